This is an optimization exercise on Yosys and OpenROAD, whose aim is a short achievable clock period and few clock cycles, not a production implementation. RTL that was checked went through simulation tests only; none was proved equivalent to the original. Order is by start time. A run may have started before the one above it ended, and the first run may already hold edits. Not every run is shown, and edits may drop behaviour that the tests do not exercise. Only the layout flow was run in runs 2 to 5, 9 and 10; the RTL was not checked for function there. Power is estimated from default activity; no workload was simulated.

## run.sh

```bash
#!/bin/bash
# synth_recipe.tcl (not shown) runs the flow's synth.tcl, then flattens the netlist and writes it again
# the make line also repeats each setting of config.mk as NAME=value (left out here)
make -C /OpenROAD-flow-scripts/flow DESIGN_CONFIG=/design/flow/config.mk WORK_HOME=/design/flow/orfs CLKGATE_MAP_FILE= SYNTH_SCRIPT=/design/flow/synth_recipe.tcl finish
```

## config.mk

```make
export PLATFORM = sky130hd
export DESIGN_NAME = top
export DESIGN_NICKNAME = top
export VERILOG_FILES = /design/flow/design.v
export SDC_FILE = /design/flow/constraint.sdc
export NUM_CORES = 4
export LEC_CHECK = 0
export CAP_MARGIN = 20
export CORE_MARGIN = 2
export CORE_UTILIZATION = 40
export SLEW_MARGIN = 20
```

## constraint.sdc

```tcl
create_clock -name core_clock -period 10.0 [get_ports {clk}]
set_input_delay 2.0000 -clock core_clock [delete_from_list [all_inputs] [get_ports {clk}]]
set_output_delay 2.0000 -clock core_clock [all_outputs]
set_load 0.01 [all_outputs]
```

## design.v

```verilog
`timescale 1ns / 1ps
module ALU_unit(
   input [3:0] alu_op,
   input [31:0] operand_1,operand_2,
   output [31:0] out,
   output zero
    );
   reg [31:0] out_d;
 always@(*)begin
 case(alu_op)
 4'b0000: out_d=operand_1& operand_2;
 4'b0001: out_d=operand_1|operand_2;
 4'b0010: out_d=operand_1+ operand_2;
 4'b0110: out_d=operand_1-operand_2;
 4'b0111: out_d={31'b0,($signed(operand_1)<$signed(operand_2))};
 4'b1100: out_d=~(operand_1|operand_2);
 default:out_d=32'b0;
 endcase
 end
 assign out=out_d;
 assign zero=(out==32'b0);
endmodule
`timescale 1ns / 1ps
module alu_control(input [1:0] AluOp,input [5:0] funct,output reg [3:0] Alu_control);
always@(*) begin
casez({AluOp,funct})
8'b00??????:Alu_control = 4'b0010;
8'b01??????:Alu_control = 4'b0110;
8'b10100000:Alu_control = 4'b0010;
8'b10100010:Alu_control = 4'b0110;
8'b10100100:Alu_control = 4'b0000;
8'b10100101:Alu_control = 4'b0001;
8'b10101010:Alu_control = 4'b0111;
default:Alu_control = 4'b1111;
endcase
end
endmodule
`timescale 1ns / 1ps
module control_unit(
input[5:0] op,
output reg Jump,
output reg RegDst, AluSrc, MemtoReg,RegWrite,Memread, MemWrite, Branch,
output reg[1:0] AluOp
);
always@* begin
Jump = (op==6'd2);
case(op)
6'd0: {RegDst, AluSrc, MemtoReg,RegWrite,Memread, MemWrite, Branch,AluOp}= 9'b100100010;
6'd35:{RegDst, AluSrc, MemtoReg,RegWrite,Memread, MemWrite, Branch,AluOp}= 9'b011110000;
6'd43:{RegDst, AluSrc, MemtoReg,RegWrite,Memread, MemWrite, Branch,AluOp}= 9'b010001000;
6'd4:{RegDst, AluSrc, MemtoReg,RegWrite,Memread, MemWrite, Branch,AluOp}= 9'b000000101;
6'd8:{RegDst, AluSrc, MemtoReg,RegWrite,Memread, MemWrite, Branch,AluOp}= 9'b010100000;
default:{RegDst, AluSrc, MemtoReg,RegWrite,Memread, MemWrite, Branch,AluOp} = 9'd0;
endcase
end
endmodule
`timescale 1ns / 1ps
module registers(input [4:0] read_reg1,read_reg2,write_reg,input clk,input RegWrite,input[31:0] write_data,output [31:0] read_data1,read_data2);
reg [31:0] mem [31:1];
assign read_data1 = (read_reg1==5'd0) ? 32'b0 : mem[read_reg1];
assign read_data2 = (read_reg2==5'd0) ? 32'b0 : mem[read_reg2];
always@(posedge clk)
begin
if(RegWrite && write_reg!=5'd0) mem[write_reg]<=write_data;
end
endmodule
`timescale 1ns / 1ps
module top(
input clk,rst,
output [31:0] imem_addr,
input  [31:0] imem_rdata,
output [31:0] dmem_addr,
output [31:0] dmem_wdata,
output        dmem_we,
input  [31:0] dmem_rdata
);
wire [3:0]alu_control;
wire [4:0] read_reg1,read_reg2,write_reg;
wire[1:0] Aluop;
wire [5:0] funct,op;
wire[31:0] operand_1, operand_2,out,addr,write_data,read_data,read_adress,instruction,write_data1,read_data1,read_data2;
wire zero,Jump,RegDst,AluSrc,MemtoReg,RegWrite,Memread,MemWrite,Branch;
wire and_out;
reg [31:0] PC;
wire [31:0] PC_next;
assign and_out  = zero & Branch;
wire [31:0] add_result;
wire [31:0] sign_extension;
wire [31:0] shifted_input;
wire [31:0] mux_1_result;
wire [31:0] PC_input;
wire [31:0] jump_ins;
assign instruction = imem_rdata;
assign op = instruction[31:26];
assign funct = instruction[5:0];
assign read_reg1 = instruction[25:21];
assign read_reg2 = instruction[20:16];
assign sign_extension = {{16{instruction[15]}},instruction[15:0]};
assign shifted_input = sign_extension << 2;
assign PC_next = PC+4;
assign add_result = PC_next+ shifted_input;
assign mux_1_result = and_out?add_result:PC_next;
assign jump_ins = {PC_next[31:28],instruction[25:0],2'b0};
assign PC_input = Jump?jump_ins:mux_1_result;
always@(posedge clk) begin
  if (rst) PC<=32'b0;
  else PC<=PC_input;
end
assign read_adress = PC;
assign imem_addr = read_adress;
ALU_unit a (.alu_op(alu_control),.operand_1(operand_1),.operand_2(operand_2),.out(out),.zero(zero));
alu_control b(.AluOp(Aluop),.funct(funct),.Alu_control(alu_control));
control_unit c(.op(op),.Jump(Jump),.RegDst(RegDst), .AluSrc(AluSrc), .MemtoReg(MemtoReg),.RegWrite(RegWrite),.Memread(Memread), .MemWrite(MemWrite), .Branch(Branch),.AluOp(Aluop));
registers f(.read_reg1(read_reg1),.read_reg2(read_reg2),.write_reg(write_reg),.clk(clk),.RegWrite(RegWrite & ~rst),.write_data(write_data1),.read_data1(read_data1),.read_data2(read_data2));
assign operand_1 = read_data1;
assign addr = out;
assign write_data = read_data2;
assign read_data = dmem_rdata;
assign dmem_addr = addr;
assign dmem_wdata = write_data;
assign dmem_we = MemWrite & ~rst;
assign write_reg=(RegDst? instruction[15:11]: instruction[20:16]);
assign operand_2=(AluSrc?sign_extension:read_data2);
assign write_data1=(MemtoReg?read_data:out);
endmodule
```

==> results of run 1 <==
==> worst reg2reg max path: stages, from the launching register on <==
cell and delay (ns):
edfxtp_1 0.39, mux4_2 0.48, mux4_2 0.50, mux2i_1 0.32, buf_4 0.21, nor3_1 0.05, a21oi_1 0.26, ha_1 0.35
nor2b_1 0.10, or4_4 0.45, o211ai_1 0.39, buf_4 0.22, nor3_1 0.06, o21ai_0 0.18, a22oi_1 0.28, buf_4 0.30
or4b_1 0.51, nor4_1 0.50, buf_4 0.23, nand4b_1 0.10, buf_4 0.19, nor4_4 0.18, buf_12 0.26, mux2i_1 0.13
a211oi_1 0.32
==> worst paths after layout <==
check	end	depth (start not counted)
worst max-delay path	dmem_addr[26]	19
worst max register to register	PC[19]	24
worst min register to register	PC[31]	3
worst min-delay path	PC[31]	3
==> cells by family after synthesis <==
logic type      after synthesis
fa+ha+maj                   129
mux                         732
other cells                   1
simple gates                677
compound gates              602
buf+inv                     374
flops                      1022
xor+xnor                     56
==> cells in the mapped netlist (all sizes together) (15+ instances only) <==
master | count | area [sq um]
a211oi | 55 | 412.9
dfxtp | 30 | 600.6
inv | 122 | 457.9
clkbuf | 186 | 698.2
nor2 | 247 | 927.1
nor4 | 20 | 131.4
nand4 | 17 | 106.4
mux4 | 556 | 12520
nand2 | 137 | 514.2
mux2 | 33 | 371.6
o211ai | 18 | 135.1
nand2b | 49 | 306.5
ha | 126 | 1577
nor3 | 51 | 255.2
a21o | 68 | 510.5
mux2i | 143 | 1431
and3 | 19 | 118.9
xor2 | 20 | 175.2
a21oi | 192 | 960.9
nor3b | 15 | 112.6
a221oi | 17 | 148.9
edfxtp | 992 | 29790
nand3 | 35 | 175.2
nor2b | 22 | 137.6
o21ai | 83 | 415.4
buf | 64 | 291.5
xnor2 | 36 | 315.3
o22ai | 22 | 137.6
a31oi | 16 | 100.1
==> sequential cells by signal, indices dropped and copies added (netlist names) <==
register	count
PC	30
f.mem	992
==> cell usage in the layout (no fill, tap or decap), types with 25 or more instances in the layout <==
master	Yosys	layout
edfxtp_1	992	992
mux4_2	556	556
buf_4	3	250
nor2_1	247	225
a21oi_1	192	190
clkdlybuf4s50_1	0	150
mux2i_1	143	143
nand2_1	137	137
ha_1	126	125
inv_1	121	121
clkbuf_16	0	110
o21ai_0	78	77
a21o_1	68	68
a211oi_1	55	54
nand2b_1	49	49
nor3_1	51	48
xnor2_1	36	36
nand3_1	35	35
mux2_2	33	33
dfxtp_1	30	30
clkinv_1	2	25
==> timing repair <==
action                     4_1_cts  5_1_grt
resized for setup                0        7
setup endpoints to repair        0        7
setup buffers                    0        0
==> report_power, final <==
| part | switching [mW] | total [mW] | internal [mW] |
|---|---|---|---|
| Clock | 1.73 | 4.16 | 2.43 |
| Sequential | 0.00450 | 5.23 | 5.22 |
| Combinational | 1.73 | 2.66 | 0.932 |
| Total | 3.46 | 12.0 | 8.58 |
==> per-layer routing <==
layer	part of all wire [%]	vias up	routed length, um	GRT usage (%)
met1	40	19430	77620	38.87
met4	3.9	10	7576	9.909
li1	-	15300	-	-
met3	11	384	21520	5.233
met2	45	2258	86850	41.15
met5	0.039	-	75	0
==> area by class of cell <==
type / count / area (sq um)
inverters: 124 / 465.4
flip-flops and latches: 1022 / 30390
diodes: 2 / 5.005
clock buffers: 138 / 2898
multi-input cells: 2198 / 24070
fillers: 11680 / 72810
clock inverters: 59 / 728.2
well taps: 1794 / 2245
repair buffers: 435 / 4046
==> per-stage QoR <==
step	std cells	setup TNS (ns)	area (sq um)
floorplan	3594	0	55570
global route	5770	-0.03103	64840
detailed placement	5573	0	61180
global placement	5571	0	61120
finish	5772	0	64850
CTS	5770	0	64800
==> flow_metrics.env, run 1 <==
export IMPL_cts_tree="done"
export IMPL_grt_start_max_net_pins=66
export IMPL_start_kind="primary input"
export IMPL_route_detailed_wl_per_inst_um=33.55
export IMPL_crit_chain="buf_8 -> buf_16 -> buf_12 -> mux2_2 -> a21oi_1 -> o21ai_0 -> a21oi_1 -> nor3b_1 -> o21ai_0 -> buf_4 -> o21ai_0 -> ha_2 -> nand4_1 -> or3_1 -> a2111o_1 -> and3_1 -> o221a_2 -> nor2_1 -> clkdlybuf4s50_1"
export IMPL_wirelength_um=193600
export IMPL_ys_types=88
export IMPL_synthArstFlopShare_pct=0
export IMPL_die_x_um=376.7
export IMPL_coreArea_sq_um=137700
export IMPL_cts_buffers=108
export IMPL_critPathBufInv=5
export IMPL_fin_util_pct=47.11
export IMPL_h_tree_depth=3
export IMPL_grt_use_total_pct=27.10
export IMPL_ys_seq_elements=1022
export IMPL_area_growth_pct=16.70
export IMPL_syn_area_sq_um=55570
export IMPL_muxShareOfSynthArea_pct=25.78
export IMPL_synth_compound_area_share_pct=7.201
export IMPL_synth_edff_count=992
export IMPL_vias=37380
export IMPL_outcome="finished clean"
export IMPL_synth_adder_area_share_pct=2.945
export IMPL_finalHoldViolCount=0
export IMPL_remaining_drc_errors=0
export IMPL_dp_hpwl_um=124700
export IMPL_pre_cts_slack_ns=0.06643
export IMPL_num_nets_final=4084
export IMPL_worst_ep_required_time_ns=8.00
export IMPL_grt_pass1_wl_um=273300
export IMPL_rr_startpoint="f.mem[24][6]"
export IMPL_antenna_found_initial=10
export IMPL_vias_per_cell=6.476
export IMPL_overflow=0
export IMPL_drive_gt1_share_pct=27.72
export IMPL_syn_inst=3593
export IMPL_synth_top_family_by_area="multiplexers"
export IMPL_cts_max_path_buffers=3
export IMPL_hold_ws_ns=0.7083
export IMPL_postCtsHoldBufs=0
export IMPL_max_cap_violations=0
export IMPL_gp_congestion=1.067
export IMPL_fin_crit_sh_pct=98.42
export IMPL_cpPeakStageDelay_ns=0.65
export IMPL_ys_warn_count=5
export IMPL_cp_arrival_ns=7.84
export IMPL_setup_viol=0
export IMPL_cpLargestDelayFamily="compound AO/OA/AOI/OAI gates"
export IMPL_slew_limit_headroom_pct=22.21
export IMPL_leakagePower_nw=21.96
export IMPL_synth_xor_area_share_pct=0.8826
export IMPL_io_pins=163
export IMPL_cp_common_cell="o21ai_0"
export IMPL_path_class="primary input to output port"
export IMPL_antenna_left=0
export IMPL_worst_pin_slew_ns=1.164
export IMPL_crit_fanout=31
export IMPL_min_delay_start="PC[31]"
export IMPL_fmax_mhz=101.6
export IMPL_cts_sinks=1022
export IMPL_portBuffers=160
export IMPL_r2r_setup_slack_ns=2.95
export IMPL_cts_root_buf="clkbuf_16"
export IMPL_synth_flop_cell="edfxtp_1"
export IMPL_slew_violations=0
export IMPL_fin_skew_ns=0.04615
export IMPL_clk_pin_slew_worst_paths_ns=0.06
export IMPL_die_y_um=376.7
export IMPL_drtPass1Iterations=7
export IMPL_die_area_sq_um=141900
export IMPL_start_util_pct=40.37
export IMPL_timing_final_crit_period_ns=9.842
export IMPL_synth_simple_gate_area_share_pct=5.881
export IMPL_clkLatencyLatePin_ns=0.73
export IMPL_yosysSeqAreaShare_pct=54.69
export IMPL_end_kind="output port"
export IMPL_startpoint="imem_rdata[16]"
export IMPL_power_density_nw_per_um2=185.7
export IMPL_timing_final_ws_setup_ns=0.1577
export IMPL_grt_pass1_vias=36590
export IMPL_syn_area_per_cell_sq_um=15.47
export IMPL_rows=136
export IMPL_crit_path_top_delay_cell="clkdlybuf4s50_1"
export IMPL_hold_class="register to register"
export IMPL_fin_total_pwr_mw=12.04
export IMPL_worst_ir_drop_vdd_mv=0.1433
export IMPL_first_iter_violations=5305
Testbench counts, summed over its fixed seeds: cycles 43,870.
==> run 2, diff against run 1 <==
==> design.v (replaced) <==
`timescale 1ns / 1ps
module ALU_unit(
   input        op_add, op_sub, op_and, op_or, op_slt,
   input [31:0] operand_1, operand_2,
   output [31:0] out,
   output        eq
    );
   wire [31:0] sum  = operand_1 + operand_2;
   wire [31:0] diff = operand_1 - operand_2;
   wire        lt   = (operand_1[31] ^ operand_2[31]) ? operand_1[31] : diff[31];
   assign out = ({32{op_add}} & sum)
              | ({32{op_sub}} & diff)
              | ({32{op_and}} & (operand_1 & operand_2))
              | ({32{op_or}}  & (operand_1 | operand_2))
              | {31'b0, op_slt & lt};
   assign eq = (operand_1 == operand_2);
endmodule
`timescale 1ns / 1ps
module alu_control(input is_r, input [5:0] funct,
                   output op_add, op_sub, op_and, op_or, op_slt);
assign op_slt = is_r &  funct[3];
assign op_sub = is_r & ~funct[3] & ~funct[2] &  funct[1];
assign op_and = is_r & ~funct[3] &  funct[2] & ~funct[0];
assign op_or  = is_r & ~funct[3] &  funct[2] &  funct[0];
assign op_add = ~(op_slt | op_sub | op_and | op_or);
endmodule
`timescale 1ns / 1ps
module control_unit(
input [31:0] ins,
output is_r, is_addi, is_lw, is_sw, is_beq, is_j,
output beq_always,       
output [4:0] dst,        
output uses_rs,          
output uses_rt,          
output use_imm
);
wire [5:0] op = ins[31:26];
assign is_r    = (op == 6'd0);
assign is_addi = (op == 6'd8);
assign is_lw   = (op == 6'd35);
assign is_sw   = (op == 6'd43);
assign is_beq  = (op == 6'd4);
assign is_j    = (op == 6'd2);
assign beq_always = is_beq & (ins[25:21] == ins[20:16]);
assign dst = is_r ? ins[15:11] : (is_addi | is_lw) ? ins[20:16] : 5'd0;
assign uses_rs = is_r | is_addi | is_lw | is_sw | (is_beq & ~beq_always);
assign uses_rt = is_r | (is_beq & ~beq_always);
assign use_imm = is_addi | is_lw | is_sw;
endmodule
`timescale 1ns / 1ps
module registers(input [4:0] read_reg1,read_reg2,write_reg,input clk,input RegWrite,input[31:0] write_data,output [31:0] read_data1,read_data2);
reg [31:0] mem [31:1];
assign read_data1 = (read_reg1==5'd0) ? 32'b0 : mem[read_reg1];
assign read_data2 = (read_reg2==5'd0) ? 32'b0 : mem[read_reg2];
always@(posedge clk)
begin
if(RegWrite && write_reg!=5'd0) mem[write_reg]<=write_data;
end
endmodule
`timescale 1ns / 1ps
module top(
input clk,rst,
output [31:0] imem_addr,
input  [31:0] imem_rdata,
output [31:0] dmem_addr,
output [31:0] dmem_wdata,
output        dmem_we,
input  [31:0] dmem_rdata
);
reg  [9:0] pc;
assign imem_addr = {20'b0, pc, 2'b00};
wire [31:0] fi = imem_rdata;
wire        f_is_j  = (fi[31:26] == 6'd2);
wire        f_is_bu = (fi[31:26] == 6'd4) & (fi[25:21] == fi[20:16]);
wire [9:0]  pc_inc  = pc + 10'd1;
wire [9:0]  f_bu_tgt = pc_inc + fi[9:0];
wire [9:0]  f_tgt = f_is_j ? fi[9:0] : f_bu_tgt;
localparam NF = 8;
reg  [NF-1:0] fv;
reg  [9:0]    fkey [0:NF-1];
reg  [9:0]    ftgt [0:NF-1];
reg  [2:0]    fptr;
reg  [9:0]    fold_tgt;
reg           fold_hit;
integer k;
always @* begin
  fold_hit = 1'b0;
  fold_tgt = 10'd0;
  for (k = 0; k < NF; k = k + 1)
    if (fv[k] && fkey[k] == pc) begin
      fold_hit = 1'b1;
      fold_tgt = fold_tgt | ftgt[k];
    end
end
reg        ir_valid;
reg [31:0] ir;
reg [9:0]  ir_pc;
reg        ex_valid;
reg [4:0]  ex_rd;
reg        ex_is_lw, ex_is_sw, ex_cbeq;
reg        ex_add, ex_sub, ex_and, ex_or, ex_slt;
reg [31:0] ex_a, ex_b, ex_sd;
reg        fa_mem, fa_wb, fb_mem, fb_wb, sd_ld, sd_mem, sd_wb;
reg [9:0]  ex_tgt;
reg [31:0] mem_res, mem_sd;
reg [4:0]  mem_rd;
reg        mem_is_lw, mem_is_sw;
reg [31:0] wb_data;
reg [4:0]  wb_rd;
wire d_is_r, d_is_addi, d_is_lw, d_is_sw, d_is_beq, d_is_j, d_beq_always;
wire [4:0] d_dst;
wire d_uses_rs, d_uses_rt, d_use_imm;
control_unit c(.ins(ir), .is_r(d_is_r), .is_addi(d_is_addi), .is_lw(d_is_lw),
  .is_sw(d_is_sw), .is_beq(d_is_beq), .is_j(d_is_j), .beq_always(d_beq_always),
  .dst(d_dst), .uses_rs(d_uses_rs), .uses_rt(d_uses_rt), .use_imm(d_use_imm));
wire d_add, d_sub, d_and, d_or, d_slt;
alu_control b(.is_r(d_is_r), .funct(ir[5:0]), .op_add(d_add), .op_sub(d_sub),
  .op_and(d_and), .op_or(d_or), .op_slt(d_slt));
wire [4:0] rs = ir[25:21];
wire [4:0] rt = ir[20:16];
wire [31:0] rf1, rf2;
registers f(.read_reg1(rs), .read_reg2(rt), .write_reg(wb_rd), .clk(clk),
  .RegWrite(1'b1), .write_data(wb_data), .read_data1(rf1), .read_data2(rf2));
wire [31:0] d_a = (wb_rd == rs && rs != 5'd0) ? wb_data : rf1;
wire [31:0] d_rt = (wb_rd == rt && rt != 5'd0) ? wb_data : rf2;
wire [31:0] d_imm = {{16{ir[15]}}, ir[15:0]};
wire stall = ir_valid & ex_valid & ex_is_lw & (ex_rd != 5'd0) &
             ((d_uses_rs & ex_rd == rs) | (d_uses_rt & ex_rd == rt));
wire m_a  = (ex_rd == rs) & (rs != 5'd0);
wire w_a  = (mem_rd == rs) & (rs != 5'd0);
wire m_b  = (ex_rd == rt) & (rt != 5'd0);
wire w_b  = (mem_rd == rt) & (rt != 5'd0);
wire [31:0] opa = fa_mem ? mem_res : fa_wb ? wb_data : ex_a;
wire [31:0] opb = fb_mem ? mem_res : fb_wb ? wb_data : ex_b;
wire [31:0] alu_out;
wire        alu_eq;
ALU_unit a(.op_add(ex_add), .op_sub(ex_sub), .op_and(ex_and), .op_or(ex_or),
  .op_slt(ex_slt), .operand_1(opa), .operand_2(opb), .out(alu_out), .eq(alu_eq));
wire [31:0] sd = sd_ld ? dmem_rdata : sd_mem ? mem_res : sd_wb ? wb_data : ex_sd;
wire redirect = ex_valid & ex_cbeq & alu_eq;
assign dmem_addr  = mem_res;
assign dmem_wdata = mem_sd;
assign dmem_we    = mem_is_sw;
always @(posedge clk) begin
  if (rst)           pc <= 10'd0;
  else if (redirect) pc <= ex_tgt;
  else if (stall)    pc <= pc;
  else if (f_is_j | f_is_bu) pc <= f_tgt;
  else if (fold_hit) pc <= fold_tgt;
  else               pc <= pc_inc;
  if (rst) begin
    fv <= {NF{1'b0}};
    fptr <= 3'd0;
  end else if (!stall && (f_is_j | f_is_bu)) begin
    fv[fptr] <= 1'b1;
    fkey[fptr] <= pc - 10'd1;
    ftgt[fptr] <= f_tgt;
    fptr <= fptr + 3'd1;
  end
  if (rst | redirect) ir_valid <= 1'b0;
  else if (!stall)    ir_valid <= 1'b1;
  if (!stall) begin
    ir <= fi;
    ir_pc <= pc;
  end
  if (rst | redirect | stall | ~ir_valid) begin
    ex_valid <= 1'b0;
    ex_rd <= 5'd0;
    ex_is_lw <= 1'b0;
    ex_is_sw <= 1'b0;
    ex_cbeq <= 1'b0;
  end else begin
    ex_valid <= 1'b1;
    ex_rd <= d_dst;
    ex_is_lw <= d_is_lw;
    ex_is_sw <= d_is_sw;
    ex_cbeq <= d_is_beq & ~d_beq_always;
  end
  ex_add <= d_add; ex_sub <= d_sub; ex_and <= d_and; ex_or <= d_or; ex_slt <= d_slt;
  ex_a  <= d_a;
  ex_b  <= d_use_imm ? d_imm : d_rt;
  ex_sd <= d_rt;
  ex_tgt <= ir_pc + 10'd1 + ir[9:0];
  fa_mem <= m_a;
  fa_wb  <= ~m_a & w_a;
  fb_mem <= ~d_use_imm & m_b;
  fb_wb  <= ~d_use_imm & ~m_b & w_b;
  sd_ld  <= m_b & ex_is_lw;
  sd_mem <= m_b & ~ex_is_lw;
  sd_wb  <= ~m_b & w_b;
  mem_res <= alu_out;
  mem_sd  <= sd;
  if (rst | ~ex_valid) begin
    mem_rd <= 5'd0;
    mem_is_lw <= 1'b0;
    mem_is_sw <= 1'b0;
  end else begin
    mem_rd <= ex_rd;
    mem_is_lw <= ex_is_lw;
    mem_is_sw <= ex_is_sw;
  end
  wb_data <= mem_is_lw ? dmem_rdata : mem_res;
  wb_rd   <= rst ? 5'd0 : mem_rd;
end
endmodule
==> run 2 against run 1 <==
Effect of this change: still clean on timing, DRC and antenna; synthesized cell count up 26%; total power up 36%; combinational power up 6%; sequential power up about 50%; via count up 13%; worst setup slack better by 4.7 ns.
==> flow_metrics.env, run 2 <==
export IMPL_final_cell_mix="edfxtp_1, mux4_2, nor2_1"
export IMPL_setup_tns_ns=0
export IMPL_mostFrequentLayoutCell="edfxtp_1"
export IMPL_h_tree_depth=4
export IMPL_cts_max_path_buffers=3
export IMPL_antenna_found_initial=1
export IMPL_seq_area_sq_um=41260
export IMPL_hold_class="register to register"
export IMPL_crit_fanout=14
export IMPL_synth_area_leader_cell="edfxtp_1"
export IMPL_finalHoldViolCount=0
export IMPL_antenna_left=0
export IMPL_largestRegisters="f.mem x992, fkey x80, ftgt x80"
export IMPL_cts_sinks=1461
export IMPL_gp_congestion=0.9168
export IMPL_grt_pass1_wl_um=298800
export IMPL_cts_tree="done"
export IMPL_clk_pin_slew_worst_paths_ns=0.06
export IMPL_cts_resized=0
export IMPL_synth_edff_count=1194
export IMPL_ys_warn_count=2
export IMPL_io_pins=163
export IMPL_ys_top_cells_by_count="edfxtp_1, mux4_2, nor2_1, dfxtp_1, nand2_1"
export IMPL_synth_flop_cell="edfxtp_1"
export IMPL_hold_depth=2
export IMPL_grt_start_max_net_pins=115
export IMPL_fmax_mhz=194.2
export IMPL_slew_violations=0
export IMPL_largest_reg_flops=992
export IMPL_power_density_nw_per_um2=207.8
export IMPL_reg2reg_depth=15
export IMPL_max_cap_violations=0
export IMPL_outcome="finished clean"
export IMPL_area_growth_pct=13.48
export IMPL_clkLatencyLatePin_ns=0.81
export IMPL_postCtsSetupBuffers=0
export IMPL_hold_ws_ns=0.4760
export IMPL_coreArea_sq_um=173400
export IMPL_num_nets_final=4827
export IMPL_portBuffers=140
export IMPL_setup_viol=0
export IMPL_timing_final_crit_period_ns=5.148
export IMPL_drtPass1Iterations=5
export IMPL_worst_pin_slew_ns=1.140
export IMPL_fillers=15110
export IMPL_fin_skew_ns=0.03674
export IMPL_die_y_um=421.3
export IMPL_yosys_cell_count_top_type="edfxtp_1"
export IMPL_start_kind="primary input"
export IMPL_syn_area_per_cell_sq_um=15.34
export IMPL_worst_ir_drop_vdd_mv=0.2026
export IMPL_route_detailed_wl_per_inst_um=29.16
export IMPL_grt_pass1_vias=42430
export IMPL_yosysSeqAreaShare_pct=59.14
export IMPL_cts_buffers=151
export IMPL_rows=153
export IMPL_vias=42240
export IMPL_cts_root_buf="clkbuf_16"
export IMPL_die_x_um=421.3
export IMPL_synth_top_area_share_pct=51.47
export IMPL_rsz0062_at_grt="false"
export IMPL_first_iter_violations=4468
export IMPL_wirelength_um=206700
export IMPL_syn_area_sq_um=69660
export IMPL_die_area_sq_um=177500
export IMPL_path_class="primary input to register"
export IMPL_postCtsHoldBufs=0
export IMPL_timing_final_ws_setup_ns=4.852
export IMPL_pre_cts_slack_ns=4.033
export IMPL_fin_total_pwr_mw=16.43
export IMPL_grt_use_total_pct=23.03
export IMPL_dp_cells=6807
export IMPL_start_util_pct=40.17
export IMPL_synthTopCellsByArea="edfxtp_1, mux4_2, dfxtp_1"
export IMPL_regMostFlops="f.mem"
export IMPL_ys_seq_elements=1461
export IMPL_ys_types=81
export IMPL_dp_hpwl_um=127000
export IMPL_synthArstFlopShare_pct=0
export IMPL_vias_per_cell=5.959
export IMPL_leakagePower_nw=26.01
export IMPL_slew_limit_headroom_pct=23.92
export IMPL_syn_inst=4540
export IMPL_worst_ep_required_time_ns=10.48
export IMPL_fin_crit_sh_pct=51.48
export IMPL_stdcell_count=7088
export IMPL_remaining_drc_errors=0
export IMPL_end_kind="register"
export IMPL_drive_gt1_share_pct=21.76
export IMPL_overflow=0
export IMPL_multi_input_area_sq_um=26980
export IMPL_cp_arrival_ns=5.63
## run 2: changes by cell type after synthesis, moves of 22 or more
cell	delta
o21ai_0	+84
a211oi_1	+27
dfxtp_1	+237
mux2i_1	+84
clkbuf_1	+36
xnor2_1	+111
nand2b_1	-35
edfxtp_1	+202
a21o_1	-47
buf_2	+22
nand2_1	+108
o21a_1	+63
nor2_1	+54
## run 2: layout make-up
class,instances,area share [%]
clock inverter,68,1.002
clock buffer,210,5.315
timing repair buffer,264,3.102
sequential,1461,52.19
multi-input combinational,2637,34.13
antenna,2,0.006331
tap,2325,3.680
inverter,121,0.5745
## run 2: kinds of logic (layout without fill, tap and decap cells)
| kind of cell | count (synthesis) | count (layout) | synth area share, % |
|---|---|---|---|
| flip-flops | 1461 | 1461 | 59.14 |
| multiplexers | 830 | 830 | 21.98 |
| AND/OR/NAND/NOR | 764 | 764 | 4.873 |
| AO/OA/AOI/OAI | 709 | 709 | 6.673 |
| buffers and inverters | 463 | 663 | 2.676 |
| XOR/XNOR | 187 | 187 | 2.351 |
| adder cells (fa/ha/maj) | 125 | 125 | 2.299 |
| other | 1 | 24 | 0.005383 |
## run 2: worst max-delay path, cell delays in order
cell and delay (ns):
clkdlybuf4s50_1 0.46, xor2_1 0.18, nor4_1 0.37, a21oi_1 0.25, or2_2 0.46, nor2_1 0.55
nand3_1 0.36, nor3_2 0.63, buf_4 0.35
## run 2: stage by stage
stage | util [%] | instance area (sq um)
floorplan | - | 69740
global placement | 42.66 | 74000
detailed placement | 42.68 | 74020
CTS | 45.56 | 79020
global route | 45.58 | 79050
finish | 45.58 | 79050
## run 2: path summary, 6_finish.rpt
check | from | end | slack, ns
setup / recovery | imem_rdata[16] | fkey[0][4] | 4.85
setup reg to reg | fb_wb | mem_res[30] | 4.94
hold / removal | ex_is_lw | sd_ld | 0.48
hold reg to reg | ex_is_lw | sd_ld | 0.48
## run 2: layer usage
layer  up-vias  part of all wire (%)  GRT usage, %  wire [um]
li1      18050                     -             -          -
met1     21980                    42         32.15      86040
met2      1838                    47         36.43      97760
met3       376                   7.0         3.261      14440
met4         2                   4.1         9.271       8411
met5         -                0.0063             0         13
## run 2: report_power, final
group	switching (mW)	internal, mW	total, mW
combinational	1.78	1.06	2.83
clock	2.39	3.36	5.75
sequential	0.397	7.46	7.86
==> run 3, diff against run 2 <==
==> design.v (replaced) <==
`timescale 1ns / 1ps
module ALU_unit(
   input        op_add, op_sub, op_and, op_or, op_slt,
   input [31:0] operand_1, operand_2,
   output [31:0] out,
   output        eq
    );
   wire [31:0] sum  = operand_1 + operand_2;
   wire [31:0] diff = operand_1 - operand_2;
   wire        lt   = (operand_1[31] ^ operand_2[31]) ? operand_1[31] : diff[31];
   assign out = ({32{op_add}} & sum)
              | ({32{op_sub}} & diff)
              | ({32{op_and}} & (operand_1 & operand_2))
              | ({32{op_or}}  & (operand_1 | operand_2))
              | {31'b0, op_slt & lt};
   assign eq = (operand_1 == operand_2);
endmodule
`timescale 1ns / 1ps
module alu_control(input is_r, input [5:0] funct,
                   output op_add, op_sub, op_and, op_or, op_slt);
assign op_slt = is_r &  funct[3];
assign op_sub = is_r & ~funct[3] & ~funct[2] &  funct[1];
assign op_and = is_r & ~funct[3] &  funct[2] & ~funct[0];
assign op_or  = is_r & ~funct[3] &  funct[2] &  funct[0];
assign op_add = ~(op_slt | op_sub | op_and | op_or);
endmodule
`timescale 1ns / 1ps
module control_unit(
input [31:0] ins,
output is_r, is_addi, is_lw, is_sw, is_beq, is_j,
output beq_always,       
output [4:0] dst,        
output uses_rs,          
output uses_rt,          
output use_imm
);
wire [5:0] op = ins[31:26];
assign is_r    = (op == 6'd0);
assign is_addi = (op == 6'd8);
assign is_lw   = (op == 6'd35);
assign is_sw   = (op == 6'd43);
assign is_beq  = (op == 6'd4);
assign is_j    = (op == 6'd2);
assign beq_always = is_beq & (ins[25:21] == ins[20:16]);
assign dst = is_r ? ins[15:11] : (is_addi | is_lw) ? ins[20:16] : 5'd0;
assign uses_rs = is_r | is_addi | is_lw | is_sw | (is_beq & ~beq_always);
assign uses_rt = is_r | (is_beq & ~beq_always);
assign use_imm = is_addi | is_lw | is_sw;
endmodule
`timescale 1ns / 1ps
module registers(input [4:0] read_reg1,read_reg2,write_reg,input clk,input[31:0] write_data,output [31:0] read_data1,read_data2);
reg [31:0] mem [31:1];
assign read_data1 = (read_reg1==5'd0) ? 32'b0 : mem[read_reg1];
assign read_data2 = (read_reg2==5'd0) ? 32'b0 : mem[read_reg2];
always@(posedge clk)
begin
if(write_reg!=5'd0) mem[write_reg]<=write_data;
end
endmodule
`timescale 1ns / 1ps
module top(
input clk,rst,
output [31:0] imem_addr,
input  [31:0] imem_rdata,
output [31:0] dmem_addr,
output [31:0] dmem_wdata,
output        dmem_we,
input  [31:0] dmem_rdata
);
reg  [9:0] pc;
localparam NF = 8;
reg  [NF-1:0] fv;
reg  [9:0]    fkey [0:NF-1];
reg  [9:0]    ftgt [0:NF-1];
reg  [2:0]    fptr;
reg        x_valid;
reg [4:0]  x_rd;
reg        x_is_lw, x_is_sw, x_cbeq;
reg        x_add, x_sub, x_and, x_or, x_slt;
reg [31:0] x_a, x_b, x_sd;
reg        fa_ld, fa_m, fa_r, fb_ld, fb_m, fb_r, sd_ld, sd_m, sd_r;
reg [9:0]  x_tgt;
reg [31:0] mem_res, mem_sd;
reg [4:0]  mem_rd;
reg        mem_is_lw, mem_is_sw;
reg [31:0] ret_data;
reg [4:0]  ret_rd;
assign imem_addr = {20'b0, pc, 2'b00};
wire [31:0] fi = imem_rdata;
reg  [9:0] fold_tgt;
reg        fold_hit;
integer k;
always @* begin
  fold_hit = 1'b0;
  fold_tgt = 10'd0;
  for (k = 0; k < NF; k = k + 1)
    if (fv[k] && fkey[k] == pc) begin
      fold_hit = 1'b1;
      fold_tgt = fold_tgt | ftgt[k];
    end
end
wire f_is_r, f_is_addi, f_is_lw, f_is_sw, f_is_beq, f_is_j, f_beq_always;
wire [4:0] f_dst;
wire f_uses_rs, f_uses_rt, f_use_imm;
control_unit c(.ins(fi), .is_r(f_is_r), .is_addi(f_is_addi), .is_lw(f_is_lw),
  .is_sw(f_is_sw), .is_beq(f_is_beq), .is_j(f_is_j), .beq_always(f_beq_always),
  .dst(f_dst), .uses_rs(f_uses_rs), .uses_rt(f_uses_rt), .use_imm(f_use_imm));
wire f_add, f_sub, f_and, f_or, f_slt;
alu_control b(.is_r(f_is_r), .funct(fi[5:0]), .op_add(f_add), .op_sub(f_sub),
  .op_and(f_and), .op_or(f_or), .op_slt(f_slt));
wire [9:0] pc_inc = pc + 10'd1;
wire [9:0] f_btgt = pc_inc + fi[9:0];
wire       f_jump = f_is_j | f_beq_always;
wire [9:0] f_jtgt = f_is_j ? fi[9:0] : f_btgt;
wire [4:0] rs = fi[25:21];
wire [4:0] rt = fi[20:16];
wire [31:0] rf1, rf2;
wire [4:0]  w_rd   = mem_rd;
wire [31:0] w_data = mem_is_lw ? dmem_rdata : mem_res;
registers f(.read_reg1(rs), .read_reg2(rt), .write_reg(w_rd), .clk(clk),
  .write_data(w_data), .read_data1(rf1), .read_data2(rf2));
wire [31:0] f_imm = {{16{fi[15]}}, fi[15:0]};
wire stall = 1'b0;
wire m_a = (x_rd == rs) & (rs != 5'd0);
wire r_a = (mem_rd == rs) & (rs != 5'd0);
wire m_b = (x_rd == rt) & (rt != 5'd0);
wire r_b = (mem_rd == rt) & (rt != 5'd0);
wire [31:0] opa = fa_ld ? dmem_rdata : fa_m ? mem_res : fa_r ? ret_data : x_a;
wire [31:0] opb = fb_ld ? dmem_rdata : fb_m ? mem_res : fb_r ? ret_data : x_b;
wire [31:0] alu_out;
wire        alu_eq;
ALU_unit a(.op_add(x_add), .op_sub(x_sub), .op_and(x_and), .op_or(x_or),
  .op_slt(x_slt), .operand_1(opa), .operand_2(opb), .out(alu_out), .eq(alu_eq));
wire [31:0] sd = sd_ld ? dmem_rdata : sd_m ? mem_res : sd_r ? ret_data : x_sd;
wire redirect = x_cbeq & alu_eq;
assign dmem_addr  = mem_res;
assign dmem_wdata = mem_sd;
assign dmem_we    = mem_is_sw;
always @(posedge clk) begin
  if (rst)           pc <= 10'd0;
  else if (redirect) pc <= x_tgt;
  else if (stall)    pc <= pc;
  else if (f_jump)   pc <= f_jtgt;
  else if (fold_hit) pc <= fold_tgt;
  else               pc <= pc_inc;
  if (rst) begin
    fv <= {NF{1'b0}};
    fptr <= 3'd0;
  end else if (!stall && f_jump) begin
    fv[fptr] <= 1'b1;
    fkey[fptr] <= pc - 10'd1;
    ftgt[fptr] <= f_jtgt;
    fptr <= fptr + 3'd1;
  end
  if (rst | redirect | stall) begin
    x_valid <= 1'b0;
    x_rd <= 5'd0;
    x_is_lw <= 1'b0;
    x_is_sw <= 1'b0;
    x_cbeq <= 1'b0;
  end else begin
    x_valid <= 1'b1;
    x_rd <= f_dst;
    x_is_lw <= f_is_lw;
    x_is_sw <= f_is_sw;
    x_cbeq <= f_is_beq & ~f_beq_always;
  end
  x_add <= f_add; x_sub <= f_sub; x_and <= f_and; x_or <= f_or; x_slt <= f_slt;
  x_a  <= rf1;
  x_b  <= f_use_imm ? f_imm : rf2;
  x_sd <= rf2;
  x_tgt <= f_btgt;
  fa_ld <= m_a & x_is_lw;
  fa_m <= m_a & ~x_is_lw;
  fa_r <= ~m_a & r_a;
  fb_ld <= ~f_use_imm & m_b & x_is_lw;
  fb_m <= ~f_use_imm & m_b & ~x_is_lw;
  fb_r <= ~f_use_imm & ~m_b & r_b;
  sd_ld <= m_b & x_is_lw;
  sd_m  <= m_b & ~x_is_lw;
  sd_r  <= ~m_b & r_b;
  mem_res <= alu_out;
  mem_sd  <= sd;
  if (rst | ~x_valid) begin
    mem_rd <= 5'd0;
    mem_is_lw <= 1'b0;
    mem_is_sw <= 1'b0;
  end else begin
    mem_rd <= x_rd;
    mem_is_lw <= x_is_lw;
    mem_is_sw <= x_is_sw;
  end
  ret_data <= w_data;
  ret_rd   <= rst ? 5'd0 : w_rd;
end
endmodule
--- a/config.mk
+++ b/config.mk
@@ -9,3 +9,4 @@
 export CORE_MARGIN = 2
 export CORE_UTILIZATION = 40
+export SETUP_SLACK_MARGIN = 5
 export SLEW_MARGIN = 20
==> run 3 against run 2 <==
Effect of this change: sequential power shrank 5.9%; synthesized cell count grew 3.9%; critical path depth is 7 higher; highest routed layer is now met4; critical endpoint is now mem_res[31]; non-clock buffer count is 9 lower.
==> flow_metrics.env, run 3 <==
export IMPL_min_delay_start="x_tgt[9]"
export IMPL_timing_final_crit_period_ns=5.110
export IMPL_crit_path_top_delay_cell="or4b_4"
export IMPL_cts_sinks=1405
export IMPL_drive_gt1_share_pct=19.94
export IMPL_fin_crit_sh_pct=51.10
export IMPL_fin_skew_ns=0.04222
export IMPL_grt_pass1_wl_um=303900
export IMPL_outcome="finished clean"
export IMPL_route_detailed_wl_per_inst_um=29.59
export IMPL_ys_warn_count=2
export IMPL_cts_buffers=149
export IMPL_design_area_sq_um=77150
export IMPL_end_kind="register"
export IMPL_syn_inst=4718
export IMPL_fmax_mhz=195.7
export IMPL_start_kind="primary input"
export IMPL_cts_max_path_buffers=3
export IMPL_die_area_sq_um=173400
export IMPL_mostFrequentLayoutCell="edfxtp_1"
export IMPL_cpLargestDelayFamily="compound AO/OA/AOI/OAI gates"
export IMPL_synthTopCellsByArea="edfxtp_1, mux4_2, dfxtp_1"
export IMPL_die_x_um=416.4
export IMPL_critPathBufInv=1
export IMPL_regMostFlops="f.mem"
export IMPL_ys_seq_elements=1405
export IMPL_remaining_drc_errors=0
export IMPL_multi_input_area_sq_um=27150
export IMPL_cts_root_buf="clkbuf_16"
export IMPL_largest_reg_flops=992
export IMPL_io_pins=163
export IMPL_setup_tns_ns=0
export IMPL_synth_area_leader_cell="edfxtp_1"
export IMPL_wirelength_um=210500
export IMPL_first_iter_violations=5230
export IMPL_gp_congestion=0.9296
export IMPL_num_nets_final=4952
export IMPL_coreArea_sq_um=169100
export IMPL_syn_area_sq_um=68020
export IMPL_slew_violations=0
export IMPL_die_y_um=416.4
export IMPL_grt_start_max_net_pins=112
export IMPL_drtPass1Iterations=6
export IMPL_rows=151
export IMPL_cpPeakStageDelay_ns=0.56
export IMPL_area_growth_pct=13.43
export IMPL_slew_limit_headroom_pct=23.84
export IMPL_dp_hpwl_um=125200
export IMPL_syn_area_per_cell_sq_um=14.42
export IMPL_ys_types=78
export IMPL_path_class="primary input to register"
export IMPL_final_cell_mix="edfxtp_1, mux4_2, mux2i_1"
export IMPL_fillers=14640
export IMPL_synthArstFlopShare_pct=0
export IMPL_setup_viol=0
export IMPL_yosysSeqAreaShare_pct=58.30
export IMPL_portBuffers=140
export IMPL_synth_flop_cell="edfxtp_1"
export IMPL_startpoint="dmem_rdata[8]"
export IMPL_synth_top_area_share_pct=50.86
export IMPL_grt_use_total_pct=24.01
export IMPL_ys_top_cells_by_count="edfxtp_1, mux4_2, mux2i_1, dfxtp_1, a21oi_1"
export IMPL_vias_per_cell=6.117
export IMPL_clk_pin_slew_worst_paths_ns=0.06
export IMPL_h_tree_depth=4
export IMPL_start_util_pct=40.23
export IMPL_overflow=0
export IMPL_placed_cell_area_sq_um=71890
export IMPL_seq_area_sq_um=39670
export IMPL_leakagePower_nw=25.61
export IMPL_clkLatencyLatePin_ns=0.81
export IMPL_largestRegisters="f.mem x992, fkey x80, ftgt x80"
export IMPL_rr_startpoint="fb_r"
export IMPL_cp_arrival_ns=5.74
export IMPL_rsz0062_at_grt="true"
export IMPL_cts_tree="done"
export IMPL_cp_common_cell="or3_4"
export IMPL_antenna_found_initial=11
export IMPL_hold_class="register to register"
export IMPL_antenna_left=0
export IMPL_worst_ep_required_time_ns=10.63
export IMPL_finalHoldViolCount=0
export IMPL_synth_edff_count=1152
export IMPL_yosys_cell_count_top_type="edfxtp_1"
export IMPL_vias=43530
export IMPL_crit_chain="clkdlybuf4s15_1 -> nand2_1 -> o31a_1 -> ha_4 -> or3_4 -> a2111o_1 -> a31oi_4 -> nor2_4 -> or4b_4 -> a21oi_4 -> or3_4 -> a31oi_2 -> o21bai_2 -> fa_1 -> a21oi_2 -> o21ai_1"
export IMPL_power_density_nw_per_um2=202.8
export IMPL_crit_fanout=7
export IMPL_worst_pin_slew_ns=1.142
export IMPL_worst_ir_drop_vdd_mv=0.1895
export IMPL_grt_pass1_vias=42960
export IMPL_max_cap_violations=0
-- run 3: changes by cell type in the layout (fill, tap and decap cells not counted), sizes merged, moves of 55 or more --
| cell | before | now |
|---|---|---|
| mux4 | 555 | 416 |
| nand2 | 245 | 176 |
| o22ai | 4 | 70 |
| mux2i | 227 | 292 |
| a21oi | 184 | 246 |
| nor2b | 17 | 139 |
| o21a | 74 | 19 |
| o221ai | 6 | 75 |
| nor2 | 301 | 237 |
| o31a | 4 | 66 |
-- run 3: final cells by class --
cell class | count | share of cell area [%]
clock buffers | 192 | 5.219
clock inverters | 77 | 0.8709
flip-flops and latches | 1405 | 51.42
well taps | 2218 | 3.597
repair buffers | 255 | 3.042
inverters | 130 | 0.6325
multi-input cells | 2830 | 35.19
diodes | 8 | 0.02595
-- run 3: metal layers --
| layer | track usage, % | part of all wire (%) | vias to the layer above |
|---|---|---|---|
| met5 | 0 | 0 | - |
| met4 | 7.544 | 3.1 | 0 |
| met3 | 4.603 | 8.7 | 361 |
| met2 | 38.54 | 47 | 2066 |
| met1 | 32.98 | 41 | 22460 |
| li1 | - | - | 18640 |
-- run 3: path summary, 6_finish.rpt --
path,slack (ns),cells after the start,to
worst min register to register,0.46,2,pc[9]
worst max register to register,4.95,17,mem_res[31]
worst max-delay path,4.89,16,mem_res[31]
worst min-delay path,0.46,2,pc[9]
-- run 3: timing repair --
action | in CTS | in global routing
hold buffers | 0 | 0
pin swaps | 9 | 10
resized for setup | 62 | 68
buffers inserted | 10 | 6
endpoints found under the setup margin | 55 | 98
-- run 3: cells by family (layout without fill, tap and decap cells) --
| kind of cell | after synthesis | after routing | synth area share [%] |
|---|---|---|---|
| adders and majority gates | 115 | 115 | 2.160 |
| buffers and inverters | 504 | 654 | 2.989 |
| xor gates and xnor gates | 162 | 162 | 2.086 |
| other | 1 | 30 | 0.005513 |
| and+or+nand+nor | 789 | 789 | 5.767 |
| AOI/OAI and AO/OA | 944 | 944 | 9.128 |
| muxes | 798 | 798 | 19.56 |
| DFF | 1405 | 1405 | 58.30 |
-- run 3: tightest hold or removal path, cell delays in order, from the launching register on --
cell,delay (ns)
dfxtp_1,0.30
nand2b_1,0.05
o21ai_0,0.06
-- run 3: power by group --
part | internal, mW | switching, mW | leakage [nW]
Sequential | 7.19 | 0.214 | 12.5
Clock | 3.01 | 2.36 | 2.29
Combinational | 0.984 | 1.88 | 10.9
-- run 3: stage by stage --
| step | power, mW | hold WS, ns | cells | util (%) | setup WS, ns |
|---|---|---|---|---|---|
| after floorplan | 9.097 | 0.4057 | 4739 | - | 4.619 |
| after global placement | 10.20 | 0.4444 | 6822 | 42.51 | 3.120 |
| after detailed placement | 10.24 | 0.4559 | 6822 | 42.51 | 3.182 |
| after CTS | 15.64 | 0.4657 | 7101 | 45.46 | 4.732 |
| after global routing | 16.18 | 0.5011 | 7107 | 45.61 | 4.823 |
| final | 15.64 | 0.4649 | 7115 | 45.63 | 4.890 |
==> run 4, diff against run 3 <==
==> flow/run.sh (new file) <==
#!/bin/bash
set -euo pipefail
MARGIN=$(cat flow/margin.txt)
bash standard.sh SETUP_SLACK_MARGIN="$MARGIN" finish > standard_flow.log 2>&1
==> flow/margin.txt (new file) <==
6.5
==> standard.sh (new file) <==
#!/bin/bash
# synth_recipe.tcl (not shown) runs the flow's synth.tcl, then flattens the netlist and writes it again
# the make line also repeats each setting of config.mk as NAME=value (left out here)
make -C /OpenROAD-flow-scripts/flow DESIGN_CONFIG=/design/flow/config.mk WORK_HOME=/design/flow/orfs CLKGATE_MAP_FILE= SYNTH_SCRIPT=/design/flow/synth_recipe.tcl "${@:-finish}"
--- a/config.mk
+++ b/config.mk
@@ -9,4 +9,3 @@
 export CORE_MARGIN = 2
 export CORE_UTILIZATION = 40
-export SETUP_SLACK_MARGIN = 5
 export SLEW_MARGIN = 20
removed: run.sh
==> run 4 against run 3 <==
Effect of this change: still clean on timing, DRC and antenna; first-iteration DRC count increased by 1.4%; synthesized area unchanged; final area increased by 6.1%; sequential share of layout area decreased by 2.8 points; flip-flop and latch count unchanged; total power increased by 4.8%; largest cell class unchanged; largest power group unchanged.
==> flow_metrics.env, run 4 <==
export IMPL_outcome="finished clean"
export IMPL_syn_inst=4718
export IMPL_p_int_mw=11.70
export IMPL_finalHoldViolCount=0
export IMPL_end_kind="register"
export IMPL_mostFrequentLayoutCell="edfxtp_1"
export IMPL_grt_pass1_wl_um=316200
export IMPL_cts_max_path_buffers=3
export IMPL_fin_util_pct=48.42
export IMPL_postCtsHoldBufs=0
export IMPL_ys_warn_count=2
export IMPL_cts_tree="done"
export IMPL_crit_fanout=4
export IMPL_drive_gt1_share_pct=29.71
export IMPL_ys_seq_elements=1405
export IMPL_h_tree_depth=4
export IMPL_clkLatencyLatePin_ns=0.83
export IMPL_start_util_pct=40.23
export IMPL_ys_top_cells_by_count="edfxtp_1, mux4_2, mux2i_1, dfxtp_1, a21oi_1"
export IMPL_regMostFlops="f.mem"
export IMPL_synth_area_leader_cell="edfxtp_1"
export IMPL_rsz0062_at_grt="true"
export IMPL_worst_ir_drop_vdd_mv=0.1816
export IMPL_clk_pin_slew_worst_paths_ns=0.06
export IMPL_grt_use_total_pct=25.25
export IMPL_first_iter_violations=5304
export IMPL_crit_chain="buf_8 -> nand2_4 -> o31a_1 -> ha_4 -> or4_4 -> a2111o_1 -> a31oi_4 -> nor2_4 -> or4b_4 -> a21oi_4 -> or3_4 -> a31oi_4 -> o21bai_4 -> fa_1 -> a21oi_2 -> o21ai_1"
export IMPL_drtPass1Iterations=8
export IMPL_hold_class="register to register"
export IMPL_combPwrFrac_pct=20.1
export IMPL_dp_hpwl_um=125900
export IMPL_slew_violations=0
export IMPL_num_nets_final=5127
export IMPL_vias_per_cell=6.172
export IMPL_area_growth_pct=20.36
export IMPL_die_area_sq_um=173400
export IMPL_synth_top_area_share_pct=50.86
export IMPL_io_pins=163
export IMPL_timing_final_crit_period_ns=5.066
export IMPL_wirelength_um=223900
export IMPL_cts_root_buf="clkbuf_16"
export IMPL_power_density_nw_per_um2=200.3
export IMPL_clkPwrFrac_pct=34.6
export IMPL_fmax_mhz=197.4
export IMPL_syn_area_sq_um=68020
export IMPL_setup_viol=0
export IMPL_synthTopCellsByArea="edfxtp_1, mux4_2, dfxtp_1"
export IMPL_final_cell_mix="edfxtp_1, mux4_2, mux2i_1"
export IMPL_synth_edff_count=1152
export IMPL_yosys_cell_count_top_type="edfxtp_1"
export IMPL_remaining_drc_errors=0
export IMPL_largestRegisters="f.mem x992, fkey x80, ftgt x80"
export IMPL_path_class="primary input to register"
export IMPL_synthArstFlopShare_pct=0
export IMPL_cp_arrival_ns=5.73
export IMPL_largest_reg_flops=992
export IMPL_worst_ep_required_time_ns=10.67
export IMPL_ys_types=78
export IMPL_coreArea_sq_um=169100
export IMPL_cts_buffers=148
export IMPL_syn_area_per_cell_sq_um=14.42
export IMPL_gp_congestion=0.9039
export IMPL_antenna_found_initial=12
export IMPL_overflow=0
export IMPL_setup_tns_ns=0
export IMPL_max_cap_violations=0
export IMPL_die_y_um=416.4
export IMPL_yosysSeqAreaShare_pct=58.30
export IMPL_fin_skew_ns=0.04212
export IMPL_cts_sinks=1405
export IMPL_worst_pin_slew_ns=0.9900
export IMPL_synth_flop_cell="edfxtp_1"
export IMPL_grt_pass1_vias=43780
export IMPL_start_kind="primary input"
export IMPL_route_detailed_wl_per_inst_um=30.70
export IMPL_fillers=14250
export IMPL_p_switching_mw=4.696
export IMPL_fin_crit_sh_pct=50.66
export IMPL_p_sw_share_pct=28.64
export IMPL_vias=45010
export IMPL_cpPeakStageDelay_ns=0.54
export IMPL_crit_path_top_delay_cell="or4_4"
export IMPL_die_x_um=416.4
export IMPL_slew_limit_headroom_pct=33.52
export IMPL_rows=151
export IMPL_leakagePower_nw=27.73
export IMPL_grt_start_max_net_pins=68
export IMPL_cp_common_cell="a31oi_4"
export IMPL_antenna_left=0
export IMPL_portBuffers=140
export IMPL_power_frac_seq_pct=45.2
==> run 4: changes by cell type in the layout (fill, tap and decap cells not counted), moves of 31 or more <==
cell	delta
dfxtp_1	-42
o221ai_1	-35
o21ai_1	+42
o221ai_2	+34
buf_16	+31
clkdlybuf4s50_1	-96
o21ai_0	-70
dlygate4sd2_1	+38
buf_4	+78
==> run 4: logic make-up after synthesis <==
kind of cell             share of synthesized area [%]
flip-flops                                       58.30
AO/OA/AOI/OAI                                    9.128
multiplexers                                     19.56
AND/OR/NAND/NOR                                  5.767
buffers and inverters                            2.989
XOR/XNOR                                         2.086
adder cells (fa/ha/maj)                          2.160
other                                         0.005513
==> run 4: what timing repair did <==
action | CTS | global route
cloned | 27 | 12
endpoints found under the setup margin | 481 | 283
gates resized for setup | 616 | 177
pin swaps | 83 | 61
setup buffers | 97 | 49
==> run 4: power groups by stage <==
stage	sequential [mW]	combinational (mW)	clock, mW
global route	7.44	3.51	5.98
floorplan	7.46	1.76	0
finish	7.42	3.30	5.68
CTS	7.41	3.08	5.75
detailed placement	7.51	2.79	0
global placement	7.51	2.77	0
==> run 4: cell type report <==
cell class                 count  area [sq um]  area share, %
clock inverter                93          1059          1.293
inverter                     130         501.7         0.6128
sequential                  1405         39780          48.59
antenna                        5         12.51        0.01528
clock buffer                 180          3909          4.774
multi-input combinational   2837         28840          35.22
tap                         2218          2775          3.390
timing repair buffer         424          4992          6.098
==> run 4: path summary, 6_finish.rpt <==
kind                       to      startpoint  depth (start not counted)  slack [ns]
setup / recovery  mem_res[31]  dmem_rdata[12]                         16        4.93
hold / removal          pc[7]        x_tgt[7]                          2        0.45
setup reg to reg  mem_res[31]            fa_r                         17        5.01
hold reg to reg         pc[7]        x_tgt[7]                          2        0.45
==> run 4: critical path, delay by kind of cell <==
family	cells	cell delay [ns]
simple gates	5	1.34
buf+inv	1	0.11
fa+ha+maj	2	0.70
compound gates	8	1.57
==> run 4: metrics by stage <==
stage	instances	hold slack [ns]	setup slack, ns	area (sq um)	power [mW]
floorplan	4739	0.4057	4.620	69970	9.215
global placement	6827	0.4373	2.991	72680	10.28
detailed placement	6828	0.4421	3.090	72700	10.31
CTS	7225	0.4430	4.975	80510	16.24
global route	7287	0.4539	4.904	81860	16.94
finish	7292	0.4466	4.934	81870	16.40
==> run 4: layer usage <==
metal	wire (um)	part of all wire [%]	track usage (%)	vias to the layer above
met3	19830	8.9	4.956	428
met5	27	0.012	0	-
met1	91060	41	34.49	23300
li1	-	-	-	19030
met4	7993	3.6	9.005	4
met2	105000	47	40.20	2243
==> run 5, diff against run 4 <==
--- a/design.v
+++ b/design.v
@@ -1,3 +1,22 @@
 `timescale 1ns / 1ps
+module ks_add32(input [31:0] a, input [31:0] b, input cin, output [31:0] s);
+wire [31:0] p0 = a ^ b;
+wire [31:0] g0 = (a & b) | {31'b0, p0[0] & cin};
+wire [31:0] g1, p1, g2, p2, g3, p3, g4, p4, g5, p5;
+genvar i;
+generate for (i = 0; i < 32; i = i + 1) begin : pre
+  if (i >= 1)  begin assign g1[i] = g0[i] | (p0[i] & g0[i-1]);  assign p1[i] = p0[i] & p0[i-1]; end
+  else         begin assign g1[i] = g0[i];                       assign p1[i] = p0[i]; end
+  if (i >= 2)  begin assign g2[i] = g1[i] | (p1[i] & g1[i-2]);  assign p2[i] = p1[i] & p1[i-2]; end
+  else         begin assign g2[i] = g1[i];                       assign p2[i] = p1[i]; end
+  if (i >= 4)  begin assign g3[i] = g2[i] | (p2[i] & g2[i-4]);  assign p3[i] = p2[i] & p2[i-4]; end
+  else         begin assign g3[i] = g2[i];                       assign p3[i] = p2[i]; end
+  if (i >= 8)  begin assign g4[i] = g3[i] | (p3[i] & g3[i-8]);  assign p4[i] = p3[i] & p3[i-8]; end
+  else         begin assign g4[i] = g3[i];                       assign p4[i] = p3[i]; end
+  if (i >= 16) begin assign g5[i] = g4[i] | (p4[i] & g4[i-16]); assign p5[i] = p4[i] & p4[i-16]; end
+  else         begin assign g5[i] = g4[i];                       assign p5[i] = p4[i]; end
+end endgenerate
+assign s = p0 ^ {g5[30:0], cin};
+endmodule
 module ALU_unit(
    input        op_add, op_sub, op_and, op_or, op_slt,
@@ -6,6 +25,7 @@
    output        eq
     );
-   wire [31:0] sum  = operand_1 + operand_2;
-   wire [31:0] diff = operand_1 - operand_2;
+   wire [31:0] sum, diff;
+   ks_add32 add_s(.a(operand_1), .b(operand_2),  .cin(1'b0), .s(sum));
+   ks_add32 add_d(.a(operand_1), .b(~operand_2), .cin(1'b1), .s(diff));
    wire        lt   = (operand_1[31] ^ operand_2[31]) ? operand_1[31] : diff[31];
    assign out = ({32{op_add}} & sum)
@@ -79,5 +99,5 @@
 reg        x_add, x_sub, x_and, x_or, x_slt;
 reg [31:0] x_a, x_b, x_sd;
-reg        fa_ld, fa_m, fa_r, fb_ld, fb_m, fb_r, sd_ld, sd_m, sd_r;
+reg        fa_m, fa_r, fb_m, fb_r, sd_ld, sd_m, sd_r;
 reg [9:0]  x_tgt;
 reg [31:0] mem_res, mem_sd;
@@ -121,11 +141,12 @@
   .write_data(w_data), .read_data1(rf1), .read_data2(rf2));
 wire [31:0] f_imm = {{16{fi[15]}}, fi[15:0]};
-wire stall = 1'b0;
+wire stall = x_valid & x_is_lw & (x_rd != 5'd0) &
+             ((f_uses_rs & x_rd == rs) | (f_uses_rt & x_rd == rt));
 wire m_a = (x_rd == rs) & (rs != 5'd0);
 wire r_a = (mem_rd == rs) & (rs != 5'd0);
 wire m_b = (x_rd == rt) & (rt != 5'd0);
 wire r_b = (mem_rd == rt) & (rt != 5'd0);
-wire [31:0] opa = fa_ld ? dmem_rdata : fa_m ? mem_res : fa_r ? ret_data : x_a;
-wire [31:0] opb = fb_ld ? dmem_rdata : fb_m ? mem_res : fb_r ? ret_data : x_b;
+wire [31:0] opa = fa_m ? mem_res : fa_r ? ret_data : x_a;
+wire [31:0] opb = fb_m ? mem_res : fb_r ? ret_data : x_b;
 wire [31:0] alu_out;
 wire        alu_eq;
@@ -171,9 +192,7 @@
   x_sd <= rf2;
   x_tgt <= f_btgt;
-  fa_ld <= m_a & x_is_lw;
-  fa_m <= m_a & ~x_is_lw;
+  fa_m <= m_a;
   fa_r <= ~m_a & r_a;
-  fb_ld <= ~f_use_imm & m_b & x_is_lw;
-  fb_m <= ~f_use_imm & m_b & ~x_is_lw;
+  fb_m <= ~f_use_imm & m_b;
   fb_r <= ~f_use_imm & ~m_b & r_b;
   sd_ld <= m_b & x_is_lw;
==> run.sh (new file) <==
#!/bin/bash
# synth_recipe.tcl (not shown) runs the flow's synth.tcl, then flattens the netlist and writes it again
# the make line also repeats each setting of config.mk as NAME=value (left out here)
make -C /OpenROAD-flow-scripts/flow DESIGN_CONFIG=/design/flow/config.mk WORK_HOME=/design/flow/orfs CLKGATE_MAP_FILE= SYNTH_SCRIPT=/design/flow/synth_recipe.tcl finish
--- a/config.mk
+++ b/config.mk
@@ -9,3 +9,4 @@
 export CORE_MARGIN = 2
 export CORE_UTILIZATION = 40
+export SETUP_SLACK_MARGIN = 5
 export SLEW_MARGIN = 20
removed: flow/run.sh
removed: flow/margin.txt
removed: standard.sh
==> run 5 against run 4 <==
Effect of this change: clock skew is essentially flat; largest power group unchanged; via count is 3.9% lower; critical path depth fell by 6; synthesized cell count fell by 3.2%; largest cell class unchanged; still clean on timing, DRC and antenna; critical path type unchanged; non-clock buffer count fell by 163; highest routed layer is now met4.
==> flow_metrics.env, run 5 <==
export IMPL_route_detailed_wl_per_inst_um=30.12
export IMPL_cts_root_buf="clkbuf_16"
export IMPL_synth_edff_count=1152
export IMPL_portBuffers=140
export IMPL_antenna_left=0
export IMPL_grt_pass1_wl_um=300800
export IMPL_grt_start_max_net_pins=144
export IMPL_setup_viol=0
export IMPL_rsz0062_at_grt="false"
export IMPL_hold_class="register to register"
export IMPL_largest_reg_flops=992
export IMPL_r2r_end="mem_res[31]"
export IMPL_clk_pin_slew_worst_paths_ns=0.06
export IMPL_p_sw_share_pct=28.35
export IMPL_num_nets_final=4827
export IMPL_rr_startpoint="fa_r"
export IMPL_h_tree_depth=4
export IMPL_grt_pass1_vias=42120
export IMPL_r2r_setup_slack_ns=5.10
export IMPL_postCtsHoldBufs=0
export IMPL_end_kind="register"
export IMPL_fin_total_pwr_mw=15.77
export IMPL_leakagePower_nw=25.41
export IMPL_ys_warn_count=2
export IMPL_max_cap_violations=0
export IMPL_rows=150
export IMPL_fin_crit_sh_pct=50.20
export IMPL_drive_gt1_share_pct=19.87
export IMPL_startpoint="imem_rdata[18]"
export IMPL_synthTopCellsByArea="edfxtp_1, mux4_2, dfxtp_1"
export IMPL_regMostFlops="f.mem"
export IMPL_vias_per_cell=6.199
export IMPL_combPwrFrac_pct=17.0
export IMPL_worst_ep_required_time_ns=10.68
export IMPL_coreArea_sq_um=166800
export IMPL_io_pins=163
export IMPL_wirelength_um=210100
export IMPL_die_y_um=413.5
export IMPL_grt_use_total_pct=24.34
export IMPL_cts_buffers=148
export IMPL_outcome="finished clean"
export IMPL_die_x_um=413.5
export IMPL_dp_hpwl_um=128100
export IMPL_design_area_sq_um=76220
export IMPL_area_growth_pct=13.64
export IMPL_start_kind="primary input"
export IMPL_largestRegisters="f.mem x992, fkey x80, ftgt x80"
export IMPL_power_density_nw_per_um2=206.9
export IMPL_finalHoldViolCount=0
export IMPL_setup_tns_ns=0
export IMPL_gp_congestion=0.8814
export IMPL_synth_area_leader_cell="edfxtp_1"
export IMPL_syn_area_sq_um=67070
export IMPL_clkPwrFrac_pct=35.8
export IMPL_first_iter_violations=4955
export IMPL_ys_seq_elements=1403
export IMPL_overflow=0
export IMPL_syn_area_per_cell_sq_um=14.68
export IMPL_slew_limit_headroom_pct=24.72
export IMPL_cp_common_cell="buf_4"
export IMPL_cpPeakStageDelay_ns=0.73
export IMPL_p_int_mw=11.30
export IMPL_fin_util_pct=45.68
export IMPL_start_util_pct=40.20
export IMPL_worst_pin_slew_ns=1.129
export IMPL_syn_inst=4568
export IMPL_crit_path_top_delay_cell="or2_4"
export IMPL_crit_chain="buf_2 -> buf_4 -> or2_4 -> buf_4 -> o221ai_1 -> o22ai_1 -> a211oi_1 -> a21oi_1 -> nor2_1 -> mux2_2"
export IMPL_die_area_sq_um=171000
export IMPL_vias=43240
export IMPL_p_switching_mw=4.470
export IMPL_path_class="primary input to register"
export IMPL_cp_endpoint="x_b[5]"
export IMPL_reg2reg_depth=12
export IMPL_clkLatencyLatePin_ns=0.82
export IMPL_cts_tree="done"
export IMPL_antenna_found_initial=12
export IMPL_remaining_drc_errors=0
export IMPL_crit_fanout=42
export IMPL_drtPass1Iterations=6
export IMPL_synthArstFlopShare_pct=0
export IMPL_yosys_cell_count_top_type="edfxtp_1"
export IMPL_worst_ir_drop_vdd_mv=0.1757
export IMPL_ys_top_cells_by_count="edfxtp_1, mux4_2, mux2i_1, nor2_1, a21oi_1"
export IMPL_ys_types=78
export IMPL_cts_max_path_buffers=3
export IMPL_synth_top_area_share_pct=51.58
export IMPL_placed_cell_area_sq_um=71070
export IMPL_final_cell_mix="edfxtp_1, mux4_2, mux2i_1"
export IMPL_yosysSeqAreaShare_pct=59.07
export IMPL_mostFrequentLayoutCell="edfxtp_1"
export IMPL_synth_flop_cell="edfxtp_1"
export IMPL_cp_arrival_ns=5.70
export IMPL_timing_final_crit_period_ns=5.020
export IMPL_fmax_mhz=199.2
export IMPL_slew_violations=0
export IMPL_power_frac_seq_pct=47.3
export IMPL_cts_sinks=1403
export IMPL_fin_skew_ns=0.04255
run 5: cell count changes after synthesis, moves of 30 or more:
cell | previous run | this run
a211oi_1 | 106 | 53
clkbuf_1 | 243 | 207
mux2i_1 | 292 | 357
nor2_1 | 237 | 312
nor2b_1 | 139 | 15
nor3b_1 | 35 | 5
o21a_1 | 19 | 75
o21ai_0 | 191 | 141
o31a_1 | 66 | 3
run 5: what timing repair did:
action	CTS	global route
gates resized for setup	9	6
pin swaps	0	2
buffers inserted	0	8
setup endpoints to repair	64	34
run 5: cell type report:
| type | count | area (sq um) |
|---|---|---|
| Clock buffer | 200 | 4043 |
| Timing Repair Buffer | 261 | 2385 |
| Multi-Input combinational cell | 2725 | 26040 |
| Antenna cell | 1 | 2.502 |
| Inverter | 108 | 405.4 |
| Sequential cell | 1403 | 39630 |
| Fill cell | 14510 | 90630 |
| Clock inverter | 74 | 957.2 |
| Tap cell | 2204 | 2758 |
run 5: kinds of logic after synthesis:
| logic type | count (synthesis) | share of synthesized area, % |
|---|---|---|
| flip-flops | 1403 | 59.07 |
| adder cells (fa/ha/maj) | 114 | 2.172 |
| multiplexers | 862 | 20.79 |
| other | 1 | 0.005591 |
| XOR/XNOR | 134 | 1.750 |
| buffers and inverters | 461 | 2.813 |
| AND/OR/NAND/NOR | 697 | 4.606 |
| AO/OA/AOI/OAI | 896 | 8.791 |
run 5: worst min path at each step:
stage | cells after the start | end | from | slack [ns]
CTS | 2 | pc[7] | x_tgt[7] | 0.43
global placement | 1 | pc[4] | x_tgt[4] | 0.41
finish | 1 | pc[4] | x_tgt[4] | 0.43
global route | 1 | pc[3] | x_tgt[3] | 0.45
floorplan | 2 | pc[1] | x_tgt[1] | 0.40
detailed placement | 1 | pc[2] | x_tgt[2] | 0.41
run 5: per-stage QoR:
stage / setup WS, ns / instances / hold WS [ns]
floorplan: 4.264 / 4589 / 0.4014
global placement: 3.742 / 6693 / 0.4060
detailed placement: 3.776 / 6693 / 0.4128
CTS: 5.030 / 6967 / 0.4342
global route: 5.003 / 6975 / 0.4472
finish: 4.980 / 6976 / 0.4296
run 5: worst max-delay path: cells and delay by family:
| kind | cells | cell delay (ns) |
|---|---|---|
| AOI/OAI and AO/OA | 4 | 1.21 |
| buffers and inverters | 3 | 1.17 |
| and+or+nand+nor | 2 | 0.84 |
| muxes | 1 | 0.29 |
run 5: metal layers:
layer	GRT usage [%]	vias to the layer above	share of wire [%]
met5	0	-	0
li1	-	18200	-
met2	38.06	2224	46
met4	7.843	0	3.2
met3	4.371	349	9.4
met1	34.42	22470	41
run 5: power groups by stage:
| stage | Clock (mW) | Sequential, mW | Combinational (mW) |
|---|---|---|---|
| floorplan | 0 | 7.45 | 1.59 |
| global placement | 0 | 7.56 | 2.59 |
| detailed placement | 0 | 7.56 | 2.63 |
| CTS | 5.71 | 7.44 | 2.64 |
| global route | 5.94 | 7.47 | 2.89 |
| finish | 5.64 | 7.45 | 2.67 |
==> run 6, diff against run 5 <==
--- a/design.v
+++ b/design.v
@@ -99,11 +99,11 @@
 reg        x_add, x_sub, x_and, x_or, x_slt;
 reg [31:0] x_a, x_b, x_sd;
-reg        fa_m, fa_r, fb_m, fb_r, sd_ld, sd_m, sd_r;
+reg        fa_m, fb_m, sd_ld, sd_m;
 reg [9:0]  x_tgt;
 reg [31:0] mem_res, mem_sd;
 reg [4:0]  mem_rd;
 reg        mem_is_lw, mem_is_sw;
-reg [31:0] ret_data;
-reg [4:0]  ret_rd;
+reg        fw_en;
+reg [9:0]  fw_key, fw_tgt;
 assign imem_addr = {20'b0, pc, 2'b00};
 wire [31:0] fi = imem_rdata;
@@ -147,11 +147,11 @@
 wire m_b = (x_rd == rt) & (rt != 5'd0);
 wire r_b = (mem_rd == rt) & (rt != 5'd0);
-wire [31:0] opa = fa_m ? mem_res : fa_r ? ret_data : x_a;
-wire [31:0] opb = fb_m ? mem_res : fb_r ? ret_data : x_b;
+wire [31:0] opa = fa_m ? mem_res : x_a;
+wire [31:0] opb = fb_m ? mem_res : x_b;
 wire [31:0] alu_out;
 wire        alu_eq;
 ALU_unit a(.op_add(x_add), .op_sub(x_sub), .op_and(x_and), .op_or(x_or),
   .op_slt(x_slt), .operand_1(opa), .operand_2(opb), .out(alu_out), .eq(alu_eq));
-wire [31:0] sd = sd_ld ? dmem_rdata : sd_m ? mem_res : sd_r ? ret_data : x_sd;
+wire [31:0] sd = sd_ld ? dmem_rdata : sd_m ? mem_res : x_sd;
 wire redirect = x_cbeq & alu_eq;
 assign dmem_addr  = mem_res;
@@ -168,10 +168,13 @@
     fv <= {NF{1'b0}};
     fptr <= 3'd0;
-  end else if (!stall && f_jump) begin
+  end else if (fw_en) begin
     fv[fptr] <= 1'b1;
-    fkey[fptr] <= pc - 10'd1;
-    ftgt[fptr] <= f_jtgt;
+    fkey[fptr] <= fw_key;
+    ftgt[fptr] <= fw_tgt;
     fptr <= fptr + 3'd1;
   end
+  fw_en  <= ~rst & ~stall & f_jump;
+  fw_key <= pc - 10'd1;
+  fw_tgt <= f_jtgt;
   if (rst | redirect | stall) begin
     x_valid <= 1'b0;
@@ -188,15 +191,12 @@
   end
   x_add <= f_add; x_sub <= f_sub; x_and <= f_and; x_or <= f_or; x_slt <= f_slt;
-  x_a  <= rf1;
-  x_b  <= f_use_imm ? f_imm : rf2;
-  x_sd <= rf2;
+  x_a  <= r_a ? w_data : rf1;
+  x_b  <= f_use_imm ? f_imm : r_b ? w_data : rf2;
+  x_sd <= r_b ? w_data : rf2;
   x_tgt <= f_btgt;
   fa_m <= m_a;
-  fa_r <= ~m_a & r_a;
   fb_m <= ~f_use_imm & m_b;
-  fb_r <= ~f_use_imm & ~m_b & r_b;
   sd_ld <= m_b & x_is_lw;
   sd_m  <= m_b & ~x_is_lw;
-  sd_r  <= ~m_b & r_b;
   mem_res <= alu_out;
   mem_sd  <= sd;
@@ -210,6 +210,4 @@
     mem_is_sw <= x_is_sw;
   end
-  ret_data <= w_data;
-  ret_rd   <= rst ? 5'd0 : w_rd;
 end
 endmodule
==> flow/run.sh (new file) <==
#!/bin/bash
set -euo pipefail
MARGIN=$(cat flow/margin.txt)
bash standard.sh SETUP_SLACK_MARGIN="$MARGIN" finish > standard_flow.log 2>&1
==> flow/margin.txt (new file) <==
6.8
==> standard.sh (new file) <==
#!/bin/bash
# synth_recipe.tcl (not shown) runs the flow's synth.tcl, then flattens the netlist and writes it again
# the make line also repeats each setting of config.mk as NAME=value (left out here)
make -C /OpenROAD-flow-scripts/flow DESIGN_CONFIG=/design/flow/config.mk WORK_HOME=/design/flow/orfs CLKGATE_MAP_FILE= SYNTH_SCRIPT=/design/flow/synth_recipe.tcl "${@:-finish}"
--- a/config.mk
+++ b/config.mk
@@ -9,4 +9,3 @@
 export CORE_MARGIN = 2
 export CORE_UTILIZATION = 40
-export SETUP_SLACK_MARGIN = 5
 export SLEW_MARGIN = 20
removed: run.sh
==> run 6 against run 5 <==
Effect of this change: still clean on timing, DRC and antenna; critical path depth is 1 lower; synthesized cell count shrank 8.1%; final area increased by 11%; die area decreased by 1.2%; flip-flop and latch count is 14 lower; largest power group unchanged; highest routed layer is now met5.
==> flow_metrics.env, run 6 <==
export IMPL_outcome="finished clean"
export IMPL_start_util_pct=40.21
export IMPL_fin_crit_sh_pct=36.38
export IMPL_vias_per_cell=6.391
export IMPL_synth_edff_count=1152
export IMPL_die_x_um=411.0
export IMPL_postCtsHoldBufs=0
export IMPL_synth_flop_cell="edfxtp_1"
export IMPL_portBuffers=140
export IMPL_multi_input_area_sq_um=28310
export IMPL_area_growth_pct=27.96
export IMPL_die_area_sq_um=168900
export IMPL_cts_max_path_buffers=3
export IMPL_coreArea_sq_um=164800
export IMPL_syn_area_per_cell_sq_um=15.78
export IMPL_rows=149
export IMPL_leakagePower_nw=28.60
export IMPL_hold_class="register to register"
export IMPL_cpPeakStageDelay_ns=0.52
export IMPL_slew_violations=0
export IMPL_cp_common_cell="buf_16"
export IMPL_yosysSeqAreaShare_pct=59.37
export IMPL_setup_viol=0
export IMPL_final_cell_mix="edfxtp_1, mux4_2, buf_4"
export IMPL_worst_ep_required_time_ns=10.70
export IMPL_num_nets_final=4895
export IMPL_cts_buffers=146
export IMPL_grt_start_max_net_pins=63
export IMPL_pre_cts_slack_ns=4.229
export IMPL_finalHoldViolCount=0
export IMPL_r2r_end="mem_res[31]"
export IMPL_hold_ws_ns=0.4443
export IMPL_grt_pass1_wl_um=328900
export IMPL_rr_startpoint="fa_m"
export IMPL_ys_seq_elements=1389
export IMPL_io_pins=163
export IMPL_fin_total_pwr_mw=17.01
export IMPL_ys_types=85
export IMPL_h_tree_depth=4
export IMPL_antenna_left=0
export IMPL_worst_ir_drop_vdd_mv=0.1712
export IMPL_overflow=0
export IMPL_cpLargestDelayFamily="multiplexers"
export IMPL_regMostFlops="f.mem"
export IMPL_r2r_setup_slack_ns=6.52
export IMPL_critPathBufInv=4
export IMPL_largest_reg_flops=992
export IMPL_die_y_um=411.0
export IMPL_rsz0062_at_grt="true"
export IMPL_p_int_mw=11.96
export IMPL_hold_depth=1
export IMPL_p_sw_share_pct=29.71
export IMPL_syn_inst=4198
export IMPL_remaining_drc_errors=0
export IMPL_end_kind="register"
export IMPL_timing_final_ws_setup_ns=6.362
export IMPL_grt_pass1_vias=42040
export IMPL_cts_root_buf="clkbuf_16"
export IMPL_min_to="mem_is_sw"
export IMPL_setup_tns_ns=0
export IMPL_cts_tree="done"
export IMPL_largestRegisters="f.mem x992, fkey x80, ftgt x80"
export IMPL_grt_use_total_pct=27.80
export IMPL_synthTopCellsByArea="edfxtp_1, mux4_2, dfxtp_1"
export IMPL_syn_area_sq_um=66260
export IMPL_timing_final_crit_period_ns=3.638
export IMPL_vias=44930
export IMPL_clkLatencyLatePin_ns=0.82
export IMPL_worst_pin_slew_ns=1.047
export IMPL_cp_arrival_ns=4.33
export IMPL_route_detailed_wl_per_inst_um=35.00
export IMPL_synth_area_leader_cell="edfxtp_1"
export IMPL_crit_path_top_delay_cell="mux4_2"
export IMPL_min_delay_start="x_is_sw"
export IMPL_start_kind="primary input"
export IMPL_path_class="primary input to register"
export IMPL_synth_top_area_share_pct=52.21
export IMPL_ys_warn_count=2
export IMPL_clkPwrFrac_pct=33.5
export IMPL_p_switching_mw=5.054
export IMPL_seq_area_sq_um=39510
export IMPL_fmax_mhz=274.9
export IMPL_fillers=13210
export IMPL_synthArstFlopShare_pct=0
export IMPL_first_iter_violations=6583
export IMPL_combPwrFrac_pct=22.9
export IMPL_yosys_cell_count_top_type="edfxtp_1"
export IMPL_reg2reg_depth=14
export IMPL_drive_gt1_share_pct=39.94
export IMPL_crit_fanout=8
export IMPL_ys_top_cells_by_count="edfxtp_1, mux4_2, mux2i_1, dfxtp_1, a21oi_1"
export IMPL_crit_chain="buf_16 -> buf_16 -> buf_12 -> buf_16 -> mux4_2 -> mux4_2 -> mux2i_4 -> o22ai_2 -> mux2_4"
export IMPL_cts_sinks=1389
export IMPL_fin_skew_ns=0.03376
export IMPL_mostFrequentLayoutCell="edfxtp_1"
export IMPL_drtPass1Iterations=6
export IMPL_gp_congestion=0.9211
export IMPL_power_frac_seq_pct=43.5
export IMPL_slew_limit_headroom_pct=30.04
export IMPL_wirelength_um=246000
export IMPL_dp_hpwl_um=124700
export IMPL_antenna_found_initial=4
export IMPL_max_cap_violations=0
export IMPL_startpoint="imem_rdata[16]"
export IMPL_power_density_nw_per_um2=200.6
export IMPL_clk_pin_slew_worst_paths_ns=0.06
[run 6: changes by cell type in the layout (fill, tap and decap cells not counted), sizes merged, moves of 22 or more]
cell and change:
a211oi -42, a21oi -72, buf +429, bufbuf +25
clkbuf +26, clkdlybuf4s50 -90, clkinvlp +49, mux2i -78
mux4 +94, nand2 -44, nor2 -146, o21a -65
o221ai -59, xnor2 +22
[run 6: layout make-up]
cell class,count,area share [%]
repair buffers,655,9.962
clock buffers,200,4.896
clock inverters,73,1.055
flip-flops and latches,1389,46.59
multi-input cells,2365,33.38
well taps,2189,3.230
diodes,1,0.002951
inverters,139,0.7171
repair inverters,19,0.1594
[run 6: how the worst max path moves through the flow]
stage                     endpoint  slack, ns  depth (start not counted)
after detailed placement    x_b[2]       4.23                          7
final                       x_b[2]       6.36                          9
after global placement      x_b[2]       4.24                          7
after floorplan            x_b[27]       6.09                          8
after global routing        x_b[2]       6.36                          9
after CTS                   x_b[9]       6.43                          8
[run 6: logic make-up (layout without fill, tap and decap cells)]
family / Yosys count / after routing / share of synthesized area [%]
muxes: 863 / 863 / 22.81
DFF: 1389 / 1389 / 59.37
buffers and inverters: 470 / 1086 / 3.100
adders and majority gates: 114 / 114 / 2.198
other: 1 / 23 / 0.005659
xor gates and xnor gates: 159 / 159 / 2.102
AOI/OAI and AO/OA: 666 / 668 / 6.554
and+or+nand+nor: 536 / 539 / 3.869
[run 6: repair_timing]
action	4_1_cts	5_1_grt
endpoints found under the setup margin	638	643
setup buffers	157	162
gates cloned	82	28
pin swaps	43	114
resized for setup	887	378
[run 6: through the flow]
step                      area, sq um  cells  util [%]
final                           84790   7030     51.45
after global routing            84790   7029     51.45
after CTS                       81150   6839     49.24
after detailed placement        70550   6327     42.81
after global placement          70540   6327     42.80
after floorplan                 67530   4219         -
[run 6: layer usage]
layer  vias up  global-route usage (%)  wire (um)  part of all wire [%]
li1      17910                       -          -                     -
met1     23300                   37.00      89630                    36
met5         -                       0         54                 0.022
met4         8                   12.35      13900                   5.6
met2      3050                   43.75     113200                    46
met3       663                   6.247      29290                    12
[run 6: power groups by stage]
| stage | Clock [mW] | Combinational (mW) | Sequential (mW) |
|---|---|---|---|
| after global placement | 0 | 2.60 | 7.52 |
| after CTS | 5.74 | 3.33 | 7.39 |
| final | 5.71 | 3.90 | 7.40 |
| after global routing | 5.96 | 4.08 | 7.40 |
| after floorplan | 0 | 1.68 | 7.35 |
| after detailed placement | 0 | 2.63 | 7.52 |
[run 6: worst reg2reg max path, cell delays in order, from the launching register on]
cell      delay [ns]
dfxtp_4         0.46
buf_16          0.19
buf_4           0.16
mux2i_4         0.26
inv_1           0.09
ha_1            0.24
inv_1           0.13
o21ai_0         0.10
a221o_1         0.39
o31ai_4         0.28
nand2_2         0.11
a211oi_2        0.25
fa_2            0.47
o22ai_1         0.17
a221o_1         0.13
Testbench counts for the RTL of run 6, summed over its fixed seeds: cycles 42,626.
==> run 7, diff against run 6 <==
==> flow/margin.txt (replaced) <==
7.5
==> run 7 against run 6 <==
Effect of this change: synthesized cell count did not move; count of clock-buffer cells in the layout fell by 15; sequential share of layout area fell by 1.3 points; combinational power rose by 9.0%; clock power fell by 2%; final area rose by 3.0%; synthesized area did not move; first-iteration DRC count fell by 2.4%; non-clock buffer count rose by 83; critical path depth did not move; clock skew fell by 0.0050 ns; cell count rose by 0.92%.
==> flow_metrics.env, run 7 <==
export IMPL_outcome="finished clean"
export IMPL_worst_pin_slew_ns=0.9882
export IMPL_p_sw_share_pct=29.67
export IMPL_start_util_pct=40.21
export IMPL_h_tree_depth=4
export IMPL_cts_root_buf="clkbuf_16"
export IMPL_grt_pass1_vias=43500
export IMPL_yosys_cell_count_top_type="edfxtp_1"
export IMPL_rr_startpoint="fa_m"
export IMPL_ys_seq_elements=1389
export IMPL_wirelength_um=248000
export IMPL_fmax_mhz=281.0
export IMPL_cpPeakStageDelay_ns=0.52
export IMPL_portBuffers=140
export IMPL_grt_start_max_net_pins=50
export IMPL_syn_inst=4198
export IMPL_slew_violations=0
export IMPL_cts_buffers=148
export IMPL_num_nets_final=4959
export IMPL_crit_fanout=8
export IMPL_crit_path_top_delay_cell="mux4_2"
export IMPL_remaining_drc_errors=0
export IMPL_io_pins=163
export IMPL_hold_class="register to register"
export IMPL_max_cap_violations=0
export IMPL_dp_cells=6312
export IMPL_first_iter_violations=6425
export IMPL_min_delay_start="x_tgt[0]"
export IMPL_timing_final_crit_period_ns=3.558
export IMPL_antenna_left=0
export IMPL_die_y_um=411.0
export IMPL_synth_top_area_share_pct=52.21
export IMPL_vias=45430
export IMPL_synth_edff_count=1152
export IMPL_fillers=12880
export IMPL_gp_congestion=0.9089
export IMPL_syn_area_per_cell_sq_um=15.78
export IMPL_area_growth_pct=31.81
export IMPL_largest_reg_flops=992
export IMPL_cts_sinks=1389
export IMPL_overflow=0
export IMPL_route_detailed_wl_per_inst_um=34.96
export IMPL_startpoint="imem_rdata[16]"
export IMPL_antenna_found_initial=6
export IMPL_postCtsHoldBufs=0
export IMPL_grt_use_total_pct=28.68
export IMPL_clk_pin_slew_worst_paths_ns=0.06
export IMPL_die_area_sq_um=168900
export IMPL_multi_input_area_sq_um=29200
export IMPL_stdcell_count=7095
export IMPL_synth_area_leader_cell="edfxtp_1"
export IMPL_synthTopCellsByArea="edfxtp_1, mux4_2, dfxtp_1"
export IMPL_seq_area_sq_um=39530
export IMPL_cp_arrival_ns=4.26
export IMPL_critPathBufInv=4
export IMPL_fin_total_pwr_mw=17.21
export IMPL_grt_pass1_wl_um=338700
export IMPL_clkPwrFrac_pct=32.6
export IMPL_worst_ir_drop_vdd_mv=0.2015
export IMPL_crit_chain="buf_16 -> buf_4 -> buf_8 -> buf_16 -> mux4_2 -> mux4_2 -> mux2i_4 -> o22ai_2 -> mux2_2"
export IMPL_dp_hpwl_um=126200
export IMPL_final_cell_mix="edfxtp_1, mux4_2, buf_4"
export IMPL_clkLatencyLatePin_ns=0.83
export IMPL_ys_types=85
export IMPL_finalHoldViolCount=0
export IMPL_hold_ws_ns=0.4654
export IMPL_fin_skew_ns=0.02873
export IMPL_cts_max_path_buffers=3
export IMPL_setup_viol=0
export IMPL_leakagePower_nw=29.81
export IMPL_worst_ep_required_time_ns=10.70
export IMPL_rsz0062_at_grt="true"
export IMPL_cpLargestDelayFamily="multiplexers"
export IMPL_fin_crit_sh_pct=35.58
export IMPL_combPwrFrac_pct=24.7
export IMPL_power_density_nw_per_um2=197.0
export IMPL_path_class="primary input to register"
export IMPL_ys_warn_count=2
export IMPL_largestRegisters="f.mem x992, fkey x80, ftgt x80"
export IMPL_ys_top_cells_by_count="edfxtp_1, mux4_2, mux2i_1, dfxtp_1, a21oi_1"
export IMPL_rows=149
export IMPL_start_kind="primary input"
export IMPL_pre_cts_slack_ns=4.469
export IMPL_yosysSeqAreaShare_pct=59.37
export IMPL_slew_limit_headroom_pct=34.12
export IMPL_end_kind="register"
export IMPL_regMostFlops="f.mem"
export IMPL_p_int_mw=12.10
export IMPL_cts_tree="done"
export IMPL_syn_area_sq_um=66260
export IMPL_synthArstFlopShare_pct=0
export IMPL_die_x_um=411.0
export IMPL_mostFrequentLayoutCell="edfxtp_1"
export IMPL_vias_per_cell=6.403
export IMPL_coreArea_sq_um=164800
export IMPL_drtPass1Iterations=9
export IMPL_setup_tns_ns=0
export IMPL_synth_flop_cell="edfxtp_1"
export IMPL_timing_final_ws_setup_ns=6.442
export IMPL_p_switching_mw=5.105
export IMPL_power_frac_seq_pct=42.7
export IMPL_drive_gt1_share_pct=43.21
## run 7: through the flow
step           instance area, sq um  util, %
2_1_floorplan                 68580        -
3_3_place_gp                  71280    43.25
3_5_place_dp                  71280    43.25
4_1_cts                       84750    51.42
5_1_grt                       87340    53.00
6_report                      87340    53.00
## run 7: timing repair
item,CTS,global route
setup endpoints to repair,1624,847
pin swaps,135,125
buffers inserted,287,105
gates resized for setup,1160,273
gates cloned,100,14
## run 7: tightest hold or removal path, stage by stage, from the launching register on
cell,delay [ns]
dfxtp_1,0.29
nand3b_1,0.07
o21ai_1,0.06
## run 7: area by class of cell
| cell class | count | area share (%) |
|---|---|---|
| Tap cell | 2189 | 3.136 |
| Multi-Input combinational cell | 2363 | 33.43 |
| Antenna cell | 2 | 0.005730 |
| Clock buffer | 185 | 4.623 |
| Clock inverter | 90 | 1.031 |
| Inverter | 139 | 0.7549 |
| Sequential cell | 1389 | 45.26 |
| Timing Repair Buffer | 738 | 11.76 |
## run 7: worst paths after layout
| kind | endpoint | slack [ns] | depth (start not counted) |
|---|---|---|---|
| hold reg to reg | pc[0] | 0.47 | 2 |
| setup reg to reg | mem_res[31] | 6.52 | 14 |
| hold / removal | pc[0] | 0.47 | 2 |
| setup / recovery | x_b[14] | 6.44 | 9 |
## run 7: cells by family (layout without fill, tap and decap cells)
logic type / after synthesis / in the layout / share of synthesized area [%]
other: 1 / 24 / 0.005659
and+or+nand+nor: 536 / 539 / 3.869
DFF: 1389 / 1389 / 59.37
xor gates and xnor gates: 159 / 159 / 2.102
muxes: 863 / 863 / 22.81
AOI/OAI and AO/OA: 666 / 666 / 6.554
adders and majority gates: 114 / 114 / 2.198
buffers and inverters: 470 / 1152 / 3.100
## run 7: power by group through the flow
stage	clock network [mW]	logic (mW)	registers (mW)
floorplan	0	1.86	7.38
global placement	0	2.77	7.52
detailed placement	0	2.81	7.52
CTS	5.65	3.84	7.32
global route	5.88	4.46	7.35
finish	5.61	4.25	7.34
## run 7: routing by layer
| metal | part of all wire, % | up-vias | global-route usage (%) |
|---|---|---|---|
| met5 | 0.017 | - | 0 |
| met4 | 5.2 | 6 | 12.45 |
| met3 | 13 | 645 | 7.573 |
| met2 | 45 | 3150 | 43.76 |
| met1 | 37 | 23590 | 38.72 |
| li1 | - | 18040 | - |
==> run 8, diff against run 7 <==
--- a/design.v
+++ b/design.v
@@ -19,13 +19,40 @@
 assign s = p0 ^ {g5[30:0], cin};
 endmodule
+module ks_add10(input [9:0] a, input [9:0] b, output [9:0] s);
+wire [9:0] p0 = a ^ b;
+wire [9:0] g0 = a & b;
+wire [9:0] g1, p1, g2, p2, g3, p3, g4;
+genvar i;
+generate for (i = 0; i < 10; i = i + 1) begin : pre
+  if (i >= 1) begin assign g1[i] = g0[i] | (p0[i] & g0[i-1]); assign p1[i] = p0[i] & p0[i-1]; end
+  else        begin assign g1[i] = g0[i];                      assign p1[i] = p0[i]; end
+  if (i >= 2) begin assign g2[i] = g1[i] | (p1[i] & g1[i-2]); assign p2[i] = p1[i] & p1[i-2]; end
+  else        begin assign g2[i] = g1[i];                      assign p2[i] = p1[i]; end
+  if (i >= 4) begin assign g3[i] = g2[i] | (p2[i] & g2[i-4]); assign p3[i] = p2[i] & p2[i-4]; end
+  else        begin assign g3[i] = g2[i];                      assign p3[i] = p2[i]; end
+  if (i >= 8) begin assign g4[i] = g3[i] | (p3[i] & g3[i-8]); end
+  else        begin assign g4[i] = g3[i]; end
+end endgenerate
+assign s = p0 ^ {g4[8:0], 1'b0};
+endmodule
 module ALU_unit(
    input        op_add, op_sub, op_and, op_or, op_slt,
-   input [31:0] operand_1, operand_2,
+   input [31:0] a_reg, b_reg, fwd,    
+   input        a_fwd, b_fwd,         
    output [31:0] out,
    output        eq
     );
-   wire [31:0] sum, diff;
-   ks_add32 add_s(.a(operand_1), .b(operand_2),  .cin(1'b0), .s(sum));
-   ks_add32 add_d(.a(operand_1), .b(~operand_2), .cin(1'b1), .s(diff));
+   wire [31:0] s_rr, s_fr, s_rf, s_ff, d_rr, d_fr, d_rf, d_ff;
+   ks_add32 as_rr(.a(a_reg), .b(b_reg), .cin(1'b0), .s(s_rr));
+   ks_add32 as_fr(.a(fwd),   .b(b_reg), .cin(1'b0), .s(s_fr));
+   ks_add32 as_rf(.a(a_reg), .b(fwd),   .cin(1'b0), .s(s_rf));
+   ks_add32 as_ff(.a(fwd),   .b(fwd),   .cin(1'b0), .s(s_ff));
+   ks_add32 ad_rr(.a(a_reg), .b(~b_reg), .cin(1'b1), .s(d_rr));
+   ks_add32 ad_fr(.a(fwd),   .b(~b_reg), .cin(1'b1), .s(d_fr));
+   ks_add32 ad_rf(.a(a_reg), .b(~fwd),   .cin(1'b1), .s(d_rf));
+   wire [31:0] sum  = a_fwd ? (b_fwd ? s_ff : s_fr) : (b_fwd ? s_rf : s_rr);
+   wire [31:0] diff = a_fwd ? (b_fwd ? 32'b0 : d_fr) : (b_fwd ? d_rf : d_rr);
+   wire [31:0] operand_1 = a_fwd ? fwd : a_reg;
+   wire [31:0] operand_2 = b_fwd ? fwd : b_reg;
    wire        lt   = (operand_1[31] ^ operand_2[31]) ? operand_1[31] : diff[31];
    assign out = ({32{op_add}} & sum)
@@ -94,4 +121,7 @@
 reg  [9:0]    ftgt [0:NF-1];
 reg  [2:0]    fptr;
+reg        d_valid;
+reg [31:0] ir;
+reg [9:0]  d_btgt;
 reg        x_valid;
 reg [4:0]  x_rd;
@@ -120,19 +150,22 @@
     end
 end
-wire f_is_r, f_is_addi, f_is_lw, f_is_sw, f_is_beq, f_is_j, f_beq_always;
-wire [4:0] f_dst;
-wire f_uses_rs, f_uses_rt, f_use_imm;
-control_unit c(.ins(fi), .is_r(f_is_r), .is_addi(f_is_addi), .is_lw(f_is_lw),
-  .is_sw(f_is_sw), .is_beq(f_is_beq), .is_j(f_is_j), .beq_always(f_beq_always),
-  .dst(f_dst), .uses_rs(f_uses_rs), .uses_rt(f_uses_rt), .use_imm(f_use_imm));
-wire f_add, f_sub, f_and, f_or, f_slt;
-alu_control b(.is_r(f_is_r), .funct(fi[5:0]), .op_add(f_add), .op_sub(f_sub),
-  .op_and(f_and), .op_or(f_or), .op_slt(f_slt));
+wire       f_is_j  = (fi[31:26] == 6'd2);
+wire       f_is_bu = (fi[31:26] == 6'd4) & (fi[25:21] == fi[20:16]);
 wire [9:0] pc_inc = pc + 10'd1;
-wire [9:0] f_btgt = pc_inc + fi[9:0];
-wire       f_jump = f_is_j | f_beq_always;
+wire [9:0] f_btgt;
+ks_add10 tadd(.a(pc_inc), .b(fi[9:0]), .s(f_btgt));
+wire       f_jump = f_is_j | f_is_bu;
 wire [9:0] f_jtgt = f_is_j ? fi[9:0] : f_btgt;
-wire [4:0] rs = fi[25:21];
-wire [4:0] rt = fi[20:16];
+wire d_is_r, d_is_addi, d_is_lw, d_is_sw, d_is_beq, d_is_j, d_beq_always;
+wire [4:0] d_dst;
+wire d_uses_rs, d_uses_rt, d_use_imm;
+control_unit c(.ins(ir), .is_r(d_is_r), .is_addi(d_is_addi), .is_lw(d_is_lw),
+  .is_sw(d_is_sw), .is_beq(d_is_beq), .is_j(d_is_j), .beq_always(d_beq_always),
+  .dst(d_dst), .uses_rs(d_uses_rs), .uses_rt(d_uses_rt), .use_imm(d_use_imm));
+wire d_add, d_sub, d_and, d_or, d_slt;
+alu_control b(.is_r(d_is_r), .funct(ir[5:0]), .op_add(d_add), .op_sub(d_sub),
+  .op_and(d_and), .op_or(d_or), .op_slt(d_slt));
+wire [4:0] rs = ir[25:21];
+wire [4:0] rt = ir[20:16];
 wire [31:0] rf1, rf2;
 wire [4:0]  w_rd   = mem_rd;
@@ -140,17 +173,16 @@
 registers f(.read_reg1(rs), .read_reg2(rt), .write_reg(w_rd), .clk(clk),
   .write_data(w_data), .read_data1(rf1), .read_data2(rf2));
-wire [31:0] f_imm = {{16{fi[15]}}, fi[15:0]};
-wire stall = x_valid & x_is_lw & (x_rd != 5'd0) &
-             ((f_uses_rs & x_rd == rs) | (f_uses_rt & x_rd == rt));
+wire [31:0] d_imm = {{16{ir[15]}}, ir[15:0]};
+wire stall = d_valid & x_valid & x_is_lw & (x_rd != 5'd0) &
+             ((d_uses_rs & x_rd == rs) | (d_uses_rt & x_rd == rt));
 wire m_a = (x_rd == rs) & (rs != 5'd0);
 wire r_a = (mem_rd == rs) & (rs != 5'd0);
 wire m_b = (x_rd == rt) & (rt != 5'd0);
 wire r_b = (mem_rd == rt) & (rt != 5'd0);
-wire [31:0] opa = fa_m ? mem_res : x_a;
-wire [31:0] opb = fb_m ? mem_res : x_b;
 wire [31:0] alu_out;
 wire        alu_eq;
 ALU_unit a(.op_add(x_add), .op_sub(x_sub), .op_and(x_and), .op_or(x_or),
-  .op_slt(x_slt), .operand_1(opa), .operand_2(opb), .out(alu_out), .eq(alu_eq));
+  .op_slt(x_slt), .a_reg(x_a), .b_reg(x_b), .fwd(mem_res), .a_fwd(fa_m), .b_fwd(fb_m),
+  .out(alu_out), .eq(alu_eq));
 wire [31:0] sd = sd_ld ? dmem_rdata : sd_m ? mem_res : x_sd;
 wire redirect = x_cbeq & alu_eq;
@@ -177,5 +209,11 @@
   fw_key <= pc - 10'd1;
   fw_tgt <= f_jtgt;
-  if (rst | redirect | stall) begin
+  if (rst | redirect) d_valid <= 1'b0;
+  else if (!stall)    d_valid <= 1'b1;
+  if (!stall) begin
+    ir <= fi;
+    d_btgt <= f_btgt;
+  end
+  if (rst | redirect | stall | ~d_valid) begin
     x_valid <= 1'b0;
     x_rd <= 5'd0;
@@ -185,16 +223,16 @@
   end else begin
     x_valid <= 1'b1;
-    x_rd <= f_dst;
-    x_is_lw <= f_is_lw;
-    x_is_sw <= f_is_sw;
-    x_cbeq <= f_is_beq & ~f_beq_always;
-  end
-  x_add <= f_add; x_sub <= f_sub; x_and <= f_and; x_or <= f_or; x_slt <= f_slt;
+    x_rd <= d_dst;
+    x_is_lw <= d_is_lw;
+    x_is_sw <= d_is_sw;
+    x_cbeq <= d_is_beq & ~d_beq_always;
+  end
+  x_add <= d_add; x_sub <= d_sub; x_and <= d_and; x_or <= d_or; x_slt <= d_slt;
   x_a  <= r_a ? w_data : rf1;
-  x_b  <= f_use_imm ? f_imm : r_b ? w_data : rf2;
+  x_b  <= d_use_imm ? d_imm : r_b ? w_data : rf2;
   x_sd <= r_b ? w_data : rf2;
-  x_tgt <= f_btgt;
+  x_tgt <= d_btgt;
   fa_m <= m_a;
-  fb_m <= ~f_use_imm & m_b;
+  fb_m <= ~d_use_imm & m_b;
   sd_ld <= m_b & x_is_lw;
   sd_m  <= m_b & ~x_is_lw;
==> run 8 against run 7 <==
Effect of this change: count of clock-buffer cells in the layout grew 11; die area is 14% higher; total power up 27%; routed wire length grew 8.7%; maximum frequency increased by 4.0%; sequential share of layout area is 2.8 points lower; highest routed layer unchanged; global-route usage down 1.6 points; clock skew rose by 0.033 ns.
==> flow_metrics.env, run 8 <==
export IMPL_outcome="finished clean"
export IMPL_slew_violations=0
export IMPL_cts_buffers=151
export IMPL_clk_pin_slew_worst_paths_ns=0.06
export IMPL_fin_skew_ns=0.06204
export IMPL_met3_usage_pct=4.825
export IMPL_grt_pass1_vias=51610
export IMPL_area_growth_pct=27.83
export IMPL_max_cap_violations=0
export IMPL_synth_area_leader_cell="edfxtp_1"
export IMPL_ys_top_cells_by_count="edfxtp_1, mux4_2, nor2_1, a21oi_1, ha_1"
export IMPL_dp_hpwl_um=152800
export IMPL_fmax_mhz=292.2
export IMPL_slew_limit_headroom_pct=26.35
export IMPL_synthArstFlopShare_pct=0
export IMPL_yosysSeqAreaShare_pct=53.84
export IMPL_stdcell_count=8561
export IMPL_vias_per_cell=6.172
export IMPL_finalHoldViolCount=0
export IMPL_drtPass1Iterations=6
export IMPL_rows=159
export IMPL_use_met1_pct=35.13
export IMPL_min_delay_start="d_btgt[5]"
export IMPL_largest_reg_flops=992
export IMPL_reg2reg_depth=13
export IMPL_dp_cells=7776
export IMPL_cts_max_path_buffers=3
export IMPL_die_area_sq_um=193000
export IMPL_h_tree_depth=4
export IMPL_p_int_mw=14.31
export IMPL_ys_warn_count=2
export IMPL_die_x_um=439.4
export IMPL_end_kind="output port"
export IMPL_largestRegisters="f.mem x992, fkey x80, ftgt x80"
export IMPL_cts_tree="done"
export IMPL_rr_startpoint="x_b[20]"
export IMPL_synth_top_area_share_pct=47.29
export IMPL_yosys_cell_count_top_type="edfxtp_1"
export IMPL_grt_start_max_net_pins=65
export IMPL_antenna_left=0
export IMPL_die_y_um=439.4
export IMPL_ys_types=107
export IMPL_setup_viol=0
export IMPL_fin_crit_sh_pct=34.22
export IMPL_cts_root_buf="clkbuf_16"
export IMPL_hold_depth=0
export IMPL_timing_final_crit_period_ns=3.422
export IMPL_antenna_found_initial=3
export IMPL_worst_ep_required_time_ns=8.00
export IMPL_synth_edff_count=1194
export IMPL_grt_pass1_wl_um=375400
export IMPL_overflow=0
export IMPL_remaining_drc_errors=0
export IMPL_grt_use_total_pct=27.10
export IMPL_portBuffers=140
export IMPL_mostFrequentLayoutCell="edfxtp_1"
export IMPL_final_cell_mix="edfxtp_1, mux4_2, nor2_1"
export IMPL_grt_busiest_layer="met2"
export IMPL_r2r_setup_slack_ns=6.61
export IMPL_start_util_pct=40.33
export IMPL_startpoint="pc[4]"
export IMPL_power_density_nw_per_um2=226.4
export IMPL_p_switching_mw=7.633
export IMPL_path_class="register to output port"
export IMPL_leakagePower_nw=33.65
export IMPL_syn_inst=5407
export IMPL_cts_sinks=1442
export IMPL_coreArea_sq_um=188000
export IMPL_hold_class="register to register"
export IMPL_cp_arrival_ns=1.42
export IMPL_power_frac_seq_pct=35.1
export IMPL_gp_congestion=0.9285
export IMPL_worst_pin_slew_ns=1.093
export IMPL_vias=52840
export IMPL_syn_area_sq_um=75820
export IMPL_combPwrFrac_pct=38.6
export IMPL_drive_gt1_share_pct=37.39
export IMPL_met2_usage_pct=44.44
export IMPL_synthTopCellsByArea="edfxtp_1, mux4_2, dfxtp_1"
export IMPL_regMostFlops="f.mem"
export IMPL_clkLatencyLatePin_ns=0.83
export IMPL_start_kind="register"
export IMPL_setup_tns_ns=0
export IMPL_syn_area_per_cell_sq_um=14.02
export IMPL_p_sw_share_pct=34.79
export IMPL_wirelength_um=269500
export IMPL_ys_seq_elements=1442
export IMPL_worst_ir_drop_vdd_mv=0.1862
export IMPL_synth_flop_cell="edfxtp_1"
export IMPL_postCtsHoldBufs=0
export IMPL_route_detailed_wl_per_inst_um=31.48
export IMPL_clkPwrFrac_pct=26.3
export IMPL_first_iter_violations=6123
export IMPL_rsz0062_at_grt="true"
export IMPL_num_nets_final=6280
export IMPL_crit_fanout=2
export IMPL_io_pins=163
[run 8: cell count changes in the layout (fill, tap and decap cells not counted), sizes merged, moves of 47 or more]
| cell | before | now |
|---|---|---|
| xnor2 | 132 | 249 |
| a211oi | 12 | 84 |
| nor2 | 167 | 374 |
| o21ai | 144 | 201 |
| nand2 | 129 | 233 |
| ha | 110 | 265 |
| mux2 | 74 | 27 |
| inv | 148 | 260 |
| a21oi | 196 | 277 |
| mux4 | 510 | 566 |
[run 8: cells by family (layout without fill, tap and decap cells)]
| group | after synthesis | in the layout | synth area share (%) |
|---|---|---|---|
| flip-flops | 1442 | 1442 | 53.84 |
| AO/OA/AOI/OAI | 993 | 993 | 8.643 |
| AND/OR/NAND/NOR | 933 | 939 | 5.687 |
| multiplexers | 828 | 828 | 20.32 |
| XOR/XNOR | 301 | 301 | 3.477 |
| adder cells (fa/ha/maj) | 272 | 272 | 4.558 |
| buffers and inverters | 637 | 1268 | 3.472 |
| other | 1 | 23 | 0.004946 |
[run 8: final timing paths]
check | endpoint
worst max-delay path | imem_addr[6]
worst min-delay path | x_tgt[5]
worst min register to register | x_tgt[5]
worst max register to register | mem_res[0]
[run 8: area by class of cell]
| class | count | area [sq um] |
|---|---|---|
| clock inverters | 80 | 943.4 |
| fillers | 15360 | 91090 |
| multi-input cells | 3355 | 36970 |
| flip-flops and latches | 1442 | 41140 |
| well taps | 2495 | 3122 |
| inverters | 260 | 1200 |
| repair buffers | 732 | 9413 |
| diodes | 1 | 2.502 |
| clock buffers | 196 | 4121 |
[run 8: repair_timing]
item | 4_1_cts | 5_1_grt
pin swaps | 215 | 171
buffers inserted | 312 | 115
endpoints found under the setup margin | 1474 | 599
gates cloned | 66 | 15
gates resized for setup | 1138 | 324
[run 8: per-stage QoR]
step                      power, mW  hold WS (ns)  setup slack (ns)  util (%)  instance area, sq um
final                         21.94        0.3327             6.578     51.55                 96910
after global routing          22.78        0.3523             6.494     51.55                 96910
after CTS                     21.24        0.3370             6.541     50.06                 94120
after detailed placement      14.01        0.3310             5.279     43.26                 81320
after global placement        13.96        0.3243             5.253     43.26                 81320
after floorplan               12.10        0.3233             6.041         -                 77740
[run 8: power by group through the flow]
stage,clock [mW],sequential [mW],combinational [mW]
CTS,5.82,7.69,7.73
finish,5.77,7.70,8.47
global placement,0,8.05,5.91
detailed placement,0,8.06,5.95
global route,6.07,7.73,8.99
floorplan,0,7.78,4.32
[run 8: per-layer routing]
metal  wire length (um)  share of wire [%]  vias to the layer above
met3              23770                8.8                      616
met1             101700                 38                    27290
met4              14650                5.4                        2
met5                 12             0.0045                        -
met2             129300                 48                     2832
li1                   -                  -                    22100
[run 8: worst max-delay path: stages (launching register included)]
cell	delay [ns]
dfxtp_4	0.36
buf_12	0.13
buf_6	0.11
Testbench counts for the RTL of run 8, summed over its fixed seeds: cycles 43,400.
==> run 9, diff against run 8 <==
--- a/design.v
+++ b/design.v
@@ -36,4 +36,7 @@
 assign s = p0 ^ {g4[8:0], 1'b0};
 endmodule
+module sumz32(input [31:0] a, input [31:0] b, output z);
+assign z = ((a ^ b) == {a[30:0] | b[30:0], 1'b0});
+endmodule
 module ALU_unit(
    input        op_add, op_sub, op_and, op_or, op_slt,
@@ -41,5 +44,6 @@
    input        a_fwd, b_fwd,         
    output [31:0] out,
-   output        eq
+   output        eq,
+   output        sum_zero             
     );
    wire [31:0] s_rr, s_fr, s_rf, s_ff, d_rr, d_fr, d_rf, d_ff;
@@ -61,5 +65,14 @@
               | ({32{op_or}}  & (operand_1 | operand_2))
               | {31'b0, op_slt & lt};
-   assign eq = (operand_1 == operand_2);
+   wire eq_rr = (a_reg == b_reg);
+   wire eq_fr = (fwd == b_reg);
+   wire eq_rf = (a_reg == fwd);
+   assign eq = a_fwd ? (b_fwd | eq_fr) : (b_fwd ? eq_rf : eq_rr);
+   wire z_rr, z_fr, z_rf, z_ff;
+   sumz32 zrr(.a(a_reg), .b(b_reg), .z(z_rr));
+   sumz32 zfr(.a(fwd),   .b(b_reg), .z(z_fr));
+   sumz32 zrf(.a(a_reg), .b(fwd),   .z(z_rf));
+   sumz32 zff(.a(fwd),   .b(fwd),   .z(z_ff));
+   assign sum_zero = a_fwd ? (b_fwd ? z_ff : z_fr) : (b_fwd ? z_rf : z_rr);
 endmodule
 `timescale 1ns / 1ps
@@ -181,10 +194,14 @@
 wire r_b = (mem_rd == rt) & (rt != 5'd0);
 wire [31:0] alu_out;
-wire        alu_eq;
+wire        alu_eq, alu_sum_zero;
 ALU_unit a(.op_add(x_add), .op_sub(x_sub), .op_and(x_and), .op_or(x_or),
   .op_slt(x_slt), .a_reg(x_a), .b_reg(x_b), .fwd(mem_res), .a_fwd(fa_m), .b_fwd(fb_m),
-  .out(alu_out), .eq(alu_eq));
+  .out(alu_out), .eq(alu_eq), .sum_zero(alu_sum_zero));
 wire [31:0] sd = sd_ld ? dmem_rdata : sd_m ? mem_res : x_sd;
 wire redirect = x_cbeq & alu_eq;
+wire d_cbeq = d_valid & d_is_beq & ~d_beq_always;
+wire x_zero = (x_add & ~x_is_lw & alu_sum_zero) | (x_sub & alu_eq);
+wire early = d_cbeq & ~stall & ~redirect & x_zero &
+             ((m_a & rt == 5'd0) | (m_b & rs == 5'd0));
 assign dmem_addr  = mem_res;
 assign dmem_wdata = mem_sd;
@@ -193,4 +210,5 @@
   if (rst)           pc <= 10'd0;
   else if (redirect) pc <= x_tgt;
+  else if (early)    pc <= d_btgt;
   else if (stall)    pc <= pc;
   else if (f_jump)   pc <= f_jtgt;
@@ -209,5 +227,5 @@
   fw_key <= pc - 10'd1;
   fw_tgt <= f_jtgt;
-  if (rst | redirect) d_valid <= 1'b0;
+  if (rst | redirect | early) d_valid <= 1'b0;
   else if (!stall)    d_valid <= 1'b1;
   if (!stall) begin
@@ -226,5 +244,5 @@
     x_is_lw <= d_is_lw;
     x_is_sw <= d_is_sw;
-    x_cbeq <= d_is_beq & ~d_beq_always;
+    x_cbeq <= d_is_beq & ~d_beq_always & ~early;
   end
   x_add <= d_add; x_sub <= d_sub; x_and <= d_and; x_or <= d_or; x_slt <= d_slt;
==> run 9 against run 8 <==
Effect of this change: clock skew down 0.013 ns; maximum frequency fell by 5.6%; combinational power rose by 26%; synthesized cell count is 6.2% higher; die area rose by 3.0%; critical endpoint is now pc[1]; largest power group unchanged; flip-flop and latch count is the same; still clean; cell count increased by 6.8%; first-iteration DRC count increased by 24%; utilization up 0.96 points; worst setup slack got worse by 0.20 ns; largest cell class unchanged; highest routed layer unchanged.
==> flow_metrics.env, run 9 <==
export IMPL_hold_ws_ns=0.3770
export IMPL_ys_seq_elements=1442
export IMPL_outcome="finished clean"
export IMPL_synth_edff_count=1194
export IMPL_fmax_mhz=275.8
export IMPL_crit_path_top_delay_cell="dfxtp_4"
export IMPL_clkPwrFrac_pct=24.0
export IMPL_syn_area_per_cell_sq_um=13.61
export IMPL_p_sw_share_pct=37.99
export IMPL_grt_start_max_net_pins=65
export IMPL_rows=162
export IMPL_syn_area_sq_um=78150
export IMPL_num_nets_final=6841
export IMPL_coreArea_sq_um=194600
export IMPL_start_util_pct=40.16
export IMPL_largestRegisters="f.mem x992, fkey x80, ftgt x80"
export IMPL_drive_gt1_share_pct=40.36
export IMPL_clkLatencyLatePin_ns=0.86
export IMPL_ys_types=92
export IMPL_die_y_um=446.0
export IMPL_grt_use_total_pct=29.80
export IMPL_die_area_sq_um=198900
export IMPL_yosysSeqAreaShare_pct=52.23
export IMPL_syn_inst=5741
export IMPL_path_class="register to register"
export IMPL_clk_pin_slew_worst_paths_ns=0.06
export IMPL_yosys_cell_count_top_type="edfxtp_1"
export IMPL_setup_viol=0
export IMPL_overflow=0
export IMPL_io_pins=163
export IMPL_cts_sinks=1442
export IMPL_dp_hpwl_um=176100
export IMPL_max_cap_violations=0
export IMPL_cp_arrival_ns=4.36
export IMPL_crit_chain="buf_16 -> mux2_2 -> xnor2_1 -> nor2_1 -> nand4_1 -> o41ai_4 -> buf_6 -> a22oi_2 -> nor3_4 -> buf_12 -> mux2_4 -> o21ai_2 -> a211oi_2"
export IMPL_drtPass1Iterations=6
export IMPL_area_growth_pct=30.75
export IMPL_fin_total_pwr_mw=24.26
export IMPL_postCtsHoldBufs=0
export IMPL_hold_class="register to register"
export IMPL_wirelength_um=306600
export IMPL_finalHoldViolCount=0
export IMPL_worst_ep_required_time_ns=10.73
export IMPL_first_iter_violations=7562
export IMPL_gp_congestion=1.007
export IMPL_antenna_found_initial=6
export IMPL_setup_tns_ns=0
export IMPL_synthArstFlopShare_pct=0
export IMPL_cts_buffers=154
export IMPL_worst_ir_drop_vdd_mv=0.2150
export IMPL_timing_final_crit_period_ns=3.625
export IMPL_synth_top_area_share_pct=45.88
export IMPL_slew_limit_headroom_pct=22.43
export IMPL_leakagePower_nw=35.00
export IMPL_die_x_um=446.0
export IMPL_end_kind="register"
export IMPL_largest_reg_flops=992
export IMPL_remaining_drc_errors=0
export IMPL_cts_tree="done"
export IMPL_h_tree_depth=4
export IMPL_cpPeakStageDelay_ns=0.48
export IMPL_regMostFlops="f.mem"
export IMPL_grt_pass1_vias=55540
export IMPL_worst_pin_slew_ns=1.164
export IMPL_synth_area_leader_cell="edfxtp_1"
export IMPL_power_frac_seq_pct=31.9
export IMPL_crit_fanout=19
export IMPL_portBuffers=140
export IMPL_slew_violations=0
export IMPL_vias=58310
export IMPL_fin_skew_ns=0.04884
export IMPL_final_cell_mix="edfxtp_1, mux4_2, buf_4"
export IMPL_cts_root_buf="clkbuf_16"
export IMPL_mostFrequentLayoutCell="edfxtp_1"
export IMPL_rsz0062_at_grt="true"
export IMPL_grt_pass1_wl_um=421800
export IMPL_synth_flop_cell="edfxtp_1"
export IMPL_antenna_left=0
export IMPL_vias_per_cell=6.376
export IMPL_synthTopCellsByArea="edfxtp_1, mux4_2, dfxtp_1"
export IMPL_route_detailed_wl_per_inst_um=33.53
export IMPL_p_int_mw=15.04
export IMPL_power_density_nw_per_um2=237.5
export IMPL_ys_warn_count=2
export IMPL_combPwrFrac_pct=44.1
export IMPL_ys_top_cells_by_count="edfxtp_1, mux4_2, nor2_1, xnor2_1, a21oi_1"
export IMPL_fin_crit_sh_pct=36.25
export IMPL_p_switching_mw=9.218
export IMPL_start_kind="register"
export IMPL_cts_max_path_buffers=3
-- run 9: cell count changes after synthesis, sizes merged, moves of 25 or more --
cell    change
clkbuf     +84
xnor2      +70
buf        -46
xor2       +40
a21oi      +33
nor3       +33
ha         +32
a211oi     +30
nor2       +29
a21boi     -27
nor4       +27
inv        -25
-- run 9: logic make-up after synthesis --
group,count (synthesis),share of synthesized area (%)
AND/OR/NAND/NOR,1024,6.129
buffers and inverters,649,3.317
AO/OA/AOI/OAI,1072,8.920
other,1,0.004799
multiplexers,838,19.85
XOR/XNOR,411,4.606
adder cells (fa/ha/maj),304,4.935
flip-flops,1442,52.23
-- run 9: critical path: cells and delay by family (launching register included) --
family,cells,cell delay (ns)
muxes,2,0.69
xor gates and xnor gates,1,0.19
buffers and inverters,3,0.56
and+or+nand+nor,3,0.89
AOI/OAI and AO/OA,4,0.67
DFF,1,0.48
-- run 9: final timing paths --
path,start,to,slack [ns],depth (start not counted)
max,fb_m,pc[1],6.37,13
min,d_btgt[8],x_tgt[8],0.38,0
max reg2reg,fb_m,pc[1],6.37,13
min reg2reg,d_btgt[8],x_tgt[8],0.38,0
-- run 9: layout make-up --
type | count | area (sq um)
Clock buffer | 198 | 4121
Antenna cell | 3 | 7.507
Sequential cell | 1442 | 41200
Multi-Input combinational cell | 3681 | 40290
Timing Repair Buffer | 925 | 11020
Tap cell | 2542 | 3181
Fill cell | 15670 | 92410
Clock inverter | 87 | 953.4
Timing Repair inverter | 33 | 245.2
Inverter | 234 | 1149
-- run 9: through the flow --
| step | util (%) | cells | area, sq um | setup slack [ns] |
|---|---|---|---|---|
| after CTS | 50.66 | 8936 | 98580 | 6.453 |
| after detailed placement | 43.01 | 8126 | 83690 | 4.869 |
| final | 52.51 | 9145 | 102200 | 6.375 |
| after global placement | 43.00 | 8125 | 83680 | 4.941 |
| after global routing | 52.51 | 9144 | 102200 | 6.410 |
| after floorplan | - | 5762 | 80200 | 6.108 |
-- run 9: power groups by stage --
stage,sequential [mW],combinational (mW),clock [mW]
3_5_place_dp,8.14,6.96,0
3_3_place_gp,8.13,6.95,0
2_1_floorplan,7.80,4.72,0
6_report,7.74,10.7,5.83
5_1_grt,7.75,11.1,6.09
4_1_cts,7.73,9.36,5.86
-- run 9: timing repair --
| action | 4_1_cts | 5_1_grt |
|---|---|---|
| resized for setup | 1462 | 397 |
| endpoints found under the setup margin | 1818 | 954 |
| cloned | 104 | 9 |
| pin swaps | 239 | 220 |
| buffers inserted | 421 | 197 |
-- run 9: metal layers --
metal  up-vias  wire length [um]  GRT usage, %  part of all wire (%)
met5         -                29             0                0.0095
met4         4             20120         15.21                   6.6
met3       867             29080         5.534                   9.5
met2      3621            145900         48.97                    48
met1     29950            111500         37.68                    36
li1      23860                 -             -                     -
==> run 10, diff against run 9 <==
--- a/config.mk
+++ b/config.mk
@@ -8,4 +8,4 @@
 export CAP_MARGIN = 20
 export CORE_MARGIN = 2
-export CORE_UTILIZATION = 40
+export CORE_UTILIZATION = 55
 export SLEW_MARGIN = 20
==> run 10 against run 9 <==
Effect of this change: clock skew down 0.0015 ns; clock power up 1%; combinational power about the same; cell count down 6.2%; critical endpoint is now pc[8].
==> flow_metrics.env, run 10 <==
export IMPL_outcome="finished clean"
export IMPL_crit_fanout=9
export IMPL_synth_top_family_by_area="multiplexers"
export IMPL_slew_violations=0
export IMPL_clk_pin_slew_worst_paths_ns=0.07
export IMPL_muxShareOfSynthArea_pct=19.85
export IMPL_start_util_pct=55.33
export IMPL_setup_tns_ns=0
export IMPL_grt_use_total_pct=42.44
export IMPL_r2r_end="pc[8]"
export IMPL_start_kind="register"
export IMPL_min_to="x_tgt[0]"
export IMPL_end_kind="register"
export IMPL_synth_area_leader_cell="edfxtp_1"
export IMPL_first_iter_violations=8586
export IMPL_timing_final_crit_period_ns=3.562
export IMPL_syn_area_sq_um=78150
export IMPL_power_density_nw_per_um2=240.2
export IMPL_grt_start_max_net_pins=64
export IMPL_syn_inst=5741
export IMPL_ys_types=92
export IMPL_postCtsHoldBufs=0
export IMPL_gp_congestion=1.081
export IMPL_synth_adder_area_share_pct=4.935
export IMPL_dp_hpwl_um=176100
export IMPL_num_nets_final=6929
export IMPL_max_cap_violations=0
export IMPL_fin_crit_sh_pct=35.62
export IMPL_worst_pin_slew_ns=1.136
export IMPL_largestRegisters="f.mem x992, fkey x80, ftgt x80"
export IMPL_h_tree_depth=4
export IMPL_grt_pass1_wl_um=432800
export IMPL_worst_ir_drop_vdd_mv=0.1994
export IMPL_fmax_mhz=280.7
export IMPL_synth_flop_cell="edfxtp_1"
export IMPL_die_x_um=380.9
export IMPL_ys_top_cells_by_count="edfxtp_1, mux4_2, nor2_1, xnor2_1, a21oi_1"
export IMPL_setup_viol=0
export IMPL_finalHoldViolCount=0
export IMPL_vias_per_cell=6.980
export IMPL_vias=59900
export IMPL_antenna_left=0
export IMPL_cts_sinks=1442
export IMPL_cts_buffers=154
export IMPL_synthArstFlopShare_pct=0
export IMPL_yosysSeqAreaShare_pct=52.23
export IMPL_rsz0062_at_grt="true"
export IMPL_syn_area_per_cell_sq_um=13.61
export IMPL_synth_top_area_share_pct=45.88
export IMPL_clkLatencyLatePin_ns=0.83
export IMPL_min_delay_start="d_btgt[0]"
export IMPL_antenna_found_initial=14
export IMPL_overflow=0
export IMPL_die_area_sq_um=145100
export IMPL_path_class="register to register"
export IMPL_synth_compound_area_share_pct=8.920
export IMPL_regMostFlops="f.mem"
export IMPL_io_pins=163
export IMPL_cts_root_buf="clkbuf_16"
export IMPL_drtPass1Iterations=6
export IMPL_hold_depth=0
export IMPL_synth_simple_gate_area_share_pct=6.129
export IMPL_remaining_drc_errors=0
export IMPL_rows=138
export IMPL_grt_pass1_vias=57040
export IMPL_reg2reg_depth=16
export IMPL_area_growth_pct=31.59
export IMPL_r2r_setup_slack_ns=6.44
export IMPL_rr_startpoint="mem_res[7]"
export IMPL_mostFrequentLayoutCell="edfxtp_1"
export IMPL_fin_skew_ns=0.04736
export IMPL_route_detailed_wl_per_inst_um=36.92
export IMPL_die_y_um=380.9
export IMPL_portBuffers=140
export IMPL_final_cell_mix="edfxtp_1, mux4_2, buf_4"
export IMPL_coreArea_sq_um=141200
export IMPL_hold_ws_ns=0.3831
export IMPL_synth_xor_area_share_pct=4.606
export IMPL_wirelength_um=316800
export IMPL_ys_warn_count=2
export IMPL_ys_seq_elements=1442
export IMPL_largest_reg_flops=992
export IMPL_drive_gt1_share_pct=41.32
export IMPL_hold_class="register to register"
export IMPL_synthTopCellsByArea="edfxtp_1, mux4_2, dfxtp_1"
export IMPL_yosys_cell_count_top_type="edfxtp_1"
export IMPL_cts_tree="done"
export IMPL_leakagePower_nw=35.72
export IMPL_synth_edff_count=1194
export IMPL_slew_limit_headroom_pct=23.92
export IMPL_cts_max_path_buffers=3
export IMPL_worst_ep_required_time_ns=10.73
export IMPL_cp_arrival_ns=4.29
-- run 10: cell count changes in the layout (fill, tap and decap cells not counted), moves of 11 or more --
cell       previous run  this run
buf_4               432       508
buf_6               219       178
buf_12               85       117
dfxtp_2              59        40
xnor2_1             301       284
xnor2_2              17        29
clkbuf_16           165       176
dfxtp_1             106       117
nor2_2               27        16
-- run 10: timing repair --
item / in CTS / in global routing
pin swaps: 270 / 223
gates resized for setup: 1445 / 378
gates cloned: 110 / 21
buffers inserted: 484 / 207
endpoints found under the setup margin: 1805 / 1055
-- run 10: cell families (layout without fill, tap and decap cells) --
| kind of cell | Yosys count | count (layout) |
|---|---|---|
| DFF | 1442 | 1442 |
| buffers and inverters | 649 | 1566 |
| xor gates and xnor gates | 411 | 411 |
| and+or+nand+nor | 1024 | 1034 |
| AOI/OAI and AO/OA | 1072 | 1072 |
| muxes | 838 | 838 |
| other | 1 | 25 |
| adders and majority gates | 304 | 304 |
-- run 10: worst max path at each step --
stage / start / endpoint / slack (ns) / cells after the start
detailed placement: fb_m / pc[5] / 4.92 / 11
CTS: fb_m / pc[5] / 6.49 / 14
floorplan: imem_rdata[0] / pc[6] / 6.11 / 12
global placement: fb_m / pc[1] / 5.05 / 12
finish: mem_res[7] / pc[8] / 6.44 / 16
global route: mem_res[10] / mem_res[31] / 6.41 / 16
-- run 10: per-layer routing --
| metal | up-vias | track usage, % | wire length, um |
|---|---|---|---|
| met5 | - | 0 | 135 |
| met4 | 20 | 24.85 | 24330 |
| met1 | 30330 | 54.77 | 110000 |
| met2 | 4420 | 64.17 | 141600 |
| met3 | 1159 | 12.36 | 40760 |
| li1 | 23980 | - | - |
-- run 10: final cells by class --
| class | instances | area (sq um) |
|---|---|---|
| flip-flops and latches | 1442 | 41210 |
| multi-input cells | 3681 | 40610 |
| fillers | 9287 | 38400 |
| repair buffers | 1006 | 11990 |
| clock buffers | 208 | 4232 |
| well taps | 1890 | 2365 |
| inverters | 234 | 1139 |
| clock inverters | 78 | 994.7 |
| repair inverters | 40 | 295.3 |
| diodes | 3 | 7.507 |
-- run 10: worst max-delay path: stages, from the launching register on --
cell and delay (ns):
dfxtp_4 0.37, buf_4 0.16, inv_4 0.09, ha_4 0.24, or4_4 0.53, nand4b_1 0.27, nor4_4 0.36, o21ai_2 0.15
o41ai_4 0.08, buf_6 0.19, a22oi_2 0.10, nor3_4 0.17, buf_12 0.16, buf_8 0.11, nor2_4 0.03, o311a_1 0.27
nor3_1 0.16
-- run 10: metrics by stage --
step | worst slack [ns] | total power, mW | instances | util (%) | cell area [sq um]
CTS | 6.490 | 23.41 | 8351 | 70.03 | 98910
floorplan | 6.108 | 12.52 | 5762 | - | 80200
global placement | 5.047 | 15.11 | 7470 | 58.67 | 82870
detailed placement | 4.918 | 15.11 | 7471 | 58.68 | 82890
finish | 6.438 | 24.71 | 8582 | 72.81 | 102800
global route | 6.414 | 25.29 | 8580 | 72.81 | 102800
-- run 10: power breakdown --
group,internal (mW),switching (mW)
Clock,3.33,2.56
Combinational,4.54,6.48
Sequential,7.38,0.411
Total,15.3,9.45
==> run 11, diff against run 10 <==
==> design.v: back to that of run 8 <==
==> run 11 against run 10 <==
Effect of this change: still clean; non-clock buffer count shrank 280; sequential share of layout area grew 2.9 points; clock power shrank 1%; largest power group unchanged.
==> flow_metrics.env, run 11 <==
export IMPL_worst_ep_required_time_ns=10.68
export IMPL_ys_seq_elements=1442
export IMPL_worst_ir_drop_vdd_mv=0.1853
export IMPL_power_frac_seq_pct=34.8
export IMPL_crit_fanout=5
export IMPL_p_switching_mw=7.829
export IMPL_grt_pass1_vias=51690
export IMPL_synthArstFlopShare_pct=0
export IMPL_slew_limit_headroom_pct=30.36
export IMPL_grt_use_total_pct=38.23
export IMPL_dp_cells=7084
export IMPL_clk_pin_slew_worst_paths_ns=0.07
export IMPL_fmax_mhz=284.4
export IMPL_cts_tree="done"
export IMPL_end_kind="register"
export IMPL_mostFrequentLayoutCell="edfxtp_1"
export IMPL_fillers=9123
export IMPL_rsz0062_at_grt="true"
export IMPL_fin_total_pwr_mw=22.27
export IMPL_path_class="register to register"
export IMPL_outcome="finished clean"
export IMPL_clkLatencyLatePin_ns=0.83
export IMPL_syn_inst=5407
export IMPL_r2r_setup_slack_ns=6.48
export IMPL_coreArea_sq_um=137200
export IMPL_max_cap_violations=0
export IMPL_synth_flop_cell="edfxtp_1"
export IMPL_setup_viol=0
export IMPL_finalHoldViolCount=0
export IMPL_synth_top_area_share_pct=47.29
export IMPL_synth_xor_area_share_pct=3.477
export IMPL_ys_types=107
export IMPL_synth_adder_area_share_pct=4.558
export IMPL_num_nets_final=6278
export IMPL_fin_util_pct=69.81
export IMPL_synth_simple_gate_area_share_pct=5.687
export IMPL_synth_top_family_by_area="multiplexers"
export IMPL_drive_gt1_share_pct=37.15
export IMPL_gp_congestion=0.9757
export IMPL_leakagePower_nw=33.43
export IMPL_final_cell_mix="edfxtp_1, mux4_2, nor2_1"
export IMPL_route_detailed_wl_per_inst_um=34.80
export IMPL_die_y_um=375.3
export IMPL_worst_pin_slew_ns=1.045
export IMPL_cts_root_buf="clkbuf_16"
export IMPL_drtPass1Iterations=6
export IMPL_first_iter_violations=6596
export IMPL_fin_crit_sh_pct=35.16
export IMPL_antenna_left=0
export IMPL_hold_class="register to register"
export IMPL_largestRegisters="f.mem x992, fkey x80, ftgt x80"
export IMPL_ys_warn_count=2
export IMPL_ys_top_cells_by_count="edfxtp_1, mux4_2, nor2_1, a21oi_1, ha_1"
export IMPL_p_int_mw=14.44
export IMPL_area_growth_pct=26.29
export IMPL_antenna_found_initial=9
export IMPL_dp_hpwl_um=150900
export IMPL_slew_violations=0
export IMPL_overflow=0
export IMPL_grt_pass1_wl_um=381500
export IMPL_power_density_nw_per_um2=232.6
export IMPL_synth_edff_count=1194
export IMPL_stdcell_count=7864
export IMPL_cts_max_path_buffers=3
export IMPL_start_util_pct=55.28
export IMPL_vias=53660
export IMPL_die_x_um=375.3
export IMPL_portBuffers=140
export IMPL_combPwrFrac_pct=39.1
export IMPL_synth_compound_area_share_pct=8.643
export IMPL_synth_area_leader_cell="edfxtp_1"
export IMPL_setup_tns_ns=0
export IMPL_clkPwrFrac_pct=26.1
export IMPL_largest_reg_flops=992
export IMPL_io_pins=163
export IMPL_syn_area_sq_um=75820
export IMPL_syn_area_per_cell_sq_um=14.02
export IMPL_synthTopCellsByArea="edfxtp_1, mux4_2, dfxtp_1"
export IMPL_die_area_sq_um=140800
export IMPL_start_kind="register"
export IMPL_p_sw_share_pct=35.16
export IMPL_wirelength_um=273700
export IMPL_grt_start_max_net_pins=66
export IMPL_rows=136
export IMPL_cts_sinks=1442
export IMPL_vias_per_cell=6.823
export IMPL_yosysSeqAreaShare_pct=53.84
export IMPL_yosys_cell_count_top_type="edfxtp_1"
export IMPL_fin_skew_ns=0.05890
export IMPL_regMostFlops="f.mem"
export IMPL_timing_final_crit_period_ns=3.516
export IMPL_h_tree_depth=4
export IMPL_remaining_drc_errors=0
export IMPL_cts_buffers=153
export IMPL_muxShareOfSynthArea_pct=20.32
export IMPL_cp_arrival_ns=4.19
-- run 11: worst paths after layout --
path,startpoint,endpoint,depth (start not counted)
worst min-delay path,d_btgt[4],x_tgt[4],0
worst min register to register,d_btgt[4],x_tgt[4],0
worst max-delay path,mem_res[0],mem_res[30],16
worst max register to register,mem_res[0],mem_res[30],16
-- run 11: worst max-delay path, stage by stage, from the launching register on --
cell       delay [ns]
dfxtp_4          0.39
buf_12           0.14
ha_4             0.15
inv_2            0.05
fa_2             0.24
a21oi_4          0.07
or4_4            0.48
a31oi_4          0.28
a41oi_4          0.19
a31oi_4          0.26
buf_6            0.14
nand4_4          0.14
a31oi_4          0.27
a31oi_1          0.12
xor2_1           0.17
a2bb2oi_1        0.17
nand3b_1         0.10
-- run 11: repair_timing --
action / 4_1_cts / 5_1_grt
hold buffers: 0 / 0
pin swaps: 211 / 185
cloned: 56 / 19
resized for setup: 1149 / 284
hold endpoints to repair: 0 / 0
setup endpoints to repair: 1118 / 768
buffers inserted: 314 / 106
-- run 11: logic make-up after synthesis --
logic type | count (synthesis)
compound gates | 993
other cells | 1
flops | 1442
xor+xnor | 301
simple gates | 933
fa+ha+maj | 272
buf+inv | 637
mux | 828
-- run 11: cell type report --
type                       instances  area [sq um]  share of cell area (%)
tap                             1794          2245                   2.344
inverter                         260          1175                   1.227
multi-input combinational       3354         36930                   38.57
clock inverter                    71         842.1                  0.8795
antenna                            2         5.005                0.005227
clock buffer                     212          4307                   4.498
timing repair buffer             726          9052                   9.455
timing repair inverter             3         41.29                 0.04312
sequential                      1442         41150                   42.98
-- run 11: power groups by stage --
stage / sequential [mW] / combinational, mW / clock (mW)
after global routing: 7.76 / 9.15 / 6.11
after CTS: 7.73 / 7.93 / 5.87
after global placement: 8.06 / 6.03 / 0
after floorplan: 7.78 / 4.32 / 0
after detailed placement: 8.06 / 6.03 / 0
final: 7.75 / 8.70 / 5.82
-- run 11: metrics by stage --
step | setup slack, ns | cell area [sq um] | hold WS, ns
after detailed placement | 5.304 | 80480 | 0.3285
after CTS | 6.542 | 93180 | 0.3428
after global routing | 6.457 | 95740 | 0.3488
after global placement | 5.264 | 80450 | 0.3242
final | 6.484 | 95750 | 0.3460
after floorplan | 6.041 | 77740 | 0.3233
-- run 11: per-layer routing --
| layer | GRT usage [%] | vias up | wire (um) |
|---|---|---|---|
| li1 | - | 22110 | - |
| met3 | 8.033 | 675 | 29380 |
| met1 | 52.45 | 27560 | 103100 |
| met5 | 0 | - | 26 |
| met4 | 15.40 | 4 | 13060 |
| met2 | 60.05 | 3303 | 128100 |
Testbench counts for the RTL of run 11, summed over its fixed seeds: cycles 43,400.
==> run 12, diff against run 11 <==
==> flow/margin.txt (replaced) <==
8.0
--- a/config.mk
+++ b/config.mk
@@ -8,4 +8,4 @@
 export CAP_MARGIN = 20
 export CORE_MARGIN = 2
-export CORE_UTILIZATION = 55
+export CORE_UTILIZATION = 40
 export SLEW_MARGIN = 20
==> run 12 against run 11 <==
Effect of this change: worst setup slack improved by 0.097 ns; sequential power shrank 0.5%; worst hold slack lost 0.030 ns; die area increased by 37%; routed wire length rose by 4.0%; maximum frequency increased by 2.9%; clock power increased by 0.7%; register-to-register slack better by 0.097 ns; highest routed layer unchanged.
==> flow_metrics.env, run 12 <==
export IMPL_synthArstFlopShare_pct=0
export IMPL_synth_top_area_share_pct=47.29
export IMPL_start_kind="register"
export IMPL_synth_simple_gate_area_share_pct=5.687
export IMPL_synth_compound_area_share_pct=8.643
export IMPL_dp_hpwl_um=155400
export IMPL_r2r_setup_slack_ns=6.58
export IMPL_io_pins=163
export IMPL_synth_xor_area_share_pct=3.477
export IMPL_hold_ws_ns=0.3155
export IMPL_rows=159
export IMPL_die_y_um=439.4
export IMPL_vias=54360
export IMPL_largest_reg_flops=992
export IMPL_rr_startpoint="x_b[20]"
export IMPL_cts_sinks=1442
export IMPL_hold_depth=0
export IMPL_wirelength_um=284800
export IMPL_ys_types=107
export IMPL_antenna_found_initial=6
export IMPL_grt_pass1_vias=53290
export IMPL_crit_chain="inv_1 -> ha_1 -> nand4_1 -> o41ai_4 -> o21bai_2 -> a31o_1 -> xnor2_1 -> nor2_1 -> or3b_4 -> a31o_1"
export IMPL_cp_endpoint="mem_res[0]"
export IMPL_slew_violations=0
export IMPL_area_growth_pct=32.72
export IMPL_start_util_pct=40.33
export IMPL_final_cell_mix="edfxtp_1, mux4_2, buf_4"
export IMPL_remaining_drc_errors=0
export IMPL_die_x_um=439.4
export IMPL_route_detailed_wl_per_inst_um=32.52
export IMPL_synth_adder_area_share_pct=4.558
export IMPL_max_cap_violations=0
export IMPL_crit_path_top_delay_cell="ha_1"
export IMPL_ys_top_cells_by_count="edfxtp_1, mux4_2, nor2_1, a21oi_1, ha_1"
export IMPL_cpPeakStageDelay_ns=0.63
export IMPL_r2r_end="mem_res[0]"
export IMPL_clkLatencyLatePin_ns=0.83
export IMPL_regMostFlops="f.mem"
export IMPL_end_kind="register"
export IMPL_synth_edff_count=1194
export IMPL_placed_cell_area_sq_um=81830
export IMPL_grt_start_max_net_pins=60
export IMPL_worst_ep_required_time_ns=10.69
export IMPL_grt_pass1_wl_um=394900
export IMPL_h_tree_depth=4
export IMPL_largestRegisters="f.mem x992, fkey x80, ftgt x80"
export IMPL_syn_area_per_cell_sq_um=14.02
export IMPL_cts_buffers=151
export IMPL_worst_pin_slew_ns=1.059
export IMPL_fmax_mhz=292.5
export IMPL_synthTopCellsByArea="edfxtp_1, mux4_2, dfxtp_1"
export IMPL_startpoint="x_b[20]"
export IMPL_hold_class="register to register"
export IMPL_num_nets_final=6467
export IMPL_cts_root_buf="clkbuf_16"
export IMPL_portBuffers=140
export IMPL_path_class="register to register"
export IMPL_reg2reg_depth=10
export IMPL_fin_crit_sh_pct=34.18
export IMPL_leakagePower_nw=35.45
export IMPL_ys_warn_count=2
export IMPL_syn_inst=5407
export IMPL_grt_use_total_pct=28.73
export IMPL_cp_common_cell="a31o_1"
export IMPL_setup_viol=0
export IMPL_syn_area_sq_um=75820
export IMPL_drtPass1Iterations=7
export IMPL_timing_final_crit_period_ns=3.418
export IMPL_setup_tns_ns=0
export IMPL_yosysSeqAreaShare_pct=53.84
export IMPL_mostFrequentLayoutCell="edfxtp_1"
export IMPL_synth_top_family_by_area="multiplexers"
export IMPL_slew_limit_headroom_pct=29.16
export IMPL_power_density_nw_per_um2=226.2
export IMPL_cts_max_path_buffers=3
export IMPL_cp_arrival_ns=4.11
export IMPL_clk_pin_slew_worst_paths_ns=0.06
export IMPL_path_depth=10
export IMPL_first_iter_violations=6578
export IMPL_synth_flop_cell="edfxtp_1"
export IMPL_gp_congestion=0.9645
export IMPL_finalHoldViolCount=0
export IMPL_overflow=0
export IMPL_drive_gt1_share_pct=41.55
export IMPL_antenna_left=0
export IMPL_worst_ir_drop_vdd_mv=0.1498
export IMPL_die_area_sq_um=193000
export IMPL_yosys_cell_count_top_type="edfxtp_1"
export IMPL_critPathBufInv=1
export IMPL_design_area_sq_um=100600
export IMPL_coreArea_sq_um=188000
export IMPL_cpLargestDelayFamily="compound AO/OA/AOI/OAI gates"
export IMPL_muxShareOfSynthArea_pct=20.32
export IMPL_crit_fanout=12
export IMPL_outcome="finished clean"
export IMPL_synth_area_leader_cell="edfxtp_1"
export IMPL_ys_seq_elements=1442
export IMPL_fin_skew_ns=0.03641
export IMPL_rsz0062_at_grt="true"
export IMPL_cts_tree="done"
export IMPL_vias_per_cell=6.208
[run 12: area by class of cell]
class / instances / area (sq um)
timing repair buffer: 880 / 11720
tap: 2495 / 3122
multi-input combinational: 3361 / 37740
sequential: 1442 / 41160
fill: 14860 / 87380
clock buffer: 189 / 4075
antenna: 3 / 7.507
clock inverter: 93 / 1092
inverter: 260 / 1363
timing repair inverter: 33 / 344.1
[run 12: worst min-delay path by stage]
stage / from / to / slack [ns]
after floorplan: d_btgt[0] / x_tgt[0] / 0.32
final: d_btgt[7] / x_tgt[7] / 0.32
after global placement: d_btgt[4] / x_tgt[4] / 0.33
after CTS: d_btgt[7] / x_tgt[7] / 0.32
after detailed placement: d_btgt[7] / x_tgt[7] / 0.33
after global routing: d_btgt[7] / x_tgt[7] / 0.35
[run 12: kinds of logic (layout without fill, tap and decap cells)]
group,count (synthesis),after routing
flip-flops,1442,1442
XOR/XNOR,301,301
buffers and inverters,637,1455
adder cells (fa/ha/maj),272,272
other,1,25
AND/OR/NAND/NOR,933,944
multiplexers,828,828
AO/OA/AOI/OAI,993,994
[run 12: report_power, final]
part	internal (mW)	switching [mW]	leakage [nW]
registers	7.38	0.334	12.9
logic	4.03	5.16	20.1
clock network	3.32	2.53	2.49
total	14.7	8.03	35.5
[run 12: per-stage QoR]
stage	total power [mW]	worst slack (ns)	util, %	cells
final	22.76	6.582	53.52	8756
after global routing	23.54	6.543	53.52	8755
after CTS	21.89	6.606	51.95	8596
after detailed placement	14.10	5.294	43.53	7776
after global placement	14.06	5.245	43.53	7776
after floorplan	12.18	6.041	-	5428
[run 12: worst reg2reg max path: cells and delay by family (launching register included)]
kind,cells,cell delay [ns]
adder cells (fa/ha/maj),1,0.63
AND/OR/NAND/NOR,3,0.91
AO/OA/AOI/OAI,4,1.08
XOR/XNOR,1,0.15
flip-flops,1,0.41
buffers and inverters,1,0.11
[run 12: per-layer routing]
metal	track usage, %	wire length [um]	up-vias
met4	16.90	19900	4
met3	5.632	26570	745
met1	36.60	106000	27850
met5	0	12	-
li1	-	-	22560
met2	45.64	132300	3202
[run 12: what timing repair did]
action                                  4_1_cts  5_1_grt
gates cloned                                116       24
hold buffers                                  0        0
pin swaps                                   267      186
setup buffers                               422      133
endpoints found under the setup margin     2437     1497
resized for setup                          1536      352

afterwards: timing with drivers on the ports:
The results above use ideal ports. As a check the final layouts listed here were re-extracted and re-timed, cells and wires unchanged.
Step 1, drivers: a clkbuf_16 drives clk and a buf_2 each remaining input, both assumed.
Step 2 also shifts input and output timing later by t, the mid clock arrival at the registers, as if the neighbouring blocks saw the same clock.
Three values: ideal, step 1, step 2; two values: the first two.
| run | t, ns | slack for setup (ns) | worst setup path at the end | worst slew at a driven data input, ns | cell pins on the clock port's net |
|---|---|---|---|---|---|
| run 1 | 0.791 | 0.158 / 0.089 / 0.089 | input to output | 0.09 | 1 |
| run 2 | 0.879 | 4.852 / 4.917 / 4.039 | input to register | 0.13 | 1 |
| run 3 | 0.865 | 4.890 / 4.936 / 4.071 | input to register | 0.12 | 1 |
| run 4 | 0.883 | 4.934 / 4.967 / 4.083 | input to register | 0.23 | 1 |
| run 5 | 0.885 | 4.980 / 5.041 / 4.156 | input to register | 0.12 | 1 |
| run 6 | 0.889 | 6.362 / 6.022 / 5.133 | input to register | 0.58 | 1 |
| run 7 | 0.895 | 6.442 / 5.973 / 5.078 | input to register | 0.65 | 1 |
| run 8 | 0.884 | 6.578 / 6.494 / 5.847 | input to register | 0.06 | 1 |
| run 9 | 0.916 | 6.375 / 6.345 / 5.753 | input to register | 0.20 | 1 |
| run 10 | 0.896 | 6.438 / 6.406 / 5.787 | input to register | 0.07 | 1 |
| run 11 | 0.879 | 6.484 / 6.449 / 5.739 | input to register | 0.08 | 1 |
| run 12 | 0.902 | 6.582 / 6.557 / 5.806 | input to register | 0.07 | 1 |
After both steps setup and hold are still met in every run listed. For run 7, which loses most, drivers alone change the setup slack by -0.469 ns; drivers and shift together by -1.364 ns.
